This is an optimization exercise on Yosys and OpenROAD, whose aim is a short achievable clock period and few clock cycles, not a production implementation.
RTL that was checked went through simulation tests only; none was proved equivalent to the original.
Runs are listed by start time; runs that overlapped did not see each other's results, and the first one shown may already differ from the original design.
Not every run is shown, and edits may drop behaviour that the tests do not exercise.
Only the layout flow was run in run 1; the RTL was not checked for function there.
Power figures rest on the tool's default switching activity, not on a simulated workload.

==> flow/run.sh <==
#!/bin/bash
# synth_recipe.tcl (not shown) runs the flow's synth.tcl, then flattens the netlist and writes it again
# the make line also repeats each setting of config.mk as NAME=value (left out here)
make -C /OpenROAD-flow-scripts/flow DESIGN_CONFIG=/design/flow/config.mk WORK_HOME=/design/flow/orfs CLKGATE_MAP_FILE= SYNTH_SCRIPT=/design/flow/synth_recipe.tcl finish
==> flow/config.mk <==
export PLATFORM = sky130hd
export DESIGN_NAME = pipeline
export DESIGN_NICKNAME = pipeline
export VERILOG_FILES = /design/flow/design.v
export SDC_FILE = /design/flow/constraint.sdc
export NUM_CORES = 4
export LEC_CHECK = 0
export ABC_CLOCK_PERIOD_IN_PS = 2500
export CAP_MARGIN = 20
export CORE_MARGIN = 2
export CORE_UTILIZATION = 40
export PLACE_DENSITY = 0.6
export SETUP_SLACK_MARGIN = 3.5
export SLEW_MARGIN = 20
==> flow/constraint.sdc <==
create_clock -name core_clock -period 6.5 [get_ports {input_clk}]
set_input_delay 1.3000 -clock core_clock [delete_from_list [all_inputs] [get_ports {input_clk}]]
set_output_delay 1.3000 -clock core_clock [all_outputs]
set_load 0.01 [all_outputs]
==> flow/design.v <==
`timescale 1ns / 1ps
module pipeline #( parameter A_SIZE = 10,
                   parameter D_SIZE = 32)
                (
                input                           input_clk,
                input                           reset,
                input           [15:0]          instruction,
                input           [D_SIZE-1:0]    data_in,
                output          [A_SIZE-1:0]    pc,
                output          [D_SIZE-1:0]    data_out,
                output          [A_SIZE-1:0]    addr,
                output                          mem_wr_en,
                output                          halted
                );
    wire clk = input_clk;
    logic [9:0]  pc_q;           
    logic        halt_q;
    logic        d_v;            
    logic [15:0] d_ir;
    logic [9:0]  d_pc1;          
    logic [9:0]  d_pnpc;         
    logic [9:0]  d_rtgt;         
    logic        e_v;            
    logic [31:0] e_a, e_b;
    logic        e_wen, e_load;
    logic [2:0]  e_dest;
    logic        e_add, e_sub, e_log, e_shr, e_shl, e_sra;
    logic [3:0]  e_tt;           
    logic [5:0]  e_sh;
    logic        e_br, e_jmp, e_rind;  
    logic [2:0]  e_c;
    logic [9:0]  e_pc1, e_pnpc, e_rtgt;
    logic        w_v, w_wen, w_load;    
    logic [2:0]  w_dest;
    logic [31:0] w_res;
    logic [31:0] rf [0:7];
    logic [9:0]  addr_q;
    logic [31:0] dout_q;
    logic        we_q;
    logic [9:0]  sh_val [0:7];   
    logic [7:0]  sh_ok;
    assign pc        = pc_q;
    assign addr      = addr_q;
    assign data_out  = dout_q;
    assign mem_wr_en = we_q;
    assign halted    = halt_q;
    wire [31:0] bx   = e_b ^ {32{e_sub}};
    wire [31:0] sum  = e_a + bx + {31'd0, e_sub};
    logic [31:0] lg;
    always_comb
        for (int i = 0; i < 32; i++) lg[i] = e_tt[{e_a[i], e_b[i]}];
    wire        fill = e_sra & e_a[31];
    wire [32:0] shr_x = $signed({fill, e_a}) >>> e_sh[4:0];
    wire [31:0] shr  = e_sh[5] ? {32{fill}} : shr_x[31:0];
    wire [31:0] shl  = e_sh[5] ? 32'd0 : (e_a << e_sh[4:0]);
    wire [31:0] alu  = ({32{e_add}} & sum) | ({32{e_log}} & lg) |
                       ({32{e_shr}} & shr) | ({32{e_shl}} & shl);
    logic cond;
    always_comb
        case (e_c[1:0])
            2'b00: cond =  e_a[31];
            2'b01: cond = ~e_a[31];
            2'b10: cond = (e_a == 32'd0);
            default: cond = (e_a != 32'd0);
        endcase
    wire       taken   = e_jmp | (~e_c[2] & cond);
    wire [9:0] tgt     = e_rind ? e_b[9:0] : e_rtgt;
    wire [9:0] act_npc = taken ? tgt : e_pc1;
    wire       mispred = e_v & e_br & (act_npc != e_pnpc);
    wire [31:0] w_val = w_load ? data_in : w_res;
    wire [6:0] op = d_ir[15:9];
    wire d_alu   = (op >= 7'd1) && (op <= 7'd10);
    wire d_shift = (op >= 7'd11) && (op <= 7'd14);
    wire d_halt  = (op == 7'd15);
    wire d_ld    = (op[6:2] == 5'b00100);
    wire d_ldc   = (op[6:2] == 5'b00101);
    wire d_st    = (op[6:2] == 5'b00110);
    wire d_jmp   = (op[6:3] == 4'b1000);
    wire d_jmpc  = (op[6:3] == 4'b1010);
    wire d_jmprc = (op[6:3] == 4'b1110);
    wire [2:0] rx = d_alu ? d_ir[5:3] : d_st ? d_ir[10:8] : d_ir[8:6];
    wire [2:0] ry = d_ir[2:0];
    wire use_x = d_alu | d_shift | d_st | ((d_jmpc | d_jmprc) & ~op[2]);
    wire use_y = d_alu | d_ld | d_st | d_jmp | (d_jmpc & ~op[2]);
    wire ld_stall = d_v & e_v & e_load &
                    ((use_x & (rx == e_dest)) | (use_y & (ry == e_dest)));
    wire e_fwd = e_v & e_wen & ~e_load;
    wire w_fwd = w_v & w_wen;
    wire [31:0] xv = (e_fwd && e_dest == rx) ? alu :
                     (w_fwd && w_dest == rx) ? w_val : rf[rx];
    wire [31:0] yv = (e_fwd && e_dest == ry) ? alu :
                     (w_fwd && w_dest == ry) ? w_val : rf[ry];
    wire d_go   = d_v & ~mispred & ~ld_stall;   
    wire f_hold = ld_stall;                     
    wire [6:0] fop    = instruction[15:9];
    wire f_jmpr  = (fop[6:3] == 4'b1100);
    wire f_jmp   = (fop[6:3] == 4'b1000);
    wire f_jmpc  = (fop[6:3] == 4'b1010) & ~fop[2];
    wire [9:0] f_pc1  = pc_q + 10'd1;
    wire [9:0] f_rtgt = pc_q + {4'd0, instruction[5:0]};
    wire [9:0] f_sht  = sh_val[instruction[2:0]];
    wire       f_shok = sh_ok[instruction[2:0]];
    wire [9:0] f_pnpc = f_jmpr ? f_rtgt :
                        ((f_jmp & f_shok) | (f_jmpc & f_shok & (f_sht <= pc_q))) ? f_sht :
                        f_pc1;
    always_ff @(posedge clk, negedge reset)
        if (!reset) begin
            pc_q   <= '0;
            halt_q <= 1'b0;
            d_v    <= 1'b0;
            e_v    <= 1'b0;
            w_v    <= 1'b0;
            we_q   <= 1'b0;
        end else if (!halt_q) begin
            if (mispred)      pc_q <= act_npc;
            else if (!f_hold) pc_q <= f_pnpc;
            if (mispred)      d_v <= 1'b0;
            else if (!f_hold) d_v <= 1'b1;
            halt_q <= d_v & d_halt & ~mispred;
            e_v    <= d_go & ~d_halt;
            we_q   <= d_go & d_st;
            w_v    <= e_v;
        end
    always_ff @(posedge clk)
        if (!halt_q) begin
            if (!f_hold) begin
                d_ir   <= instruction;
                d_pc1  <= f_pc1;
                d_pnpc <= f_pnpc;
                d_rtgt <= f_rtgt;
            end
        end
    always_ff @(posedge clk)
        if (!halt_q) begin
            e_a    <= d_ldc ? {24'd0, d_ir[7:0]} : xv;
            e_b    <= d_ldc ? 32'd0 : yv;
            e_wen  <= d_alu | d_shift | d_ld | d_ldc;
            e_load <= d_ld;
            e_dest <= (d_ld | d_ldc) ? d_ir[10:8] : d_ir[8:6];
            e_add  <= d_alu & (op <= 7'd4);
            e_sub  <= d_alu & (op >= 7'd3) & (op <= 7'd4);
            e_log  <= (d_alu & (op >= 7'd5)) | d_ldc;
            case (op)
                7'd5:    e_tt <= 4'b1000;    
                7'd6:    e_tt <= 4'b1110;    
                7'd7:    e_tt <= 4'b0110;    
                7'd8:    e_tt <= 4'b0111;    
                7'd9:    e_tt <= 4'b0001;    
                7'd10:   e_tt <= 4'b1001;    
                default: e_tt <= 4'b1100;    
            endcase
            e_shr  <= (op == 7'd11) | (op == 7'd12);
            e_sra  <= (op == 7'd12);
            e_shl  <= (op == 7'd13) | (op == 7'd14);
            e_sh   <= d_ir[5:0];
            e_br   <= d_jmp | ((d_jmpc | d_jmprc) & ~op[2]);
            e_jmp  <= d_jmp;
            e_rind <= d_jmp | d_jmpc;
            e_c    <= op[2:0];
            e_pc1  <= d_pc1;
            e_pnpc <= d_pnpc;
            e_rtgt <= d_rtgt;
        end
    always_ff @(posedge clk)
        if (!halt_q) begin
            addr_q <= d_st ? xv[9:0] : yv[9:0];
            dout_q <= yv;
        end
    always_ff @(posedge clk)
        if (!halt_q) begin
            w_wen  <= e_wen;
            w_load <= e_load;
            w_dest <= e_dest;
            w_res  <= alu;
        end
    always_ff @(posedge clk, negedge reset)
        if (!reset) begin
            for (int i = 0; i < 8; i++) rf[i] <= '0;
        end else if (!halt_q && w_v && w_wen)
            rf[w_dest] <= w_val;
    wire [2:0] f_d8  = instruction[8:6];
    wire [2:0] f_d10 = instruction[10:8];
    wire [9:0] f_shl = instruction[5] ? 10'd0 : (sh_val[f_d8] << instruction[4:0]);
    always_ff @(posedge clk, negedge reset)
        if (!reset) begin
            for (int i = 0; i < 8; i++) sh_val[i] <= '0;
            sh_ok <= 8'hff;
        end else if (!halt_q && !mispred && !f_hold) begin
            if (fop[6:2] == 5'b00101) begin
                sh_val[f_d10]  <= {2'b00, instruction[7:0]};
                sh_ok[f_d10]   <= 1'b1;
            end else if (fop == 7'd13 || fop == 7'd14)
                sh_val[f_d8]   <= f_shl;
            else if (fop >= 7'd1 && fop <= 7'd12)
                sh_ok[f_d8]    <= 1'b0;
            else if (fop[6:2] == 5'b00100)
                sh_ok[f_d10]   <= 1'b0;
        end
endmodule
==> results.cfg, run 1 <==
[run_status]
status = no timing/DRC/antenna violations

[routing]
wl_per_cell_um = 27.1
wl_um = 151000
drc = 0
firstDrtPassIters = 8
antenna_left = 0
post_drt_via_cell_ratio = 6.30
vias = 35100
drtIter0Drc = 4602

[timing]
final-max-slew-violation-count = 0
finalHoldViolations = 0
rsz0062_at_grt = true
finalClockSkew_ns = 0.0324
slew_headroom_pct = 16.8
tns_ns = 0
finalCriticalPeriod_ns = 3.93
max_freq_mhz = 254
tightestPinTransition_ns = 1.21
fin_crit_sh_pct = 60.5
setup_viol = 0

[run]
cap_violations = 0

[placement]
portBuffers = 103
placed_area_um2 = 40300
gp_routability_congestion = 0.975
dpl.hpwl_um = 89400

[yosys]
post-synth-top-area-cell = dfrtp_1
synthFlopType = dfrtp_1
yosys_warnings = 3
yosysUniqueCellTypes = 86
async_reset_ff_share_pct = 59.3
syn_avg_cell_area_um2 = 9.90
ys_seq_area_share_pct = 43.5
synthTopCellsByArea = dfrtp_1, edfxtp_1, mux4_2, nor2_1, a21oi_1
netlist.area_leader.share_pct = 23.3
synth_edf_count = 246
ys_ff_latch = 605
syn_nets = 3919
syn_inst = 3807
netlist_area_um2 = 37700

[clock_tree]
clock_sinks = 605
cts_tree = done
cts_hold_buf = 0
clk_latency_ns = 0.65
cts_max_path_buffers = 3
cts_root_buf = clkbuf_16
cts_buffers = 71
clk_pin_slew_worst_paths_ns = 0.06
htree_levels = 3

[setup_path]
path_max_fanout = 8
critPathMostFrequentCell = mux2_4
cpMaxStageDelayCell = a221oi_4
cp.required_ns = 7.02
cpPeakStageDelay_ns = 0.35
cp-start-kind = primary input
timing.rr.start = e_a[29]
crit_start = instruction[0]
end_kind = register
path_class = in2reg
arrival_ns = 4.46
worstPathCellList = buf_16, mux2_4, a22o_4, a221oi_4, nor2_4, ha_4, buf_6, nand4_1, a21oi_2, nor4_2, o31ai_1, a21oi_1, o21a_4, mux2_4, mux2_4, mux2i_1, a21oi_1

[power_and_ir_drop]
leakage_nw = 20.1
powerDensity_nw_per_um2 = 650
peakVddDrop_v = 0.000342

[grt]
grt_pass1_vias = 33100
antenna_found_initial = 4
grt_usage_pct = 29.8
overflow = 0
grt_pass1_wl_um = 220000
grt_max_degree = 137

[cells_and_area]
multi_input_area_um2 = 23400
mostFrequentLayoutCells = nor2_1, nand2_1, buf_4, dfrtp_1, a21oi_1
final_common_cell = nor2_1
num-nets-final = 4373
area_delta_synth_final_pct = 34.6
seqCellArea_um2 = 16400
fillers = 7966
finalInstanceArea_um2 = 50700
drive_gt1_share_pct = 34.3

[hold_path]
min_from = d_rtgt[8]
hold_class = reg2reg

[die]
die_area_um2 = 96700
num_rows = 112
start_util_pct = 40.4
fp.dieH_um = 311
die_w_um = 311
ios = 104
core_area_um2 = 93300
## critical path: cells and delay by family
kind            cells  cell delay (ns)
compound gates      7             1.39
mux                 4             1.03
fa+ha+maj           1             0.28
simple gates        3             0.24
buf+inv             2             0.21
## layer usage
metal	routed length (µm)	vias up	GRT usage, %
met5	0	-	0
met4	8820	0	15.0
met3	15000	479	5.87
met2	66900	2138	45.1
met1	60100	17400	40.9
li1	-	15100	-
## cells in the mapped netlist (34+ instances only)
| master | number |
|---|---|
| edfxtp_1 | 246 |
| o21ai_0 | 328 |
| mux2_2 | 58 |
| o211ai_1 | 40 |
| mux2i_1 | 167 |
| clkbuf_1 | 237 |
| mux4_2 | 130 |
| and2_1 | 34 |
| mux2_4 | 80 |
| o22ai_1 | 38 |
| xor2_1 | 46 |
| ha_1 | 60 |
| dfrtp_1 | 351 |
| a211oi_1 | 60 |
| nand2_1 | 391 |
| a21oi_1 | 340 |
| nor2_1 | 457 |
| nor3_1 | 66 |
| a221oi_1 | 34 |
| inv_1 | 82 |
| nand3_1 | 62 |
## logic make-up (layout without fill, tap and decap cells)
group	after synthesis	count (layout)	share of synthesized area, %
buffers and inverters	367	873	3.71
adders and majority gates	62	62	2.10
other	0	2	0
muxes	440	440	17.5
AOI/OAI and AO/OA	1104	1104	18.2
xor gates and xnor gates	79	79	1.84
DFF	605	605	43.5
and+or+nand+nor	1150	1155	13.3
## final cells by class
cell class	count	share of cell area [%]
multi-input combinational	2840	46.1
clock inverter	34	0.612
inverter	88	0.700
sequential	605	32.3
tap	1254	3.09
timing repair buffer	655	13.3
antenna	2	0.00986
clock buffer	96	3.85
## metrics by stage
| step | setup WS (ns) | power (W) | util (%) | hold slack, ns | instances |
|---|---|---|---|---|---|
| after floorplan | 1.93 | 0.0167 | - | 0.400 | 3807 |
| after global placement | 1.04 | 0.0213 | 43.2 | 0.402 | 4975 |
| after detailed placement | 0.982 | 0.0214 | 43.2 | 0.405 | 4975 |
| after CTS | 2.58 | 0.0302 | 51.9 | 0.418 | 5441 |
| after global routing | 2.42 | 0.0343 | 54.4 | 0.425 | 5572 |
| final | 2.57 | 0.0330 | 54.4 | 0.418 | 5574 |
## power by group
part | switching (W) | internal, W | total (W)
combinational | 0.0117 | 0.00955 | 0.0213
clock | 0.00174 | 0.00222 | 0.00396
sequential | 0.00157 | 0.00616 | 0.00773
total | 0.0150 | 0.0179 | 0.0330
## repair_timing
| action | in CTS | in global routing |
|---|---|---|
| gates cloned | 23 | 2 |
| gates resized for setup | 648 | 279 |
| setup buffers | 313 | 129 |
| endpoints found under the setup margin | 313 | 297 |
| pin swaps | 192 | 193 |
## flip-flops by register name (all words and copies together), names as in the netlist, 16 cells and up
name / count
d_ir: 16
w_res: 32
e_b: 32
rf: 256
sh_val: 80
e_a: 32
dout_q: 32
## final timing paths
kind | to | slack, ns | depth (start not counted)
max in group asynchronous | pc_q[8] | 4.48 | 2
hold reg to reg | e_rtgt[8] | 0.42 | 0
setup / recovery | pc_q[9] | 2.57 | 17
hold / removal | e_rtgt[8] | 0.42 | 0
setup reg to reg | sh_val[5][2] | 2.62 | 12
min in group asynchronous | rf[6][5] | 0.69 | 1
==> run 2, diff against run 1 <==
==> flow/design.v (replaced) <==
`timescale 1ns / 1ps
module pipeline #( parameter A_SIZE = 10,
                   parameter D_SIZE = 32)
                (
                input                           input_clk,
                input                           reset,
                input           [15:0]          instruction,
                input           [D_SIZE-1:0]    data_in,
                output          [A_SIZE-1:0]    pc,
                output          [D_SIZE-1:0]    data_out,
                output          [A_SIZE-1:0]    addr,
                output                          mem_wr_en,
                output                          halted
                );
    wire clk = input_clk;
    logic [9:0]  pc_q;           
    logic        halt_q;
    logic        d_v;
    logic [15:0] d_ir;
    logic [9:0]  d_pc1;          
    logic [9:0]  d_pnpc;         
    logic        d_pt;           
    logic [9:0]  d_rtgt;         
    logic        d_alu, d_shift, d_halt, d_ld, d_ldc, d_st, d_wr, d_shl;
    logic        d_use_x, d_use_y, d_br, d_jmp, d_rind;
    logic [2:0]  d_dest, d_rx;
    logic        d_add, d_sub, d_log, d_shr, d_sra;
    logic [3:0]  d_tt;
    logic [7:0]  d_top;          
    logic        e_v;            
    logic [31:0] e_a, e_b;
    logic        e_wen, e_load;
    logic [2:0]  e_dest;
    logic        e_add, e_sub, e_log, e_shr, e_shl, e_sra;
    logic [3:0]  e_tt;           
    logic [5:0]  e_sh;
    logic        e_br, e_jmp, e_rind;  
    logic [2:0]  e_c;
    logic        e_pt;
    logic [9:0]  e_pc1, e_pnpc, e_rtgt;
    logic        w_v, w_wen, w_load;    
    logic [2:0]  w_dest;
    logic [31:0] w_res;
    logic [31:0] rf [0:7];
    logic [9:0]  addr_q;
    logic [31:0] dout_q;
    logic        we_q;
    logic [9:0]  sv [0:7];       
    logic [7:0]  sk;             
    logic [7:0]  ss;             
    assign pc        = pc_q;
    assign addr      = addr_q;
    assign data_out  = dout_q;
    assign mem_wr_en = we_q;
    assign halted    = halt_q;
    wire [31:0] sum_a, sum_s;
    ks_add #(32) add_a (.a(e_a), .b(e_b),  .cin(1'b0), .s(sum_a), .cout());
    ks_add #(32) add_s (.a(e_a), .b(~e_b), .cin(1'b1), .s(sum_s), .cout());
    logic [31:0] lg;
    always_comb
        for (int i = 0; i < 32; i++) lg[i] = e_tt[{e_a[i], e_b[i]}];
    wire        fill  = e_sra & e_a[31];
    wire [32:0] shr_x = $signed({fill, e_a}) >>> e_sh[4:0];
    wire [31:0] shr   = e_sh[5] ? {32{fill}} : shr_x[31:0];
    wire [31:0] shl   = e_sh[5] ? 32'd0 : (e_a << e_sh[4:0]);
    wire [31:0] alu_o = ({32{e_log}} & lg) | ({32{e_shr}} & shr) | ({32{e_shl}} & shl);
    wire [31:0] alu   = e_add ? (e_sub ? sum_s : sum_a) : alu_o;
    logic cond;
    always_comb
        case (e_c[1:0])
            2'b00: cond =  e_a[31];
            2'b01: cond = ~e_a[31];
            2'b10: cond = (e_a == 32'd0);
            default: cond = (e_a != 32'd0);
        endcase
    wire       taken   = e_jmp | (~e_c[2] & cond);
    wire       tgt_bad = e_rind & (e_b[9:0] != e_pnpc);
    wire       mispred = e_v & e_br & ((taken ^ e_pt) | (taken & tgt_bad));
    wire [9:0] act_npc = taken ? (e_rind ? e_b[9:0] : e_rtgt) : e_pc1;
    wire [31:0] w_val = w_load ? data_in : w_res;
    wire [2:0] d_ry = d_ir[2:0];
    wire [7:0] imm  = d_ir[7:0];
    wire ld_stall = d_v & e_v & e_load &
                    ((d_use_x & (d_rx == e_dest)) | (d_use_y & (d_ry == e_dest)));
    wire e_fwd = e_v & e_wen & ~e_load;
    wire w_fwd = w_v & w_wen;
    wire [31:0] xo = d_ldc ? {24'd0, imm} : (w_fwd && w_dest == d_rx) ? w_val : rf[d_rx];
    wire [31:0] yo = d_ldc ? 32'd0 : (w_fwd && w_dest == d_ry) ? w_val : rf[d_ry];
    wire xsel = ~d_ldc & e_fwd & (e_dest == d_rx);
    wire ysel = ~d_ldc & e_fwd & (e_dest == d_ry);
    wire xs_a = xsel & e_add & ~e_sub, xs_s = xsel & e_add & e_sub, xs_o = xsel & ~e_add;
    wire ys_a = ysel & e_add & ~e_sub, ys_s = ysel & e_add & e_sub, ys_o = ysel & ~e_add;
    wire [31:0] xv = ({32{xs_a}} & sum_a) | ({32{xs_s}} & sum_s) | ({32{xs_o}} & alu_o) | ({32{~xsel}} & xo);
    wire [31:0] yv = ({32{ys_a}} & sum_a) | ({32{ys_s}} & sum_s) | ({32{ys_o}} & alu_o) | ({32{~ysel}} & yo);
    wire as_a = d_st ? xs_a : ys_a, as_s = d_st ? xs_s : ys_s, as_o = d_st ? xs_o : ys_o;
    wire as_n = d_st ? ~xsel : ~ysel;
    wire [9:0] ao = d_st ? xo[9:0] : yo[9:0];
    wire [9:0] av = ({10{as_a}} & sum_a[9:0]) | ({10{as_s}} & sum_s[9:0]) | ({10{as_o}} & alu_o[9:0]) | ({10{as_n}} & ao);
    wire d_go   = d_v & ~mispred & ~ld_stall;   
    wire f_hold = ld_stall;                     
    wire [2:0] ta = d_ir[5:3], tb = d_ir[2:0], td = d_ir[8:6];
    wire [9:0] va = sv[ta], vb = sv[tb], vd = sv[td];
    wire [9:0] t_add, t_sub;
    wire       t_add_c, t_sub_c;
    ks_add #(10, 4) add_t (.a(va), .b(vb),  .cin(1'b0), .s(t_add), .cout(t_add_c));
    ks_add #(10, 4) sub_t (.a(va), .b(~vb), .cin(1'b1), .s(t_sub), .cout(t_sub_c));
    wire [41:0] t_shl = {32'd0, vd} << d_ir[4:0];
    wire        sab   = ss[ta] & ss[tb];
    wire [9:0]  n_alu = ({10{d_top[0]}} & t_add) | ({10{d_top[1]}} & t_sub) |
                        ({10{d_top[2]}} & (va & vb)) | ({10{d_top[3]}} & (va | vb)) |
                        ({10{d_top[4]}} & (va ^ vb)) | ({10{d_top[5]}} & ~(va & vb)) |
                        ({10{d_top[6]}} & ~(va | vb)) | ({10{d_top[7]}} & ~(va ^ vb));
    wire        s_alu = (d_top[0] & sab & ~t_add_c) | (d_top[1] & sab & t_sub_c) |
                        (d_top[2] & (ss[ta] | ss[tb])) | ((d_top[3] | d_top[4]) & sab);
    logic [9:0] n_v;
    logic       n_k, n_s;
    always_comb begin
        n_v = 10'd0; n_k = 1'b0; n_s = 1'b0;
        if (d_ldc) begin
            n_v = {2'b00, imm}; n_k = 1'b1; n_s = 1'b1;
        end else if (d_alu) begin
            n_v = n_alu;
            n_k = sk[ta] & sk[tb];
            n_s = s_alu & n_k;
        end else if (d_shl) begin
            if (d_ir[5]) begin
                n_v = 10'd0; n_k = 1'b1; n_s = 1'b1;
            end else begin
                n_v = t_shl[9:0]; n_k = sk[td]; n_s = ss[td] & (t_shl[41:10] == 32'd0);
            end
        end else if (d_shift) begin              
            n_k = (d_ir[5] & ~d_sra) | ss[td];
            n_s = n_k;
            n_v = d_ir[5] ? 10'd0 : (vd >> d_ir[4:0]);
        end
    end
    always_ff @(posedge clk, negedge reset)
        if (!reset) begin
            for (int i = 0; i < 8; i++) sv[i] <= '0;
            sk <= 8'hff;
            ss <= 8'hff;
        end else if (d_go && d_wr) begin
            sv[d_dest] <= n_v;
            sk[d_dest] <= n_k;
            ss[d_dest] <= n_s;
        end
    wire [9:0] b_v  = d_ldc ? {2'b00, imm} : d_ir[5] ? 10'd0 : t_shl[9:0];
    wire       b_k  = d_ldc | (d_shl & (d_ir[5] | sk[td]));
    wire       b_bk = ~d_ldc | ({2'b00, imm} <= pc_q);
    logic [9:0] fv [0:7];
    logic [7:0] ftk, fbk, czk, cnz, csk;
    always_comb
        for (int j = 0; j < 8; j++) begin
            if (d_v && d_wr && d_dest == j) begin
                fv[j]  = b_v;
                ftk[j] = b_k;
                fbk[j] = b_bk;
                czk[j] = d_ldc;
                cnz[j] = (imm != 8'd0);
                csk[j] = d_ldc;
            end else begin
                fv[j]  = sv[j];
                ftk[j] = sk[j];
                fbk[j] = (sv[j] <= pc_q);
                czk[j] = sk[j] & (ss[j] | (sv[j] != 10'd0));
                cnz[j] = (sv[j] != 10'd0);
                csk[j] = ss[j];
            end
        end
    wire [6:0] fop = instruction[15:9];
    logic f_alu, f_shift, f_halt, f_ld, f_ldc, f_st, f_jmp, f_jmpc, f_jmprc, f_jmpr;
    logic f_add, f_sub, f_log, f_shr, f_sra, f_shl;
    logic [3:0] f_tt;
    logic [7:0] f_top;
    always_comb begin
        {f_alu, f_shift, f_halt, f_ld, f_ldc, f_st, f_jmp, f_jmpc, f_jmprc, f_jmpr} = '0;
        {f_add, f_sub, f_log, f_shr, f_sra, f_shl} = '0;
        f_tt  = 4'b1100;                         
        f_top = 8'd0;
        casez (fop)
            7'd1, 7'd2:  begin f_alu = 1'b1; f_add = 1'b1; f_top[0] = 1'b1; end
            7'd3, 7'd4:  begin f_alu = 1'b1; f_add = 1'b1; f_sub = 1'b1; f_top[1] = 1'b1; end
            7'd5:        begin f_alu = 1'b1; f_log = 1'b1; f_tt = 4'b1000; f_top[2] = 1'b1; end
            7'd6:        begin f_alu = 1'b1; f_log = 1'b1; f_tt = 4'b1110; f_top[3] = 1'b1; end
            7'd7:        begin f_alu = 1'b1; f_log = 1'b1; f_tt = 4'b0110; f_top[4] = 1'b1; end
            7'd8:        begin f_alu = 1'b1; f_log = 1'b1; f_tt = 4'b0111; f_top[5] = 1'b1; end
            7'd9:        begin f_alu = 1'b1; f_log = 1'b1; f_tt = 4'b0001; f_top[6] = 1'b1; end
            7'd10:       begin f_alu = 1'b1; f_log = 1'b1; f_tt = 4'b1001; f_top[7] = 1'b1; end
            7'd11:       begin f_shift = 1'b1; f_shr = 1'b1; end
            7'd12:       begin f_shift = 1'b1; f_shr = 1'b1; f_sra = 1'b1; end
            7'd13, 7'd14: begin f_shift = 1'b1; f_shl = 1'b1; end
            7'd15:       f_halt = 1'b1;
            7'b00100??:  f_ld = 1'b1;
            7'b00101??:  begin f_ldc = 1'b1; f_log = 1'b1; end
            7'b00110??:  f_st = 1'b1;
            7'b1000???:  f_jmp = 1'b1;
            7'b1100???:  f_jmpr = 1'b1;
            7'b1010???:  f_jmpc = 1'b1;
            7'b1110???:  f_jmprc = 1'b1;
            default: ;
        endcase
    end
    wire       f_cc   = ~fop[2];                 
    wire       f_wr   = f_alu | f_shift | f_ld | f_ldc;
    wire [2:0] f_dest = (f_ld | f_ldc) ? instruction[10:8] : instruction[8:6];
    wire [2:0] f_rx   = f_alu ? instruction[5:3] : f_st ? instruction[10:8] : instruction[8:6];
    wire f_use_x = f_alu | f_shift | f_st | ((f_jmpc | f_jmprc) & f_cc);
    wire f_use_y = f_alu | f_ld | f_st | f_jmp | (f_jmpc & f_cc);
    wire f_br    = f_jmp | ((f_jmpc | f_jmprc) & f_cc);
    wire f_rind  = f_jmp | f_jmpc;
    wire [2:0] fc     = fop[2:0];
    wire [2:0] fr     = instruction[8:6];
    wire [2:0] ft     = instruction[2:0];
    wire [9:0] f_pc1  = pc_q + 10'd1;
    wire [9:0] f_rtgt = pc_q + {4'd0, instruction[5:0]};
    wire       t_k  = ftk[ft], t_bk = fbk[ft];
    wire [9:0] t_v  = fv[ft];
    wire c_known = fc[1] ? czk[fr] : csk[fr];
    wire c_val   = fc[1] ? (fc[0] ? cnz[fr] : ~cnz[fr]) : fc[0];
    wire pt_reg  = (f_jmp & t_k) |
                   (f_jmpc & f_cc & t_k & (c_known ? c_val : t_bk));
    wire pt_rel  = f_jmpr | (f_jmprc & f_cc & c_known & c_val);
    wire [9:0] f_pnpc = pt_rel ? f_rtgt : pt_reg ? t_v : f_pc1;
    wire       f_pt   = pt_rel | pt_reg;
    always_ff @(posedge clk, negedge reset)
        if (!reset) begin
            pc_q   <= '0;
            halt_q <= 1'b0;
            d_v    <= 1'b0;
            e_v    <= 1'b0;
            w_v    <= 1'b0;
            we_q   <= 1'b0;
        end else if (!halt_q) begin
            if (mispred)      pc_q <= act_npc;
            else if (!f_hold) pc_q <= f_pnpc;
            if (mispred)      d_v <= 1'b0;
            else if (!f_hold) d_v <= 1'b1;
            halt_q <= d_v & d_halt & ~mispred;
            e_v    <= d_go & ~d_halt;
            we_q   <= d_go & d_st;
            w_v    <= e_v;
        end
    always_ff @(posedge clk)
        if (!f_hold) begin
            d_ir    <= instruction;
            d_pc1   <= f_pc1;
            d_pnpc  <= f_pnpc;
            d_pt    <= f_pt;
            d_rtgt  <= f_rtgt;
            d_alu   <= f_alu;
            d_shift <= f_shift;
            d_halt  <= f_halt;
            d_ld    <= f_ld;
            d_ldc   <= f_ldc;
            d_st    <= f_st;
            d_wr    <= f_wr;
            d_shl   <= f_shl;
            d_use_x <= f_use_x;
            d_use_y <= f_use_y;
            d_br    <= f_br;
            d_jmp   <= f_jmp;
            d_rind  <= f_rind;
            d_dest  <= f_dest;
            d_rx    <= f_rx;
            d_add   <= f_add;
            d_sub   <= f_sub;
            d_log   <= f_log;
            d_shr   <= f_shr;
            d_sra   <= f_sra;
            d_tt    <= f_tt;
            d_top   <= f_top;
        end
    always_ff @(posedge clk) begin
        e_a    <= xv;
        e_b    <= yv;
        e_wen  <= d_wr;
        e_load <= d_ld;
        e_dest <= d_dest;
        e_add  <= d_add;
        e_sub  <= d_sub;
        e_log  <= d_log;
        e_tt   <= d_tt;
        e_shr  <= d_shr;
        e_sra  <= d_sra;
        e_shl  <= d_shl;
        e_sh   <= d_ir[5:0];
        e_br   <= d_br;
        e_jmp  <= d_jmp;
        e_rind <= d_rind;
        e_c    <= d_ir[11:9];
        e_pt   <= d_pt;
        e_pc1  <= d_pc1;
        e_pnpc <= d_pnpc;
        e_rtgt <= d_rtgt;
    end
    always_ff @(posedge clk) begin
        addr_q <= av;
        dout_q <= yv;
    end
    always_ff @(posedge clk) begin
        w_wen  <= e_wen;
        w_load <= e_load;
        w_dest <= e_dest;
        w_res  <= alu;
    end
    always_ff @(posedge clk, negedge reset)
        if (!reset) begin
            for (int i = 0; i < 8; i++) rf[i] <= '0;
        end else if (!halt_q && w_v && w_wen)
            rf[w_dest] <= w_val;
endmodule
module ks_add #(parameter W = 32, parameter L = 5) (
    input  [W-1:0] a,
    input  [W-1:0] b,
    input          cin,
    output [W-1:0] s,
    output         cout
);
    wire [W-1:0] g [0:L];
    wire [W-1:0] p [0:L];
    assign g[0] = a & b;
    assign p[0] = a ^ b;
    genvar l, i;
    generate
        for (l = 0; l < L; l = l + 1) begin : lv
            for (i = 0; i < W; i = i + 1) begin : bt
                if (i >= (1 << l)) begin : c
                    assign g[l+1][i] = g[l][i] | (p[l][i] & g[l][i - (1 << l)]);
                    assign p[l+1][i] = p[l][i] & p[l][i - (1 << l)];
                end else begin : n
                    assign g[l+1][i] = g[l][i];
                    assign p[l+1][i] = p[l][i];
                end
            end
        end
    endgenerate
    wire [W-1:0] co = g[L] | (p[L] & {W{cin}});
    assign s    = p[0] ^ {co[W-2:0], cin};
    assign cout = co[W-1];
endmodule
==> run 2 against run 1 <==
  * Sequential cell count is 9 higher
  * Sequential power down 17%
  * Register-to-register slack lost 0.34 ns
  * Cell count rose by 22%
  * First-iteration DRC count rose by 27%
  * Clock power rose by 6.1%
  * Highest routed layer is now met5
  * Global-route usage up 7.3 points
  * Critical path depth is the same
  * Non-clock buffer count is 34 lower
  * Sequential share of layout area down 5.7 points
  * Design area is 12% higher
  * Combinational power fell by 56%
  * Largest power group unchanged
==> results.cfg, run 2 <==
[run_status]
status = no timing/DRC/antenna violations

[die]
ios = 104
die_w_um = 335
num_rows = 121
fp.dieH_um = 335
die_area_um2 = 112000
start_util_pct = 40.3
core_area_um2 = 109000

[setup_path]
end_kind = register
path_class = reg2reg
worstPathCellList = buf_6, buf_12, buf_6, buf_4, mux2i_1, a221oi_1, o22ai_1, ha_1, inv_1, o22ai_1, a21o_1, a31o_2, a221o_1, a21oi_2, a211oi_4, buf_12, mux2_4
arrival_ns = 4.75
crit_family = compound AO/OA/AOI/OAI gates
cp.required_ns = 7.03
cp.buffers_inverters = 6
cpPeakStageDelay_ns = 0.59
cp-start-kind = register
path_max_fanout = 8
cpMaxStageDelayCell = a221oi_1

[cells_and_area]
drive_gt1_share_pct = 28.7
reg.largest.list = rf (256), sv (80)
final_common_cell = nand2_1
area_delta_synth_final_pct = 29.5
num-nets-final = 5554
top_register = rf
mostFrequentLayoutCells = nand2_1, nor2_1, a21oi_1, buf_4, o21ai_0
largest_register_ffs = 256

[timing]
setup_viol = 0
finalHoldWorstSlack_ns = 0.337
tns_ns = 0
finalHoldViolations = 0
final-max-slew-violation-count = 0
fin_crit_sh_pct = 64.9
rsz0062_at_grt = true
max_freq_mhz = 237
finalCriticalPeriod_ns = 4.22
finalClockSkew_ns = 0.0273
tightestPinTransition_ns = 1.20
slew_headroom_pct = 19.7

[yosys]
netlist.area_leader.share_pct = 20.0
yosys_warnings = 6
ys_seq_area_share_pct = 34.0
synth_edf_count = 78
syn_inst = 4986
syn_avg_cell_area_um2 = 8.80
synthTopCellsByArea = dfrtp_1, mux4_2, dfxtp_1, ha_1, edfxtp_1
post-synth-top-area-cell = dfrtp_1
async_reset_ff_share_pct = 59.8
yosysUniqueCellTypes = 100
netlist_area_um2 = 43900
synthFlopType = dfrtp_1
ys_top_cells_by_count = nand2_1, nor2_1, a21oi_1, o21ai_0, dfrtp_1
synth.most_common_cell = nand2_1
ys_ff_latch = 614
syn_nets = 5228

[placement]
dpl.hpwl_um = 139000
portBuffers = 103
gp_routability_congestion = 1.07

[routing]
wl_met3_um = 20800
wl_per_cell_um = 31.8
drtIter0Drc = 5855
firstDrtPassIters = 6
wl_um = 216000
wl_met1_um = 80700
antenna_left = 0
drc = 0
met2_length_um = 94200
routed.top_layer = met5
post_drt_via_cell_ratio = 6.69
vias = 45400

[clock_tree]
cts_tree = done
cts_root_buf = clkbuf_16
clk_pin_slew_worst_paths_ns = 0.07
clock_sinks = 614
clk_latency_ns = 0.66
cts_max_path_buffers = 3
htree_levels = 3
cts_buffers = 70

[grt]
grt_pass1_vias = 42600
antenna_found_initial = 11
overflow = 0
grt_pass1_wl_um = 306000
grt_usage_pct = 37.1
grt_max_degree = 148

[hold_path]
hold_class = reg2reg

[power_and_ir_drop]
powerDensity_nw_per_um2 = 354
leakage_nw = 23.0
power_w = 0.0201
peakVddDrop_v = 0.000190

[run]
cap_violations = 0
==> run 2: cell types whose count changed after synthesis, sizes merged, moves of 36 or more <==
cell    previous run  this run
a21oi            348       446
a22oi             18       121
buf               41        92
clkbuf           238       281
dfxtp              0       169
edfxtp           246        78
ha                60       189
inv               86       177
nand2            391       502
nand2b            14        50
nand4              9        61
o21ai            343       425
o31ai             16        53
==> run 2: logic make-up after synthesis <==
family                   Yosys count  synth area share (%)
AO/OA/AOI/OAI                   1608                  23.5
XOR/XNOR                          71                  1.42
adder cells (fa/ha/maj)          192                  5.53
buffers and inverters            553                  4.93
flip-flops                       614                  34.0
multiplexers                     456                  15.1
AND/OR/NAND/NOR                 1492                  15.5
==> run 2: cell type report <==
type                            count  area [µm²]
Antenna cell                        4        10.0
Clock buffer                      107        2110
Clock inverter                     22         327
Fill cell                        9838       52000
Inverter                          180         761
Multi-Input combinational cell   3825       30300
Sequential cell                   614       15100
Tap cell                         1414        1770
Timing Repair Buffer              621        6390
==> run 2: path summary, 6_finish.rpt <==
check | slack [ns] | cells after the start | start | endpoint
worst max-delay path | 2.28 | 17 | d_ir[2] | sv[0][8]
worst min-delay path | 0.34 | 0 | d_pc1[3] | e_pc1[3]
worst max register to register | 2.28 | 17 | d_ir[2] | sv[0][8]
worst min register to register | 0.34 | 0 | d_pc1[3] | e_pc1[3]
max in group asynchronous | 4.49 | 2 | reset | rf[6][5]
min in group asynchronous | 0.62 | 1 | reset | we_q
==> run 2: worst reg2reg max path, delay by kind of cell, from the launching register on <==
| family | cells | cell delay [ns] |
|---|---|---|
| compound gates | 8 | 2.05 |
| fa+ha+maj | 1 | 0.38 |
| buf+inv | 6 | 0.86 |
| mux | 2 | 0.39 |
| flops | 1 | 0.43 |
==> run 2: timing repair <==
action	in CTS	in global routing
hold buffers	0	0
resized for setup	720	264
pin swaps	180	138
setup endpoints to repair	379	249
buffers inserted	279	80
cloned	23	5
==> run 2: routing by layer <==
metal / vias up / GRT usage (%)
li1: 19300 / -
met3: 834 / 8.07
met4: 8 / 28.4
met5: - / 0
met1: 22200 / 46.0
met2: 3007 / 56.4
==> run 2: report_power, final <==
part           internal [W]  switching [W]
sequential          0.00512        0.00131
clock               0.00247        0.00173
combinational       0.00420        0.00527
total                0.0118        0.00831
==> run 2: per-stage QoR <==
step	instances	util [%]	setup slack, ns	instance area, µm²
2_1_floorplan	4986	-	2.36	44800
3_3_place_gp	6267	43.0	1.38	46800
3_5_place_dp	6267	43.0	1.35	46800
4_1_cts	6698	50.5	2.34	54900
5_1_grt	6786	52.2	2.15	56800
6_report	6787	52.2	2.28	56800
Testbench counts for the RTL of run 2, summed over its fixed seeds: cycles 153,521.
==> run 3, diff against run 2 <==
--- a/flow/design.v
+++ b/flow/design.v
@@ -34,5 +34,7 @@
     logic        e_add, e_sub, e_log, e_shr, e_shl, e_sra;
     logic [3:0]  e_tt;           
-    logic [5:0]  e_sh;
+    logic [7:0]  e_shlo;         
+    logic [3:0]  e_shhi;         
+    logic        e_s5;
     logic        e_br, e_jmp, e_rind;  
     logic [2:0]  e_c;
@@ -49,4 +51,7 @@
     logic [7:0]  sk;             
     logic [7:0]  ss;             
+    logic [9:0]  e_nv;           
+    logic        e_nk, e_ns;
+    logic [7:0]  d_ta_oh, d_tb_oh, d_td_oh;    
     assign pc        = pc_q;
     assign addr      = addr_q;
@@ -61,7 +66,29 @@
         for (int i = 0; i < 32; i++) lg[i] = e_tt[{e_a[i], e_b[i]}];
     wire        fill  = e_sra & e_a[31];
-    wire [32:0] shr_x = $signed({fill, e_a}) >>> e_sh[4:0];
-    wire [31:0] shr   = e_sh[5] ? {32{fill}} : shr_x[31:0];
-    wire [31:0] shl   = e_sh[5] ? 32'd0 : (e_a << e_sh[4:0]);
+    wire [63:0] x_r   = {{32{fill}}, e_a};
+    wire [63:0] x_l   = {e_a, 32'd0};
+    logic [55:0] r1;
+    logic [31:0] shr, l1, shl;
+    always_comb begin
+        r1 = '0;
+        for (int i = 0; i < 56; i++)
+            for (int k = 0; k < 8; k++)
+                r1[i] = r1[i] | (e_shlo[k] & x_r[i + k]);
+        for (int i = 0; i < 32; i++) begin
+            shr[i] = e_s5 & fill;
+            for (int m = 0; m < 4; m++)
+                shr[i] = shr[i] | (e_shhi[m] & r1[i + 8*m]);
+        end
+        for (int i = 0; i < 32; i++) begin
+            l1[i] = 1'b0;
+            for (int k = 0; k < 8; k++)
+                l1[i] = l1[i] | (e_shlo[k] & x_l[32 + i - k]);
+        end
+        for (int i = 0; i < 32; i++) begin
+            shl[i] = 1'b0;
+            for (int m = 0; m < 4; m++)
+                if (i >= 8*m) shl[i] = shl[i] | (e_shhi[m] & l1[i - 8*m]);
+        end
+    end
     wire [31:0] alu_o = ({32{e_log}} & lg) | ({32{e_shr}} & shr) | ({32{e_shl}} & shl);
     wire [31:0] alu   = e_add ? (e_sub ? sum_s : sum_a) : alu_o;
@@ -99,6 +126,21 @@
     wire d_go   = d_v & ~mispred & ~ld_stall;   
     wire f_hold = ld_stall;                     
+    wire       e_tw = e_v & e_wen;
     wire [2:0] ta = d_ir[5:3], tb = d_ir[2:0], td = d_ir[8:6];
-    wire [9:0] va = sv[ta], vb = sv[tb], vd = sv[td];
+    wire       eb_a = e_tw & (e_dest == ta);
+    wire       eb_b = e_tw & (e_dest == tb);
+    wire       eb_d = e_tw & (e_dest == td);
+    logic [9:0] va, vb, vd;
+    logic       ka, kb, kd, sa, sb, sd;
+    always_comb begin
+        va = eb_a ? e_nv : 10'd0; ka = eb_a & e_nk; sa = eb_a & e_ns;
+        vb = eb_b ? e_nv : 10'd0; kb = eb_b & e_nk; sb = eb_b & e_ns;
+        vd = eb_d ? e_nv : 10'd0; kd = eb_d & e_nk; sd = eb_d & e_ns;
+        for (int j = 0; j < 8; j++) begin
+            if (d_ta_oh[j] && !eb_a) begin va = va | sv[j]; ka = ka | sk[j]; sa = sa | ss[j]; end
+            if (d_tb_oh[j] && !eb_b) begin vb = vb | sv[j]; kb = kb | sk[j]; sb = sb | ss[j]; end
+            if (d_td_oh[j] && !eb_d) begin vd = vd | sv[j]; kd = kd | sk[j]; sd = sd | ss[j]; end
+        end
+    end
     wire [9:0] t_add, t_sub;
     wire       t_add_c, t_sub_c;
@@ -106,5 +148,5 @@
     ks_add #(10, 4) sub_t (.a(va), .b(~vb), .cin(1'b1), .s(t_sub), .cout(t_sub_c));
     wire [41:0] t_shl = {32'd0, vd} << d_ir[4:0];
-    wire        sab   = ss[ta] & ss[tb];
+    wire        sab   = sa & sb;
     wire [9:0]  n_alu = ({10{d_top[0]}} & t_add) | ({10{d_top[1]}} & t_sub) |
                         ({10{d_top[2]}} & (va & vb)) | ({10{d_top[3]}} & (va | vb)) |
@@ -112,5 +154,5 @@
                         ({10{d_top[6]}} & ~(va | vb)) | ({10{d_top[7]}} & ~(va ^ vb));
     wire        s_alu = (d_top[0] & sab & ~t_add_c) | (d_top[1] & sab & t_sub_c) |
-                        (d_top[2] & (ss[ta] | ss[tb])) | ((d_top[3] | d_top[4]) & sab);
+                        (d_top[2] & (sa | sb)) | ((d_top[3] | d_top[4]) & sab);
     logic [9:0] n_v;
     logic       n_k, n_s;
@@ -121,5 +163,5 @@
         end else if (d_alu) begin
             n_v = n_alu;
-            n_k = sk[ta] & sk[tb];
+            n_k = ka & kb;
             n_s = s_alu & n_k;
         end else if (d_shl) begin
@@ -127,12 +169,17 @@
                 n_v = 10'd0; n_k = 1'b1; n_s = 1'b1;
             end else begin
-                n_v = t_shl[9:0]; n_k = sk[td]; n_s = ss[td] & (t_shl[41:10] == 32'd0);
+                n_v = t_shl[9:0]; n_k = kd; n_s = sd & (t_shl[41:10] == 32'd0);
             end
         end else if (d_shift) begin              
-            n_k = (d_ir[5] & ~d_sra) | ss[td];
+            n_k = (d_ir[5] & ~d_sra) | sd;
             n_s = n_k;
             n_v = d_ir[5] ? 10'd0 : (vd >> d_ir[4:0]);
         end
     end
+    always_ff @(posedge clk) begin
+        e_nv <= n_v;
+        e_nk <= n_k;
+        e_ns <= n_s;
+    end
     always_ff @(posedge clk, negedge reset)
         if (!reset) begin
@@ -140,14 +187,14 @@
             sk <= 8'hff;
             ss <= 8'hff;
-        end else if (d_go && d_wr) begin
-            sv[d_dest] <= n_v;
-            sk[d_dest] <= n_k;
-            ss[d_dest] <= n_s;
+        end else if (e_tw) begin
+            sv[e_dest] <= e_nv;
+            sk[e_dest] <= e_nk;
+            ss[e_dest] <= e_ns;
         end
     wire [9:0] b_v  = d_ldc ? {2'b00, imm} : d_ir[5] ? 10'd0 : t_shl[9:0];
-    wire       b_k  = d_ldc | (d_shl & (d_ir[5] | sk[td]));
-    wire       b_bk = ~d_ldc | ({2'b00, imm} <= pc_q);
+    wire       b_k  = d_ldc | (d_shl & (d_ir[5] | kd));
+    wire       e_nz = (e_nv != 10'd0);
     logic [9:0] fv [0:7];
-    logic [7:0] ftk, fbk, czk, cnz, csk;
+    logic [7:0] ftk, czk, cnz, csk;
     always_comb
         for (int j = 0; j < 8; j++) begin
@@ -155,12 +202,16 @@
                 fv[j]  = b_v;
                 ftk[j] = b_k;
-                fbk[j] = b_bk;
                 czk[j] = d_ldc;
                 cnz[j] = (imm != 8'd0);
                 csk[j] = d_ldc;
+            end else if (e_tw && e_dest == j) begin
+                fv[j]  = e_nv;
+                ftk[j] = e_nk;
+                czk[j] = e_nk & (e_ns | e_nz);
+                cnz[j] = e_nz;
+                csk[j] = e_ns;
             end else begin
                 fv[j]  = sv[j];
                 ftk[j] = sk[j];
-                fbk[j] = (sv[j] <= pc_q);
                 czk[j] = sk[j] & (ss[j] | (sv[j] != 10'd0));
                 cnz[j] = (sv[j] != 10'd0);
@@ -214,11 +265,14 @@
     wire [9:0] f_pc1  = pc_q + 10'd1;
     wire [9:0] f_rtgt = pc_q + {4'd0, instruction[5:0]};
-    wire       t_k  = ftk[ft], t_bk = fbk[ft];
+    wire       t_k  = ftk[ft];
     wire [9:0] t_v  = fv[ft];
-    wire c_known = fc[1] ? czk[fr] : csk[fr];
-    wire c_val   = fc[1] ? (fc[0] ? cnz[fr] : ~cnz[fr]) : fc[0];
-    wire pt_reg  = (f_jmp & t_k) |
-                   (f_jmpc & f_cc & t_k & (c_known ? c_val : t_bk));
-    wire pt_rel  = f_jmpr | (f_jmprc & f_cc & c_known & c_val);
+    logic [3:0] kt [0:7];
+    always_comb
+        for (int j = 0; j < 8; j++)
+            kt[j] = {czk[j] & cnz[j], czk[j] & ~cnz[j], csk[j], 1'b0};
+    wire [3:0] kt_r = kt[fr];
+    wire cond_t  = f_cc & kt_r[fc[1:0]];
+    wire pt_reg  = t_k & (f_jmp | (f_jmpc & cond_t));
+    wire pt_rel  = f_jmpr | (f_jmprc & cond_t);
     wire [9:0] f_pnpc = pt_rel ? f_rtgt : pt_reg ? t_v : f_pc1;
     wire       f_pt   = pt_rel | pt_reg;
@@ -270,4 +324,7 @@
             d_tt    <= f_tt;
             d_top   <= f_top;
+            d_ta_oh <= 8'd1 << instruction[5:3];
+            d_tb_oh <= 8'd1 << instruction[2:0];
+            d_td_oh <= 8'd1 << instruction[8:6];
         end
     always_ff @(posedge clk) begin
@@ -284,5 +341,7 @@
         e_sra  <= d_sra;
         e_shl  <= d_shl;
-        e_sh   <= d_ir[5:0];
+        e_shlo <= 8'd1 << d_ir[2:0];
+        e_shhi <= d_ir[5] ? 4'd0 : (4'd1 << d_ir[4:3]);
+        e_s5   <= d_ir[5];
         e_br   <= d_br;
         e_jmp  <= d_jmp;
==> run 3 against run 2 <==
  * Setup slack better by 0.25 ns
  * Design area down 6.1%
  * Sequential cell count up 43
  * Critical path depth down 6
  * Clock skew up 0.040 ns
  * Synthesized area down 4.8%
  * Global-route usage up 0.47 points
  * Register-to-register slack better by 0.25 ns
  * Critical path type unchanged
  * Largest cell class unchanged
==> results.cfg, run 3 <==
[yosys]
ys_top_cells_by_count = nand2_1, a22oi_1, clkbuf_1, o21ai_0, dfrtp_1
netlist.area_leader.share_pct = 21.0
synth_edf_count = 102
synth.most_common_cell = nand2_1
ys_seq_area_share_pct = 38.4
ys_ff_latch = 657
netlist_area_um2 = 41800
synthTopCellsByArea = dfrtp_1, dfxtp_1, edfxtp_1, a22oi_1, nand2_1
post-synth-top-area-cell = dfrtp_1
yosys_warnings = 7
synthFlopType = dfrtp_1
async_reset_ff_share_pct = 55.9
syn_nets = 4943
yosysUniqueCellTypes = 98
syn_avg_cell_area_um2 = 8.74
syn_inst = 4783

[power_and_ir_drop]
pwr-share-clk_pct = 24.1
powerDensity_nw_per_um2 = 367
swShare_pct = 41.0
switching_power_w = 0.00804
p_int_w = 0.0116
pwr-share-seq_pct = 33.7
p_comb_share_pct = 42.2
peakVddDrop_v = 0.000218
leakage_nw = 21.6

[placement]
gp_routability_congestion = 1.04
post-place-ws_ns = 1.20
dpl.hpwl_um = 135000
portBuffers = 103

[hold_path]
hold_class = reg2reg
min_path_cells = 0
min_from = d_ir[11]
min_to = e_c[2]

[routing]
wl_per_cell_um = 32.4
wl_um = 209000
firstDrtPassIters = 9
vias = 44600
post_drt_via_cell_ratio = 6.89
drc = 0
antenna_left = 0
drtIter0Drc = 8122

[timing]
setup_slack_ns = 2.53
tns_ns = 0
slew_headroom_pct = 19.6
fin_crit_sh_pct = 61.0
rsz0062_at_grt = true
final-max-slew-violation-count = 0
finalCriticalPeriod_ns = 3.97
max_freq_mhz = 252
tightestPinTransition_ns = 1.20
setup_viol = 0
finalClockSkew_ns = 0.0676
finalHoldViolations = 0

[setup_path]
arrival_ns = 4.54
end_kind = register
cp-start-kind = register
ff2ff_path_depth = 11
path_max_fanout = 3
cp.required_ns = 7.07
path_class = reg2reg
r2r-end = e_a[28]
r2r_setup_slack_ns = 2.53
timing.rr.start = dout_q[10]

[cells_and_area]
drive_gt1_share_pct = 24.8
final_common_cell = nand2_1
largest_register_ffs = 256
fillers = 9529
area_delta_synth_final_pct = 27.7
mostFrequentLayoutCells = nand2_1, a22oi_1, buf_4, dfrtp_1, nor2_1
top_register = rf
num-nets-final = 5180
reg.largest.list = rf (256), sv (80)

[die]
ios = 104
core_area_um2 = 104000
start_util_pct = 40.3
die_w_um = 327
die_area_um2 = 107000
fp.dieH_um = 327
num_rows = 118

[grt]
grt_pass1_wl_um = 297000
antenna_found_initial = 17
overflow = 0
grt_usage_pct = 37.6
grt_max_degree = 86
grt_pass1_vias = 41200

[clock_tree]
htree_levels = 3
cts_hold_buf = 0
cts_tree = done
cts_buffers = 75
clk_latency_ns = 0.70
clock_sinks = 657
clk_pin_slew_worst_paths_ns = 0.06
cts_max_path_buffers = 3
cts_root_buf = clkbuf_16

[run]
cap_violations = 0

[run_status]
status = no timing/DRC/antenna violations
-- run 3: changes by cell type after synthesis, moves of 61 or more --
| cell | previous run | this run |
|---|---|---|
| a21oi_1 | 446 | 335 |
| mux4_2 | 154 | 41 |
| o21ai_0 | 422 | 361 |
| nand4_1 | 61 | 160 |
| nor2_1 | 473 | 322 |
| ha_1 | 189 | 107 |
| a22oi_1 | 121 | 372 |
| clkbuf_1 | 280 | 367 |
-- run 3: area by class of cell --
class | instances | area [µm²] | share of cell area (%)
Timing Repair inverter | 1 | 7.51 | 0.0141
Timing Repair Buffer | 573 | 5590 | 10.5
Inverter | 168 | 664 | 1.24
Clock buffer | 109 | 2220 | 4.15
Tap cell | 1380 | 1730 | 3.23
Multi-Input combinational cell | 3544 | 26400 | 49.4
Sequential cell | 657 | 16200 | 30.4
Antenna cell | 6 | 15.0 | 0.0281
Clock inverter | 31 | 556 | 1.04
-- run 3: power by group through the flow --
stage                     registers [W]  logic [W]  clock network (W)
after floorplan                 0.00616    0.00392                  0
after global placement          0.00670    0.00599                  0
after detailed placement        0.00670    0.00602                  0
after CTS                       0.00654    0.00714            0.00474
after global routing            0.00670    0.00868            0.00492
final                           0.00662    0.00827            0.00472
-- run 3: repair_timing --
action	4_1_cts	5_1_grt
pin swaps	126	113
resized for setup	590	257
cloned	13	1
buffers inserted	252	77
endpoints found under the setup margin	292	173
-- run 3: kinds of logic (layout without fill, tap and decap cells) --
group	Yosys count	count (layout)	synth area share (%)
compound gates	1609	1610	25.9
simple gates	1423	1426	16.2
flops	657	657	38.4
buf+inv	586	882	5.35
mux	311	311	8.97
fa+ha+maj	110	110	3.35
xor+xnor	87	87	1.84
other cells	0	6	0
-- run 3: metrics by stage --
step	area [µm²]	utilization (%)	std cells	total power, W	hold WS, ns
global route	53400	51.5	6464	0.0203	0.341
detailed placement	44400	42.8	5980	0.0127	0.327
finish	53400	51.5	6469	0.0196	0.334
CTS	51500	49.7	6385	0.0184	0.334
floorplan	42200	-	4783	0.0101	0.323
global placement	44400	42.8	5980	0.0127	0.323
-- run 3: worst max-delay path: stages, from the launching register on --
cell and delay (ns):
dfxtp_4 0.42, inv_2 0.06, ha_4 0.24, or4_4 0.54, or4_4 0.59, or3_4 0.40
a211o_4 0.37, a2111oi_4 0.32, o41ai_2 0.14, xnor2_2 0.37, a21oi_4 0.14, a22o_1 0.28
-- run 3: how the worst max path moves through the flow --
stage | start | end | cells past startpoint
3_3_place_gp | instruction[8] | pc_q[2] | 11
2_1_floorplan | d_ir[1] | e_ns | 18
4_1_cts | e_a[10] | dout_q[29] | 14
3_5_place_dp | instruction[8] | pc_q[2] | 11
5_1_grt | dout_q[10] | dout_q[29] | 14
6_report | dout_q[10] | e_a[28] | 11
-- run 3: per-layer routing --
layer	GRT usage, %	part of all wire (%)	vias up
met5	0	0.049	-
met4	23.7	8.6	16
met3	12.4	13	972
met2	54.5	41	3628
met1	48.1	37	21500
li1	-	-	18500
Testbench counts for the RTL of run 3, summed over its fixed seeds: cycles 153,521.
==> run 4, diff against run 3 <==
--- a/flow/design.v
+++ b/flow/design.v
@@ -30,4 +30,5 @@
     logic        e_v;            
     logic [31:0] e_a, e_b;
+    logic [31:0] e_sa, e_ca;     
     logic        e_wen, e_load;
     logic [2:0]  e_dest;
@@ -54,4 +55,5 @@
     logic        e_nk, e_ns;
     logic [7:0]  d_ta_oh, d_tb_oh, d_td_oh;    
+    logic [7:0]  d_rx_oh, d_ry_oh;             
     assign pc        = pc_q;
     assign addr      = addr_q;
@@ -65,7 +67,7 @@
     always_comb
         for (int i = 0; i < 32; i++) lg[i] = e_tt[{e_a[i], e_b[i]}];
-    wire        fill  = e_sra & e_a[31];
-    wire [63:0] x_r   = {{32{fill}}, e_a};
-    wire [63:0] x_l   = {e_a, 32'd0};
+    wire        fill  = e_sra & e_sa[31];
+    wire [63:0] x_r   = {{32{fill}}, e_sa};
+    wire [63:0] x_l   = {e_sa, 32'd0};
     logic [55:0] r1;
     logic [31:0] shr, l1, shl;
@@ -96,8 +98,8 @@
     always_comb
         case (e_c[1:0])
-            2'b00: cond =  e_a[31];
-            2'b01: cond = ~e_a[31];
-            2'b10: cond = (e_a == 32'd0);
-            default: cond = (e_a != 32'd0);
+            2'b00: cond =  e_ca[31];
+            2'b01: cond = ~e_ca[31];
+            2'b10: cond = (e_ca == 32'd0);
+            default: cond = (e_ca != 32'd0);
         endcase
     wire       taken   = e_jmp | (~e_c[2] & cond);
@@ -112,6 +114,15 @@
     wire e_fwd = e_v & e_wen & ~e_load;
     wire w_fwd = w_v & w_wen;
-    wire [31:0] xo = d_ldc ? {24'd0, imm} : (w_fwd && w_dest == d_rx) ? w_val : rf[d_rx];
-    wire [31:0] yo = d_ldc ? 32'd0 : (w_fwd && w_dest == d_ry) ? w_val : rf[d_ry];
+    wire xw = w_fwd & (w_dest == d_rx);
+    wire yw = w_fwd & (w_dest == d_ry);
+    logic [31:0] xo, yo;
+    always_comb begin
+        xo = ({32{xw & ~d_ldc}} & w_val) | ({32{d_ldc}} & {24'd0, imm});
+        yo = {32{yw & ~d_ldc}} & w_val;
+        for (int j = 0; j < 8; j++) begin
+            xo = xo | ({32{d_rx_oh[j] & ~xw & ~d_ldc}} & rf[j]);
+            yo = yo | ({32{d_ry_oh[j] & ~yw & ~d_ldc}} & rf[j]);
+        end
+    end
     wire xsel = ~d_ldc & e_fwd & (e_dest == d_rx);
     wire ysel = ~d_ldc & e_fwd & (e_dest == d_ry);
@@ -120,4 +131,8 @@
     wire [31:0] xv = ({32{xs_a}} & sum_a) | ({32{xs_s}} & sum_s) | ({32{xs_o}} & alu_o) | ({32{~xsel}} & xo);
     wire [31:0] yv = ({32{ys_a}} & sum_a) | ({32{ys_s}} & sum_s) | ({32{ys_o}} & alu_o) | ({32{~ysel}} & yo);
+    wire [31:0] xv_s = ({32{xs_a & d_shift}} & sum_a) | ({32{xs_s & d_shift}} & sum_s) |
+                       ({32{xs_o & d_shift}} & alu_o) | ({32{~xsel & d_shift}} & xo);
+    wire [31:0] xv_c = ({32{xs_a & d_br}} & sum_a) | ({32{xs_s & d_br}} & sum_s) |
+                       ({32{xs_o & d_br}} & alu_o) | ({32{~xsel & d_br}} & xo);
     wire as_a = d_st ? xs_a : ys_a, as_s = d_st ? xs_s : ys_s, as_o = d_st ? xs_o : ys_o;
     wire as_n = d_st ? ~xsel : ~ysel;
@@ -325,4 +340,6 @@
             d_top   <= f_top;
             d_ta_oh <= 8'd1 << instruction[5:3];
+            d_rx_oh <= 8'd1 << f_rx;
+            d_ry_oh <= 8'd1 << instruction[2:0];
             d_tb_oh <= 8'd1 << instruction[2:0];
             d_td_oh <= 8'd1 << instruction[8:6];
@@ -330,4 +347,6 @@
     always_ff @(posedge clk) begin
         e_a    <= xv;
+        e_sa   <= xv_s;
+        e_ca   <= xv_c;
         e_b    <= yv;
         e_wen  <= d_wr;
@@ -355,5 +374,5 @@
     always_ff @(posedge clk) begin
         addr_q <= av;
-        dout_q <= yv;
+        if (d_st) dout_q <= yv;          
     end
     always_ff @(posedge clk) begin
==> run 4 against run 3 <==
  * Cell count increased by 11%
  * Critical path depth increased by 6
  * Non-clock buffer count increased by 49
  * Largest power group unchanged
  * Design area increased by 12%
  * Sequential share of layout area increased by 0.85 points
  * Largest cell class unchanged
  * Combinational power increased by 7.9%
  * Hold slack improved by 0.00089 ns
  * Die area increased by 11%
  * Register-to-register slack improved by 0.04 ns
  * Synthesized cell count increased by 11%
  * Sequential cell count increased by 104
  * Setup slack improved by 0.043 ns
==> results.cfg, run 4 <==
[cells_and_area]
final_util_pct = 52.1
top_register = rf
final_common_cell = nand2_1
mostFrequentLayoutCells = nand2_1, a22oi_1, buf_4, nor2_1, dfrtp_1
num-nets-final = 5726
largest_register_ffs = 256
drive_gt1_share_pct = 26.6
reg.largest.list = rf (256), sv (80)
area_delta_synth_final_pct = 28.9

[yosys]
yosys_warnings = 7
synth.most_common_cell = nand2_1
post-synth-top-area-cell = dfrtp_1
syn_avg_cell_area_um2 = 8.76
syn_inst = 5288
ys_ff_latch = 761
synthFlopType = dfrtp_1
netlist_area_um2 = 46300
syn_nets = 5448
ys_seq_area_share_pct = 40.0
async_reset_ff_share_pct = 48.2
netlist.area_leader.share_pct = 19.0
yosysUniqueCellTypes = 103
synthTopCellsByArea = dfrtp_1, dfxtp_1, edfxtp_1, a22oi_1, a21oi_1
ys_top_cells_by_count = nand2_1, a21oi_1, a22oi_1, nor2_1, clkbuf_1
synth_edf_count = 142

[power_and_ir_drop]
peakVddDrop_v = 0.000249
leakage_nw = 23.6
powerDensity_nw_per_um2 = 359

[routing]
drtIter0Drc = 7833
wl_per_cell_um = 32.4
post_drt_via_cell_ratio = 6.80
antenna_left = 0
drc = 0
vias = 48700
firstDrtPassIters = 9
wl_um = 232000

[timing]
setup_slack_ns = 2.58
fin_crit_sh_pct = 60.4
final-max-slew-violation-count = 0
setup_viol = 0
finalHoldViolations = 0
finalHoldWorstSlack_ns = 0.335
tns_ns = 0
finalClockSkew_ns = 0.0578
finalCriticalPeriod_ns = 3.92
slew_headroom_pct = 22.8
max_freq_mhz = 255
rsz0062_at_grt = true
tightestPinTransition_ns = 1.15

[die]
start_util_pct = 40.4
die_area_um2 = 119000
fp.dieH_um = 344
ios = 104
num_rows = 124
die_w_um = 344
core_area_um2 = 115000

[setup_path]
path_max_fanout = 4
arrival_ns = 4.50
r2r_setup_slack_ns = 2.58
path_class = reg2reg
end_kind = register
cp-start-kind = register
cp.required_ns = 7.08

[clock_tree]
clk_latency_ns = 0.73
cts_hold_buf = 0
cts_buffers = 88
clock_sinks = 761
cts_root_buf = clkbuf_16
clk_pin_slew_worst_paths_ns = 0.07
cts_tree = done
cts_max_path_buffers = 3
htree_levels = 3

[grt]
grt_pass1_wl_um = 323000
grt_pass1_vias = 44400
grt_usage_pct = 37.2
grt_max_degree = 138
overflow = 0
antenna_found_initial = 8

[placement]
post-place-ws_ns = 1.51
gp_routability_congestion = 1.03
portBuffers = 103
dpl.hpwl_um = 152000

[run_status]
status = no timing/DRC/antenna violations

[hold_path]
hold_class = reg2reg

[run]
cap_violations = 0
-- run 4: cell types whose count changed after synthesis, sizes merged, moves of 30 or more --
cell    before  now
o21ai      368  398
inv        162  196
dfxtp      188  252
a21oi      335  415
a221oi      90   59
nor2       322  396
edfxtp     102  142
-- run 4: worst max-delay path: stages (launching register included) --
cell,delay [ns]
edfxtp_1,0.57
xor2_2,0.23
nor4_2,0.34
buf_6,0.20
mux2i_4,0.27
inv_2,0.08
ha_4,0.17
fa_2,0.34
a21o_1,0.16
a21o_1,0.18
a21oi_2,0.12
o21bai_1,0.10
a21o_1,0.18
a21oi_2,0.21
o21ai_2,0.07
a311oi_2,0.30
o21ai_2,0.12
o2111ai_2,0.14
-- run 4: metrics by stage --
stage	total power [W]	std cells	instance area [µm²]
after floorplan	0.0110	5288	46800
after global placement	0.0132	6590	48900
after detailed placement	0.0132	6590	48900
after CTS	0.0200	6990	56400
after global routing	0.0222	7151	59700
final	0.0214	7155	59700
-- run 4: layout make-up --
class | count | area, µm²
diodes | 4 | 10.0
repair inverters | 1 | 7.51
multi-input cells | 3889 | 29300
clock buffers | 124 | 2550
fillers | 10400 | 55000
clock inverters | 39 | 493
repair buffers | 622 | 5940
well taps | 1512 | 1890
flip-flops and latches | 761 | 18700
inverters | 203 | 798
-- run 4: report_power, final --
part           switching (W)  internal [W]
Clock                0.00227       0.00299
Combinational        0.00505       0.00386
Sequential           0.00114       0.00609
Total                0.00847        0.0129
-- run 4: cell families (layout without fill, tap and decap cells) --
| logic type | count (synthesis) | count (layout) | share of synthesized area [%] |
|---|---|---|---|
| compound gates | 1807 | 1807 | 26.1 |
| simple gates | 1593 | 1595 | 16.2 |
| flops | 761 | 761 | 40.0 |
| buf+inv | 640 | 989 | 5.33 |
| mux | 276 | 276 | 7.40 |
| fa+ha+maj | 110 | 110 | 3.02 |
| xor+xnor | 101 | 101 | 1.91 |
| other cells | 0 | 4 | 0 |
-- run 4: worst paths after layout --
kind	from	endpoint	cells after the start
min in group asynchronous	reset	rf[1][27]	1
max in group asynchronous	reset	pc_q[1]	2
hold reg to reg	d_rtgt[7]	e_rtgt[7]	0
setup reg to reg	d_ir[0]	e_ns	17
hold / removal	d_rtgt[7]	e_rtgt[7]	0
setup / recovery	d_ir[0]	e_ns	17
-- run 4: what timing repair did --
item	CTS	global route
pin swaps	135	201
cloned	2	12
setup endpoints to repair	339	273
resized for setup	670	435
setup buffers	235	149
-- run 4: per-layer routing --
layer	wire, µm	share of wire, %	GRT usage (%)
met4	21400	9.2	27.5
met3	27100	12	9.42
met1	85300	37	47.3
met2	97800	42	54.6
met5	33	0.014	0
Testbench counts for the RTL of run 4, summed over its fixed seeds: cycles 153,521.
==> run 5, diff against run 4 <==
--- a/flow/design.v
+++ b/flow/design.v
@@ -54,5 +54,6 @@
     logic [9:0]  e_nv;           
     logic        e_nk, e_ns;
-    logic [7:0]  d_ta_oh, d_tb_oh, d_td_oh;    
+    logic [9:0]  d_va, d_vb, d_vd;             
+    logic        d_ka, d_kb, d_kd, d_sa, d_sb, d_sd;
     logic [7:0]  d_rx_oh, d_ry_oh;             
     assign pc        = pc_q;
@@ -142,20 +143,18 @@
     wire f_hold = ld_stall;                     
     wire       e_tw = e_v & e_wen;
-    wire [2:0] ta = d_ir[5:3], tb = d_ir[2:0], td = d_ir[8:6];
-    wire       eb_a = e_tw & (e_dest == ta);
-    wire       eb_b = e_tw & (e_dest == tb);
-    wire       eb_d = e_tw & (e_dest == td);
-    logic [9:0] va, vb, vd;
-    logic       ka, kb, kd, sa, sb, sd;
-    always_comb begin
-        va = eb_a ? e_nv : 10'd0; ka = eb_a & e_nk; sa = eb_a & e_ns;
-        vb = eb_b ? e_nv : 10'd0; kb = eb_b & e_nk; sb = eb_b & e_ns;
-        vd = eb_d ? e_nv : 10'd0; kd = eb_d & e_nk; sd = eb_d & e_ns;
+    wire [9:0] va = d_va, vb = d_vb, vd = d_vd;
+    wire       ka = d_ka, kb = d_kb, kd = d_kd, sa = d_sa, sb = d_sb, sd = d_sd;
+    logic [9:0] pv [0:7];
+    logic [7:0] pk, ps;
+    always_comb
         for (int j = 0; j < 8; j++) begin
-            if (d_ta_oh[j] && !eb_a) begin va = va | sv[j]; ka = ka | sk[j]; sa = sa | ss[j]; end
-            if (d_tb_oh[j] && !eb_b) begin vb = vb | sv[j]; kb = kb | sk[j]; sb = sb | ss[j]; end
-            if (d_td_oh[j] && !eb_d) begin vd = vd | sv[j]; kd = kd | sk[j]; sd = sd | ss[j]; end
+            if (d_v && d_wr && d_dest == j) begin
+                pv[j] = {2'b00, imm}; pk[j] = d_ldc; ps[j] = d_ldc;
+            end else if (e_tw && e_dest == j) begin
+                pv[j] = e_nv; pk[j] = e_nk; ps[j] = e_ns;
+            end else begin
+                pv[j] = sv[j]; pk[j] = sk[j]; ps[j] = ss[j];
+            end
         end
-    end
     wire [9:0] t_add, t_sub;
     wire       t_add_c, t_sub_c;
@@ -339,9 +338,15 @@
             d_tt    <= f_tt;
             d_top   <= f_top;
-            d_ta_oh <= 8'd1 << instruction[5:3];
             d_rx_oh <= 8'd1 << f_rx;
             d_ry_oh <= 8'd1 << instruction[2:0];
-            d_tb_oh <= 8'd1 << instruction[2:0];
-            d_td_oh <= 8'd1 << instruction[8:6];
+            d_va    <= pv[instruction[5:3]];
+            d_vb    <= pv[instruction[2:0]];
+            d_vd    <= pv[instruction[8:6]];
+            d_ka    <= pk[instruction[5:3]];
+            d_kb    <= pk[instruction[2:0]];
+            d_kd    <= pk[instruction[8:6]];
+            d_sa    <= ps[instruction[5:3]];
+            d_sb    <= ps[instruction[2:0]];
+            d_sd    <= ps[instruction[8:6]];
         end
     always_ff @(posedge clk) begin
==> run 5 against run 4 <==
  * Largest power group unchanged
  * Sequential share of layout area is 0.88 points higher
  * Critical path depth is 3 lower
  * Count of clock-buffer cells in the layout is 9 lower
  * Setup slack better by 0.39 ns
  * Sequential cell count is 19 higher
  * Still clean
  * Routed wire length is 3.4% lower
  * Fmax is 11% higher
  * Largest cell class unchanged
  * Sequential power is 3% higher
  * Critical endpoint is now pc_q[2]
  * Utilization is 0.55 points lower
  * Design area is 0.27% higher
==> results.cfg, run 5 <==
[run_status]
status = no timing/DRC/antenna violations

[timing]
fin_crit_sh_pct = 54.4
final-max-slew-violation-count = 0
finalHoldViolations = 0
finalClockSkew_ns = 0.0552
tns_ns = 0
setup_viol = 0
finalCriticalPeriod_ns = 3.53
max_freq_mhz = 283
slew_headroom_pct = 25.5
tightestPinTransition_ns = 1.09
rsz0062_at_grt = true

[hold_path]
hold_class = reg2reg
min_from = d_rind

[yosys]
netlist_area_um2 = 46800
syn_inst = 5324
async_reset_ff_share_pct = 47.1
synth_simple_gate_area_share_pct = 16.1
muxShareOfSynthArea_pct = 8.14
synth_edf_count = 161
ys_top_cells_by_count = nand2_1, nor2_1, a21oi_1, o21ai_0, clkbuf_1
synth_xor_area_share_pct = 1.80
yosysUniqueCellTypes = 98
ys_seq_area_share_pct = 40.8
yosys_warnings = 8
post-synth-top-area-cell = dfrtp_1
synth_top_family_by_area = compound AO/OA/AOI/OAI gates
synthFlopType = dfrtp_1
synthAdderAreaFrac_pct = 2.99
ys_ff_latch = 780
synth_compound_area_share_pct = 24.8
syn_nets = 5484
synthTopCellsByArea = dfrtp_1, dfxtp_1, edfxtp_1, nand2_1, a21oi_1
synth.most_common_cell = nand2_1
netlist.area_leader.share_pct = 18.8
syn_avg_cell_area_um2 = 8.79

[setup_path]
timing.rr.start = e_nv[2]
crit_family = compound AO/OA/AOI/OAI gates
cp.required_ns = 7.08
worstPathCellList = buf_12, or4_4, o41ai_4, buf_6, o22a_1, a21oi_1, a22o_1, o41ai_4, o21ai_4, buf_12, buf_8, a211oi_4, o32ai_2, a22o_1
cpPeakStageDelay_ns = 0.55
path_max_fanout = 7
cpMaxStageDelayCell = or4_4
arrival_ns = 4.11
crit_start = e_nv[2]
end_kind = register
path_class = reg2reg
cp.buffers_inverters = 4
cp-start-kind = register

[die]
start_util_pct = 40.3
ios = 104
fp.dieH_um = 346
core_area_um2 = 116000
num_rows = 125
die_area_um2 = 120000
die_w_um = 346

[routing]
firstDrtPassIters = 9
wl_per_cell_um = 31.4
drc = 0
vias = 47600
antenna_left = 0
post_drt_via_cell_ratio = 6.68
wl_um = 224000
drtIter0Drc = 7269

[power_and_ir_drop]
peakVddDrop_v = 0.000253
power_w = 0.0223
leakage_nw = 24.2
powerDensity_nw_per_um2 = 373

[clock_tree]
clock_sinks = 780
cts_max_path_buffers = 3
cts_tree = done
clk_pin_slew_worst_paths_ns = 0.06
cts_root_buf = clkbuf_16
clk_latency_ns = 0.73
htree_levels = 3
cts_buffers = 91

[grt]
antenna_found_initial = 12
grt_pass1_vias = 44300
overflow = 0
grt_max_degree = 116
grt_pass1_wl_um = 315000
grt_usage_pct = 35.4

[cells_and_area]
fillers = 10500
reg.largest.list = rf (256), sv (80)
largest_register_ffs = 256
num-nets-final = 5678
area_delta_synth_final_pct = 27.8
top_register = rf
final_common_cell = nand2_1
drive_gt1_share_pct = 25.4
mostFrequentLayoutCells = nand2_1, nor2_1, a21oi_1, dfrtp_1, buf_4
final_util_pct = 51.5
finalInstanceArea_um2 = 59800

[run]
cap_violations = 0

[placement]
portBuffers = 103
gp_routability_congestion = 1.08
dpl.hpwl_um = 151000
placed_area_um2 = 49500
-- run 5: changes by cell type after synthesis, moves of 23 or more --
| cell | previous run | this run |
|---|---|---|
| nand4_1 | 171 | 119 |
| nor2_1 | 395 | 439 |
| a22oi_1 | 400 | 249 |
| nand3_1 | 113 | 90 |
| inv_1 | 194 | 218 |
| mux2i_1 | 144 | 186 |
| o22ai_1 | 44 | 78 |
| a221oi_1 | 59 | 88 |
| nand2_1 | 543 | 594 |
-- run 5: worst register-to-register path, cell delays in order (launching register included) --
cell,delay [ns]
dfxtp_2,0.33
buf_12,0.12
or4_4,0.55
o41ai_4,0.30
buf_6,0.19
o22a_1,0.19
a21oi_1,0.07
a22o_1,0.27
o41ai_4,0.40
o21ai_4,0.09
buf_12,0.18
buf_8,0.12
a211oi_4,0.26
o32ai_2,0.11
a22o_1,0.22
-- run 5: logic make-up (layout without fill, tap and decap cells) --
logic type	count (synthesis)	in the layout
DFF	780	780
and+or+nand+nor	1623	1625
AOI/OAI and AO/OA	1746	1746
adders and majority gates	110	110
xor gates and xnor gates	96	96
other	0	3
buffers and inverters	665	936
muxes	304	304
-- run 5: final timing paths --
path	to	slack (ns)	cells past startpoint
setup reg to reg	pc_q[2]	2.97	14
hold / removal	e_rind	0.31	0
setup / recovery	pc_q[2]	2.97	14
min in group asynchronous	rf[3][27]	0.63	1
max in group asynchronous	rf[6][3]	4.56	2
hold reg to reg	e_rind	0.31	0
-- run 5: timing repair --
action | 4_1_cts | 5_1_grt
setup buffers | 176 | 124
setup endpoints to repair | 443 | 320
cloned | 7 | 5
hold buffers | 0 | 0
pin swaps | 137 | 168
resized for setup | 662 | 401
-- run 5: per-layer routing --
metal | vias to the layer above | routed length [µm] | GRT usage [%]
met1 | 23100 | 82000 | 44.6
met5 | - | 37 | 0
li1 | 20200 | - | -
met2 | 3445 | 98200 | 54.7
met4 | 6 | 19400 | 24.6
met3 | 855 | 24100 | 6.78
-- run 5: final cells by class --
class	count	area, µm²	share of cell area [%]
diodes	3	7.51	0.0125
clock buffers	115	2470	4.12
clock inverters	57	842	1.41
inverters	220	893	1.49
multi-input cells	3881	29400	49.1
flip-flops and latches	780	19300	32.2
well taps	1524	1910	3.19
repair buffers	541	5100	8.52
repair inverters	3	20.0	0.0335
-- run 5: where the power goes --
part / internal (W) / switching [W] / total, W
clock: 0.00331 / 0.00236 / 0.00567
sequential: 0.00629 / 0.00113 / 0.00742
combinational: 0.00397 / 0.00527 / 0.00923
total: 0.0136 / 0.00876 / 0.0223
-- run 5: through the flow --
step,std cells,worst slack [ns],hold slack [ns]
2_1_floorplan,5324,2.88,0.323
3_3_place_gp,6637,1.74,0.324
3_5_place_dp,6637,1.64,0.327
4_1_cts,6992,3.07,0.316
5_1_grt,7122,2.90,0.338
6_report,7124,2.97,0.311
Testbench counts for the RTL of run 5, summed over its fixed seeds: cycles 153,591.
==> run 6, diff against run 5 <==
--- a/flow/config.mk
+++ b/flow/config.mk
@@ -6,9 +6,9 @@
 export NUM_CORES = 4
 export LEC_CHECK = 0
-export ABC_CLOCK_PERIOD_IN_PS = 2500
 export CAP_MARGIN = 20
 export CORE_MARGIN = 2
 export CORE_UTILIZATION = 40
-export PLACE_DENSITY = 0.6
-export SETUP_SLACK_MARGIN = 3.5
+export PLACE_DENSITY = 0.65
+export SETUP_SLACK_MARGIN = 4.0
 export SLEW_MARGIN = 20
+export TNS_END_PERCENT = 100
==> run 6 against run 5 <==
  * Cell count is 3.3% higher
  * Clock skew is 0.011 ns higher
  * Synthesized cell count stayed put
  * Sequential power hardly changed
  * Still clean on timing, DRC and antenna
  * Count of clock-buffer cells in the layout is 9 higher
  * Hold slack better by 0.019 ns
  * Combinational power is 8% higher
==> results.cfg, run 6 <==
[yosys]
synth.most_common_cell = nand2_1
netlist_area_um2 = 46800
syn_nets = 5484
syn_inst = 5324
synth_edf_count = 161
syn_avg_cell_area_um2 = 8.79
yosysUniqueCellTypes = 98
synthTopCellsByArea = dfrtp_1, dfxtp_1, edfxtp_1, nand2_1, a21oi_1
ys_seq_area_share_pct = 40.8
post-synth-top-area-cell = dfrtp_1
ys_ff_latch = 780
ys_top_cells_by_count = nand2_1, nor2_1, a21oi_1, o21ai_0, clkbuf_1
netlist.area_leader.share_pct = 18.8
synthFlopType = dfrtp_1
yosys_warnings = 8
async_reset_ff_share_pct = 47.1

[run]
cap_violations = 0

[cells_and_area]
fillers = 9843
instances_no_fill = 7358
final_common_cell = nand2_1
area_delta_synth_final_pct = 37.5
num-nets-final = 5915
top_register = rf
mostFrequentLayoutCells = nand2_1, buf_4, nor2_1, dfrtp_1, a21oi_1
largest_register_ffs = 256
drive_gt1_share_pct = 34.5
multi_input_area_um2 = 31500
reg.largest.list = rf (256), sv (80)
seqCellArea_um2 = 19300

[die]
die_area_um2 = 120000
ios = 104
num_rows = 125
fp.dieH_um = 346
core_area_um2 = 116000
start_util_pct = 40.3
die_w_um = 346

[timing]
slew_headroom_pct = 20.1
finalHoldViolations = 0
setup_viol = 0
fin_crit_sh_pct = 51.9
max_freq_mhz = 296
finalCriticalPeriod_ns = 3.38
tightestPinTransition_ns = 1.19
tns_ns = 0
finalClockSkew_ns = 0.0661
rsz0062_at_grt = true
final-max-slew-violation-count = 0

[grt]
grt_usage_pct = 35.9
overflow = 0
grt_max_degree = 186
antenna_found_initial = 8
grt_pass1_vias = 46100
grt_pass1_wl_um = 322000

[hold_path]
min_path_cells = 0
hold_class = reg2reg
min_to = e_load
min_from = d_ld

[setup_path]
worstPathCellList = buf_4, nor4_2, buf_4, a211oi_1, a31oi_1, nand4b_1, o2111ai_2, o41ai_4, o21ai_4, buf_6, a211oi_2, o32ai_1, a22o_1
end_kind = register
cp.buffers_inverters = 3
worst-path-stages = 13
cp.required_ns = 7.07
arrival_ns = 3.95
cpPeakStageDelay_ns = 0.43
path_class = reg2reg
cpMaxStageDelayCell = a211oi_1
r2r_setup_slack_ns = 3.12
ff2ff_path_depth = 13
critPathMostFrequentCell = buf_4
timing.rr.start = d_ir[4]
crit_family = compound AO/OA/AOI/OAI gates
r2r-end = pc_q[2]
cp-start-kind = register
path_max_fanout = 18

[routing]
post_drt_via_cell_ratio = 6.82
antenna_left = 0
firstDrtPassIters = 12
drc = 0
drtIter0Drc = 8077
wl_um = 231000
wl_per_cell_um = 31.4
vias = 50200

[power_and_ir_drop]
powerDensity_nw_per_um2 = 353
p_comb_share_pct = 44.1
peakVddDrop_v = 0.000239
leakage_nw = 26.0
pwr-share-seq_pct = 32.8
swShare_pct = 39.9
switching_power_w = 0.00907
pwr-share-clk_pct = 23.2
p_int_w = 0.0136

[clock_tree]
clock_sinks = 780
cts_max_path_buffers = 3
clk_latency_ns = 0.72
cts_tree = done
htree_levels = 3
clk_pin_slew_worst_paths_ns = 0.06
cts_buffers = 87
cts_root_buf = clkbuf_16

[placement]
portBuffers = 103
dp_cells = 6627
gp_routability_congestion = 1.05
dpl.hpwl_um = 147000

[run_status]
status = no timing/DRC/antenna violations
-- run 6: cell counts after synthesis --
Identical to the previous run, type by type.
-- run 6: kinds of logic after synthesis --
logic type / Yosys count / synth area share, %
adder cells (fa/ha/maj): 110 / 2.99
buffers and inverters: 665 / 5.39
XOR/XNOR: 96 / 1.80
flip-flops: 780 / 40.8
AO/OA/AOI/OAI: 1746 / 24.8
multiplexers: 304 / 8.14
AND/OR/NAND/NOR: 1623 / 16.1
-- run 6: per-layer routing --
| layer | track usage [%] | share of wire, % | vias to the layer above |
|---|---|---|---|
| li1 | - | - | 20700 |
| met1 | 45.5 | 36 | 24100 |
| met2 | 53.7 | 42 | 4209 |
| met3 | 8.50 | 13 | 1182 |
| met5 | 0 | 0.030 | - |
| met4 | 25.6 | 9.6 | 10 |
-- run 6: how the worst max path moves through the flow --
stage	startpoint	endpoint	slack (ns)
after floorplan	d_ir[0]	d_add	2.88
after global placement	instruction[10]	pc_q[5]	2.06
after detailed placement	instruction[10]	pc_q[5]	1.97
after CTS	e_nv[1]	pc_q[5]	3.23
after global routing	e_b[2]	dout_q[31]	3.05
final	d_ir[4]	pc_q[2]	3.12
-- run 6: per-stage QoR --
step / area (µm²) / setup slack, ns / util, % / total power (W) / hold slack [ns]
floorplan: 48400 / 2.88 / - / 0.0117 / 0.323
global placement: 50000 / 2.06 / 43.0 / 0.0138 / 0.324
detailed placement: 50000 / 1.97 / 43.0 / 0.0139 / 0.327
CTS: 60400 / 3.23 / 51.9 / 0.0210 / 0.331
global route: 64400 / 3.05 / 55.4 / 0.0234 / 0.337
finish: 64400 / 3.12 / 55.4 / 0.0227 / 0.331
-- run 6: timing repair --
action | 4_1_cts | 5_1_grt
pin swaps | 203 | 265
endpoints found under the setup margin | 496 | 466
resized for setup | 1259 | 514
hold buffers | 0 | 0
setup buffers | 341 | 192
cloned | 20 | 9
-- run 6: final cells by class --
type                       count  share of cell area [%]
antenna                        5                  0.0194
clock buffer                 124                    3.90
clock inverter                39                   0.830
inverter                     220                    1.39
multi-input combinational   3883                    48.9
sequential                   780                    30.0
tap                         1524                    2.96
timing repair buffer         780                    12.0
timing repair inverter         3                  0.0350
-- run 6: power groups by stage --
stage	sequential (W)	clock, W	combinational (W)
2_1_floorplan	0.00702	0	0.00463
3_3_place_gp	0.00745	0	0.00640
3_5_place_dp	0.00748	0	0.00645
4_1_cts	0.00736	0.00527	0.00834
5_1_grt	0.00754	0.00546	0.0104
6_report	0.00744	0.00526	0.0100
==> run 7, diff against run 6 <==
--- a/flow/design.v
+++ b/flow/design.v
@@ -56,4 +56,5 @@
     logic [9:0]  d_va, d_vb, d_vd;             
     logic        d_ka, d_kb, d_kd, d_sa, d_sb, d_sd;
+    logic        d_immnz;                      
     logic [7:0]  d_rx_oh, d_ry_oh;             
     assign pc        = pc_q;
@@ -217,5 +218,5 @@
                 ftk[j] = b_k;
                 czk[j] = d_ldc;
-                cnz[j] = (imm != 8'd0);
+                cnz[j] = d_immnz;
                 csk[j] = d_ldc;
             end else if (e_tw && e_dest == j) begin
@@ -340,4 +341,5 @@
             d_rx_oh <= 8'd1 << f_rx;
             d_ry_oh <= 8'd1 << instruction[2:0];
+            d_immnz <= (instruction[7:0] != 8'd0);
             d_va    <= pv[instruction[5:3]];
             d_vb    <= pv[instruction[2:0]];
==> run 7 against run 6 <==
  * Critical endpoint is now d_pnpc[8]
  * Synthesized cell count about the same
  * Register-to-register slack got worse by 0.37 ns
  * Highest routed layer unchanged
  * Sequential power about the same
  * Clock skew decreased by 0.036 ns
  * Clock power about the same
  * Global-route usage decreased by 0.092 points
  * Critical path type unchanged
  * Hold slack got worse by 0.00079 ns
==> results.cfg, run 7 <==
[placement]
portBuffers = 103
dpl.hpwl_um = 142000
gp_routability_congestion = 1.00
placed_area_um2 = 49600
dp_cells = 6627
post-place-ws_ns = 1.12

[yosys]
netlist.area_leader.share_pct = 18.8
ys_ff_latch = 781
ys_seq_area_share_pct = 40.9
muxShareOfSynthArea_pct = 8.42
synth_compound_area_share_pct = 24.9
syn_inst = 5327
synth_simple_gate_area_share_pct = 15.3
netlist_area_um2 = 46700
syn_avg_cell_area_um2 = 8.78
synth_edf_count = 162
synth.most_common_cell = nand2_1
synthAdderAreaFrac_pct = 2.99
yosys_warnings = 8
async_reset_ff_share_pct = 47.0
ys_top_cells_by_count = nand2_1, nor2_1, a21oi_1, o21ai_0, clkbuf_1
yosysUniqueCellTypes = 89
synthFlopType = dfrtp_1
post-synth-top-area-cell = dfrtp_1
syn_nets = 5487
synth_xor_area_share_pct = 1.97
synthTopCellsByArea = dfrtp_1, dfxtp_1, edfxtp_1, a21oi_1, nand2_1
synth_top_family_by_area = compound AO/OA/AOI/OAI gates

[cells_and_area]
top_register = rf
fillers = 9978
reg.largest.list = rf (256), sv (80)
num-nets-final = 5913
largest_register_ffs = 256
mostFrequentLayoutCells = nand2_1, nor2_1, buf_4, a21oi_1, dfrtp_1
area_delta_synth_final_pct = 35.4
final_common_cell = nand2_1
instances_no_fill = 7356
drive_gt1_share_pct = 31.9
finalInstanceArea_um2 = 63300

[timing]
final-max-slew-violation-count = 0
slew_headroom_pct = 15.5
finalClockSkew_ns = 0.0302
setup_viol = 0
max_freq_mhz = 267
rsz0062_at_grt = true
finalHoldViolations = 0
setup_slack_ns = 2.75
tightestPinTransition_ns = 1.25
tns_ns = 0
finalCriticalPeriod_ns = 3.75
fin_crit_sh_pct = 57.7

[clock_tree]
htree_levels = 3
clock_sinks = 781
clk_latency_ns = 0.71
cts_buffers = 89
cts_tree = done
cts_root_buf = clkbuf_16
cts_max_path_buffers = 3
clk_pin_slew_worst_paths_ns = 0.06

[power_and_ir_drop]
peakVddDrop_v = 0.000276
powerDensity_nw_per_um2 = 358
power_w = 0.0227
leakage_nw = 25.9

[hold_path]
hold_class = reg2reg
min_to = e_rtgt[5]
min_path_cells = 0
min_from = d_rtgt[5]

[die]
start_util_pct = 40.3
die_area_um2 = 120000
ios = 104
fp.dieH_um = 346
core_area_um2 = 116000
die_w_um = 346
num_rows = 125

[grt]
overflow = 0
grt_max_degree = 178
grt_pass1_vias = 46000
antenna_found_initial = 8
grt_pass1_wl_um = 320000
grt_usage_pct = 35.8

[setup_path]
cpMaxStageDelayCell = or4_4
cp.buffers_inverters = 4
end_kind = register
arrival_ns = 4.20
cp-start-kind = register
ff2ff_path_depth = 14
crit_family = simple AND/OR/NAND/NOR gates
critPathMostFrequentCell = o21a_1
path_max_fanout = 5
cp.required_ns = 6.95
r2r_setup_slack_ns = 2.75
r2r-end = d_pnpc[8]
timing.rr.start = e_nv[8]
worstPathCellList = or4_4, or3_4, buf_6, o21a_1, mux2_2, o22ai_2, nor4_2, o41ai_2, buf_4, nand4_4, buf_12, buf_16, mux2i_2, o21a_1
cpPeakStageDelay_ns = 0.57
path_class = reg2reg

[routing]
vias = 49400
firstDrtPassIters = 10
antenna_left = 0
wl_per_cell_um = 31.0
wl_um = 228000
drtIter0Drc = 7756
drc = 0
post_drt_via_cell_ratio = 6.71

[run_status]
status = no timing/DRC/antenna violations

[run]
cap_violations = 0
## run 7: cell count changes in the layout (fill, tap and decap cells not counted), moves of 16 or more
| cell | previous run | this run |
|---|---|---|
| a21oi_1 | 296 | 356 |
| o21ai_0 | 254 | 294 |
| buf_4 | 429 | 402 |
| mux2i_1 | 104 | 129 |
| dfxtp_2 | 18 | 40 |
| dfxtp_1 | 191 | 170 |
| a222oi_1 | 52 | 70 |
| o22ai_1 | 49 | 66 |
| o22ai_2 | 25 | 9 |
## run 7: cell type report
| cell class | instances | area, µm² | area share [%] |
|---|---|---|---|
| clock buffer | 129 | 2590 | 4.09 |
| antenna | 3 | 7.51 | 0.0119 |
| clock inverter | 38 | 444 | 0.702 |
| sequential | 781 | 19300 | 30.5 |
| multi-input combinational | 3878 | 30200 | 47.7 |
| tap | 1524 | 1910 | 3.01 |
| timing repair buffer | 775 | 7920 | 12.5 |
| inverter | 228 | 897 | 1.42 |
## run 7: through the flow
stage	util [%]	hold WS, ns
after global routing	54.6	0.342
after detailed placement	42.8	0.327
final	54.6	0.330
after floorplan	-	0.323
after CTS	51.9	0.332
after global placement	42.7	0.323
## run 7: where the power goes
| part | switching [W] | leakage [nW] | internal [W] |
|---|---|---|---|
| clock network | 0.00226 | 1.48 | 0.00301 |
| registers | 0.00111 | 8.23 | 0.00630 |
| logic | 0.00549 | 16.2 | 0.00450 |
| total | 0.00886 | 25.9 | 0.0138 |
## run 7: cells by family after synthesis
family	after synthesis
flip-flops	781
multiplexers	321
AO/OA/AOI/OAI	1770
buffers and inverters	678
XOR/XNOR	105
AND/OR/NAND/NOR	1562
adder cells (fa/ha/maj)	110
## run 7: worst max-delay path by stage
stage	from	endpoint	slack, ns	depth (start not counted)
floorplan	d_ir[0]	pc_q[1]	-0.09	9
global placement	instruction[7]	d_pnpc[0]	1.23	11
detailed placement	instruction[7]	d_pnpc[4]	1.12	12
CTS	sv[1][2]	d_pnpc[0]	2.86	12
global route	instruction[7]	d_pnpc[6]	2.72	14
finish	e_nv[8]	d_pnpc[8]	2.75	14
## run 7: what timing repair did
item,CTS,global route
endpoints found under the setup margin,507,434
setup buffers,363,149
resized for setup,1297,371
cloned,25,22
hold buffers,0,0
pin swaps,237,189
## run 7: metal layers
metal,share of wire (%),GRT usage (%),up-vias
met5,0.021,0,-
met4,10,28.2,8
met3,11,8.70,1120
met2,43,53.7,3773
met1,36,44.0,23800
li1,-,-,20700
Testbench counts for the RTL of run 7, summed over its fixed seeds: cycles 153,591.
==> run 8, diff against run 7 <==
--- a/flow/design.v
+++ b/flow/design.v
@@ -56,5 +56,4 @@
     logic [9:0]  d_va, d_vb, d_vd;             
     logic        d_ka, d_kb, d_kd, d_sa, d_sb, d_sd;
-    logic        d_immnz;                      
     logic [7:0]  d_rx_oh, d_ry_oh;             
     assign pc        = pc_q;
@@ -218,5 +217,5 @@
                 ftk[j] = b_k;
                 czk[j] = d_ldc;
-                cnz[j] = d_immnz;
+                cnz[j] = (imm != 8'd0);
                 csk[j] = d_ldc;
             end else if (e_tw && e_dest == j) begin
@@ -341,5 +340,4 @@
             d_rx_oh <= 8'd1 << f_rx;
             d_ry_oh <= 8'd1 << instruction[2:0];
-            d_immnz <= (instruction[7:0] != 8'd0);
             d_va    <= pv[instruction[5:3]];
             d_vb    <= pv[instruction[2:0]];
--- a/flow/config.mk
+++ b/flow/config.mk
@@ -10,5 +10,5 @@
 export CORE_UTILIZATION = 40
 export PLACE_DENSITY = 0.65
-export SETUP_SLACK_MARGIN = 4.0
+export SETUP_SLACK_MARGIN = 4.5
 export SLEW_MARGIN = 20
 export TNS_END_PERCENT = 100
==> run 8 against run 7 <==
  * Routed wire length up 4.8%
  * Synthesized area rose by 0.17%
  * Cell count rose by 0.76%
  * Utilization up 2.9 points
  * Highest routed layer unchanged
==> results.cfg, run 8 <==
[timing]
slew_headroom_pct = 29.1
tns_ns = 0
finalHoldViolations = 0
final-max-slew-violation-count = 0
max_freq_mhz = 295
rsz0062_at_grt = true
tightestPinTransition_ns = 1.05
finalClockSkew_ns = 0.0786
fin_crit_sh_pct = 52.2
finalCriticalPeriod_ns = 3.39
setup_viol = 0

[clock_tree]
cts_max_path_buffers = 3
clk_latency_ns = 0.76
cts_buffers = 88
cts_tree = done
cts_hold_buf = 0
htree_levels = 3
clock_sinks = 780
clk_pin_slew_worst_paths_ns = 0.07
cts_root_buf = clkbuf_16

[grt]
grt_pass1_wl_um = 326000
antenna_found_initial = 4
grt_pass1_vias = 46100
grt_usage_pct = 36.6
overflow = 0
grt_max_degree = 131

[die]
die_area_um2 = 120000
num_rows = 125
core_area_um2 = 116000
die_w_um = 346
start_util_pct = 40.3
fp.dieH_um = 346
ios = 104

[yosys]
netlist_area_um2 = 46800
netlist.area_leader.share_pct = 18.8
ys_top_cells_by_count = nand2_1, nor2_1, a21oi_1, o21ai_0, clkbuf_1
post-synth-top-area-cell = dfrtp_1
synthTopCellsByArea = dfrtp_1, dfxtp_1, edfxtp_1, nand2_1, a21oi_1
async_reset_ff_share_pct = 47.1
syn_inst = 5324
yosys_warnings = 8
ys_seq_area_share_pct = 40.8
yosysUniqueCellTypes = 98
synthFlopType = dfrtp_1
syn_nets = 5484
synth_edf_count = 161
ys_ff_latch = 780
syn_avg_cell_area_um2 = 8.79
synth.most_common_cell = nand2_1

[setup_path]
ff2ff_path_depth = 12
timing.rr.start = e_nv[5]
path_max_fanout = 8
worstPathCellList = buf_12, or4_4, o41ai_4, buf_6, o22a_1, a21oi_1, a22o_1, o41ai_4, o21ai_4, nand2_4, a22oi_2, a211o_1
end_kind = register
critPathMostFrequentCell = o41ai_4
cpPeakStageDelay_ns = 0.54
arrival_ns = 4.00
cpMaxStageDelayCell = or4_4
cp.required_ns = 7.11
cp-start-kind = register
r2r_setup_slack_ns = 3.11
r2r-end = pc_q[5]
path_class = reg2reg

[cells_and_area]
drive_gt1_share_pct = 37.2
top_register = rf
finalInstanceArea_um2 = 66700
reg.largest.list = rf (256), sv (80)
num-nets-final = 5973
area_delta_synth_final_pct = 42.5
final_common_cell = nand2_1
largest_register_ffs = 256
antennaDiodeCount = 0
mostFrequentLayoutCells = nand2_1, buf_4, nor2_1, dfrtp_1, a21oi_1

[routing]
firstDrtPassIters = 13
drtIter0Drc = 8290
post_drt_via_cell_ratio = 6.82
drc = 0
antenna_left = 0
wl_um = 239000
wl_per_cell_um = 32.3
vias = 50600

[placement]
dpl.hpwl_um = 147000
gp_routability_congestion = 1.06
placed_area_um2 = 50500
portBuffers = 103

[run]
cap_violations = 0

[hold_path]
min_from = d_ld
hold_class = reg2reg
min_path_cells = 0
min_to = e_load

[power_and_ir_drop]
leakage_nw = 26.7
powerDensity_nw_per_um2 = 340
peakVddDrop_v = 0.000292

[run_status]
status = no timing/DRC/antenna violations
run 8: cell count changes after synthesis, sizes merged, moves of 9 or more:
cell,before,now
nand2,573,596
mux2i,202,186
a31oi,25,39
and3,34,46
nor2,451,439
o211ai,37,25
o21ai,417,407
a222oi,70,52
a221o,36,27
a21oi,446,406
o21a,40,29
run 8: through the flow:
stage               hold slack (ns)  power [W]  instances  utilization [%]  setup slack, ns
global placement              0.324     0.0140       6605             43.4             1.90
floorplan                     0.323     0.0118       5324                -             2.88
detailed placement            0.327     0.0140       6605             43.4             1.84
finish                        0.283     0.0227       7412             57.4             3.11
global route                  0.306     0.0234       7412             57.4             3.09
CTS                           0.293     0.0211       7189             53.6             3.17
run 8: worst max path at each step:
stage                     slack, ns  cells past startpoint         end            start
final                          3.11                     12     pc_q[5]          e_nv[5]
after global placement         1.90                     10     pc_q[5]  instruction[10]
after global routing           3.09                     14  dout_q[30]           e_b[0]
after detailed placement       1.84                     10     pc_q[5]  instruction[10]
after CTS                      3.17                     11   d_pnpc[1]          e_nv[2]
after floorplan                2.88                      7       d_add          d_ir[0]
run 8: critical path, delay by kind of cell (launching register included):
| kind | cells | cell delay (ns) |
|---|---|---|
| flip-flops | 1 | 0.33 |
| buffers and inverters | 2 | 0.32 |
| AND/OR/NAND/NOR | 2 | 0.75 |
| AO/OA/AOI/OAI | 8 | 1.84 |
run 8: cells by family (layout without fill, tap and decap cells):
kind of cell | after synthesis | in the layout | share of synthesized area, %
AND/OR/NAND/NOR | 1623 | 1628 | 16.1
flip-flops | 780 | 780 | 40.8
multiplexers | 304 | 304 | 8.14
buffers and inverters | 665 | 1222 | 5.39
AO/OA/AOI/OAI | 1746 | 1748 | 24.8
adder cells (fa/ha/maj) | 110 | 110 | 2.99
XOR/XNOR | 96 | 96 | 1.80
run 8: final cells by class:
class	instances	area [µm²]
Sequential cell	780	19300
Tap cell	1524	1910
Inverter	220	908
Fill cell	9456	49500
Timing Repair inverter	1	7.51
Multi-Input combinational cell	3886	32400
Clock inverter	57	634
Timing Repair Buffer	836	9120
Clock buffer	108	2400
run 8: routing by layer:
layer  track usage [%]  part of all wire, %  vias up
met4              26.3                  9.4        4
met1              46.0                   36    24300
met3              9.09                   13     1182
met5                 0                0.010        -
met2              54.9                   42     4220
li1                  -                    -    20900
run 8: repair_timing:
action,in CTS,in global routing
cloned,37,26
gates resized for setup,1410,505
pin swaps,303,214
setup endpoints to repair,809,921
setup buffers,382,197
run 8: where the power goes:
group / internal, W / total, W / switching (W) / leakage, nW
Clock: 0.00296 / 0.00528 / 0.00233 / 1.46
Combinational: 0.00433 / 0.00989 / 0.00556 / 17.0
Sequential: 0.00630 / 0.00749 / 0.00119 / 8.22
Total: 0.0136 / 0.0227 / 0.00908 / 26.7
Testbench counts for the RTL of run 8, summed over its fixed seeds: cycles 153,591.
==> run 9, diff against run 8 <==
--- a/flow/config.mk
+++ b/flow/config.mk
@@ -10,5 +10,5 @@
 export CORE_UTILIZATION = 40
 export PLACE_DENSITY = 0.65
-export SETUP_SLACK_MARGIN = 4.5
+export SETUP_SLACK_MARGIN = 5.0
 export SLEW_MARGIN = 20
 export TNS_END_PERCENT = 100
==> run 9 against run 8 <==
  * Non-clock buffer count grew 300
  * Clock skew grew 0.0032 ns
  * Sequential share of layout area shrank 3.0 points
  * Setup slack lost 0.31 ns
  * Utilization grew 6.7 points
  * Die area is the same
  * Sequential cell count is the same
  * Register-to-register slack lost 0.31 ns
  * Synthesized area is the same
  * Critical path type unchanged
  * Largest power group unchanged
==> results.cfg, run 9 <==
[routing]
routed.top_layer = met5
post_drt_via_cell_ratio = 7.20
met2_length_um = 113000
wl_met1_um = 90700
antenna_left = 0
vias = 55700
drc = 0
drtIter0Drc = 10600
wl_met3_um = 41300
firstDrtPassIters = 14
wl_per_cell_um = 36.0
wl_um = 278000

[clock_tree]
cts_max_path_buffers = 3
cts_buffers = 89
cts_tree = done
clk_pin_slew_worst_paths_ns = 0.06
htree_levels = 3
clock_sinks = 780
cts_root_buf = clkbuf_16
clk_latency_ns = 0.79

[placement]
gp_routability_congestion = 1.03
dpl.hpwl_um = 152000
portBuffers = 103

[yosys]
yosysUniqueCellTypes = 98
ys_top_cells_by_count = nand2_1, nor2_1, a21oi_1, o21ai_0, clkbuf_1
synth_compound_area_share_pct = 24.8
muxShareOfSynthArea_pct = 8.14
synthFlopType = dfrtp_1
synth.most_common_cell = nand2_1
synth_edf_count = 161
synthTopCellsByArea = dfrtp_1, dfxtp_1, edfxtp_1, nand2_1, a21oi_1
netlist_area_um2 = 46800
yosys_warnings = 8
syn_inst = 5324
post-synth-top-area-cell = dfrtp_1
ys_ff_latch = 780
async_reset_ff_share_pct = 47.1
ys_seq_area_share_pct = 40.8
syn_nets = 5484
synth_top_family_by_area = compound AO/OA/AOI/OAI gates
netlist.area_leader.share_pct = 18.8
synth_xor_area_share_pct = 1.80
synth_simple_gate_area_share_pct = 16.1
synthAdderAreaFrac_pct = 2.99
syn_avg_cell_area_um2 = 8.79

[setup_path]
end_kind = register
worstPathCellList = buf_6, buf_4, buf_8, xor2_2, nor4_4, buf_6, nor2_4, and2_1, buf_6, a22o_1, a221oi_1, nand3_1, o21a_1
cp-start-kind = register
cp.required_ns = 6.98
path_max_fanout = 25
cpMaxStageDelayCell = nand3_1
arrival_ns = 4.18
path_class = reg2reg
cpPeakStageDelay_ns = 0.57
critPathMostFrequentCell = buf_6

[die]
fp.dieH_um = 346
start_util_pct = 40.3
num_rows = 125
die_w_um = 346
core_area_um2 = 116000
die_area_um2 = 120000
ios = 104

[timing]
final-max-slew-violation-count = 0
tightestPinTransition_ns = 1.22
finalHoldViolations = 0
finalHoldWorstSlack_ns = 0.340
finalCriticalPeriod_ns = 3.70
slew_headroom_pct = 18.0
max_freq_mhz = 270
rsz0062_at_grt = true
fin_crit_sh_pct = 56.9
setup_viol = 0
finalClockSkew_ns = 0.0818
tns_ns = 0

[cells_and_area]
largest_register_ffs = 256
num-nets-final = 6277
reg.largest.list = rf (256), sv (80)
final_common_cell = buf_4
top_register = rf
area_delta_synth_final_pct = 59.2
mostFrequentLayoutCells = buf_4, nand2_1, dfrtp_1, buf_6, a22oi_1
drive_gt1_share_pct = 48.6

[grt]
antenna_found_initial = 18
grt_pass1_wl_um = 363000
grt_pass1_vias = 50300
grt_usage_pct = 41.1
grt_max_degree = 98
overflow = 0

[run_status]
status = no timing/DRC/antenna violations

[power_and_ir_drop]
leakage_nw = 29.6
powerDensity_nw_per_um2 = 335
peakVddDrop_v = 0.000326

[run]
cap_violations = 0

[hold_path]
hold_class = reg2reg
[run 9: cell counts after synthesis]
No cell type changed its count.
[run 9: path summary, 6_finish.rpt]
path	from	to	slack (ns)	cells past startpoint
max	d_ir[0]	dout_q[31]	2.80	13
min	d_rtgt[3]	e_rtgt[3]	0.34	0
max reg2reg	d_ir[0]	dout_q[31]	2.80	13
min reg2reg	d_rtgt[3]	e_rtgt[3]	0.34	0
max in group asynchronous	reset	ss[7]	5.17	2
min in group asynchronous	reset	rf[0][24]	0.40	1
[run 9: power by group]
group / leakage (nW) / internal [W] / switching (W) / total, W
clock: 1.50 / 0.00305 / 0.00244 / 0.00548
sequential: 8.22 / 0.00629 / 0.00161 / 0.00791
combinational: 19.9 / 0.00524 / 0.00631 / 0.0116
[run 9: metal layers]
metal	up-vias	global-route usage, %
li1	21500	-
met1	26700	49.0
met2	5378	59.8
met3	2017	13.3
met4	16	35.3
met5	-	0
[run 9: critical path, delay by kind of cell, from the launching register on]
family,cells,cell delay [ns]
AND/OR/NAND/NOR,4,1.10
buffers and inverters,5,0.82
XOR/XNOR,1,0.19
flip-flops,1,0.47
AO/OA/AOI/OAI,3,0.80
[run 9: cells by family (layout without fill, tap and decap cells)]
logic type / count (synthesis) / count (layout)
muxes: 304 / 304
other: 0 / 8
DFF: 780 / 780
buffers and inverters: 665 / 1526
xor gates and xnor gates: 96 / 96
and+or+nand+nor: 1623 / 1628
AOI/OAI and AO/OA: 1746 / 1750
adders and majority gates: 110 / 110
[run 9: through the flow]
stage	util (%)	setup slack, ns	std cells	instance area [µm²]	power (W)
2_1_floorplan	-	2.88	5324	50300	0.0119
3_3_place_gp	44.0	1.86	6612	51100	0.0141
3_5_place_dp	44.0	1.83	6612	51100	0.0142
4_1_cts	58.5	3.11	7417	68000	0.0224
5_1_grt	64.1	2.85	7718	74500	0.0255
6_report	64.1	2.80	7726	74500	0.0249
[run 9: area by class of cell]
cell class	instances	area, µm²
diodes	8	20.0
clock buffers	121	2480
clock inverters	47	639
fillers	8329	41700
inverters	220	921
multi-input cells	3888	35700
flip-flops and latches	780	19300
well taps	1524	1910
repair buffers	1136	13500
repair inverters	2	15.0
[run 9: what timing repair did]
action / CTS / global route
buffers inserted: 551 / 278
endpoints found under the hold margin: 0 / 0
gates cloned: 86 / 23
hold buffers: 0 / 0
pin swaps: 383 / 342
endpoints found under the setup margin: 1161 / 973
gates resized for setup: 2022 / 909

==> port drivers added, routing unchanged <==
How much do the figures lean on ideal ports? The routed layouts below were timed once more, with nothing changed but the port constraints.
Step 1 (the two cells are an assumption about what drives the block):
set clk [get_ports {input_clk}]
set_driving_cell -lib_cell sky130_fd_sc_hd__clkbuf_16 $clk
set_driving_cell -lib_cell sky130_fd_sc_hd__buf_2 [delete_from_list [all_inputs] $clk]
Step 2 adds t to the input delays and takes it off the output delays; t is the mean of the earliest and latest rising clock arrival at the registers after step 1. Input paths then give back, and output paths get back, about the clock's delay inside the block.
a / b / c = no drivers / after step 1 / after step 2; a / b = the first two.
run	shift t [ns]	setup WS [ns]	worst register clock-pin slew, ns	worst slew at a driven data input, ns	pins driven straight from the clock port
run 1	0.711	2.566 / 2.554 / 1.843	0.07 / 0.07	0.09	1
run 2	0.726	2.280 / 2.280 / 1.931	0.07 / 0.07	0.10	1
run 3	0.741	2.534 / 2.534 / 1.939	0.09 / 0.09	0.18	1
run 4	0.776	2.577 / 2.577 / 2.201	0.07 / 0.07	0.16	1
run 5	0.787	2.966 / 2.966 / 2.244	0.08 / 0.08	0.17	1
run 6	0.765	3.125 / 3.125 / 2.534	0.07 / 0.07	0.14	1
run 7	0.776	2.752 / 2.752 / 2.053	0.07 / 0.07	0.19	1
run 8	0.806	3.107 / 3.107 / 2.432	0.07 / 0.07	0.18	1
run 9	0.838	2.800 / 2.800 / 2.303	0.08 / 0.08	0.30	1
After both steps setup and hold are still met in every run listed. For run 1, which loses most, drivers alone change the setup slack by -0.012 ns; drivers and shift together by -0.723 ns.
